Source: an optimization exercise on an open RTL-to-GDS flow (aim: small area). Production flows keep margins and buffers that such runs may drop.
Only simulation tests tie the RTL to the original design; equivalence was not proved.
Runs are listed by start time; runs that overlapped did not see each other's results, and the first one shown may already differ from the original design.
Not every run is shown, and edits may drop behaviour that the tests do not exercise.
Power and IR drop assume default switching activity.

--- flow/run.sh ---
#!/bin/bash
# Standard ORFS layout (standard.sh, unchanged synthesis, floorplan, tap cells and power
# grid), with two knobs ORFS reads from the environment:
#  - port buffers use the smallest buffer cell instead of a clock delay buffer;
#  - CTS uses clkbuf_8 only, clusters up to 20 sinks, and adds no dummy loads.
set -euo pipefail
export BUFFER_PORTS_ARGS="-buffer_cell sky130_fd_sc_hd__buf_1"
export CTS_ARGS="-sink_clustering_enable -repair_clock_nets -dont_use_dummy_load -buf_list sky130_fd_sc_hd__clkbuf_8 -sink_clustering_size 20 -sink_clustering_max_diameter 60"
bash standard.sh > standard.log 2>&1
--- standard.sh ---
#!/bin/bash
# synth_recipe.tcl (not shown) runs the flow's synth.tcl, then flattens the netlist and writes it again
# the make line also repeats each setting of config.mk as NAME=value (left out here)
make -C /OpenROAD-flow-scripts/flow DESIGN_CONFIG=/design/flow/config.mk WORK_HOME=/design/flow/orfs CLKGATE_MAP_FILE= SYNTH_SCRIPT=/design/flow/synth_recipe.tcl "${@:-finish}"
--- config.mk ---
export PLATFORM = sky130hd
export DESIGN_NAME = lookahead_router_wrapper
export DESIGN_NICKNAME = lookahead_router_wrapper
export VERILOG_FILES = /design/flow/design.v
export SDC_FILE = /design/flow/constraint.sdc
export NUM_CORES = 4
export LEC_CHECK = 0
export CAP_MARGIN = 30
export CORE_MARGIN = 2
export CORE_UTILIZATION = 65
export CTS_BUF_LIST = sky130_fd_sc_hd__clkbuf_8
export CTS_CLUSTER_DIAMETER = 60
export CTS_CLUSTER_SIZE = 20
export SLEW_MARGIN = 20
--- constraint.sdc ---
create_clock -name core_clock -period 5.5 [get_ports {clk}]
set_input_delay 1.1000 -clock core_clock [delete_from_list [all_inputs] [get_ports {clk}]]
set_output_delay 1.1000 -clock core_clock [all_outputs]
set_load 0.01 [all_outputs]
--- design.v ---
package noc;
  parameter int unsigned PortQueueDepth = 4;
  parameter int unsigned xMax = 8;
  parameter int unsigned yMax = 8;
  parameter int unsigned messageTypeWidth = 5;
  parameter bit [4:0] AllPorts               = 5'b11111;
  parameter bit [4:0] TopLeftRouterPorts     = 5'b11010;
  parameter bit [4:0] TopRightRouterPorts    = 5'b10110;
  parameter bit [4:0] BottomLeftRouterPorts  = 5'b11001;
  parameter bit [4:0] BottomRightRouterPorts = 5'b10101;
  typedef enum logic [2:0] {
    kNorthPort = 3'd0,
    kSouthPort = 3'd1,
    kWestPort  = 3'd2,
    kEastPort  = 3'd3,
    kLocalPort = 3'd4
  } noc_port_t;
  typedef struct packed {
    logic        go_local;
    logic        go_east;
    logic        go_west;
    logic        go_south;
    logic        go_north;
  } direction_t;
  parameter direction_t goNorth = 5'b00001;
  parameter direction_t goSouth = 5'b00010;
  parameter direction_t goWest  = 5'b00100;
  parameter direction_t goEast  = 5'b01000;
  parameter direction_t goLocal = 5'b10000;
  parameter int unsigned xWidth = $clog2(xMax);
  parameter int unsigned yWidth = $clog2(xMax);
  typedef struct packed {
    logic [yWidth-1:0] y;
    logic [xWidth-1:0] x;
  } xy_t;
  typedef enum logic {
    kFlowControlAckNack = 1'b0,
    kFlowControlCreditBased = 1'b1
  } noc_flow_control_t;
  parameter int unsigned CreditsWidth = $clog2(PortQueueDepth + 1);
  typedef logic [4:0][CreditsWidth-1:0] credits_t;
  typedef logic [messageTypeWidth-1:0] message_t;
  typedef struct packed {
    logic head;
    logic tail;
  } preamble_t;
  typedef struct packed {
    xy_t source;
    xy_t destination;
    message_t message;
  } packet_info_t;
endpackage
module lookahead_router_wrapper
  #(
    parameter bit FlowControl = noc::kFlowControlAckNack,
    parameter int unsigned Width = 66,
    parameter bit [4:0] Ports = noc::AllPorts
    )
  (
   input  logic clk,
   input  logic rst,
   input  logic[2:0] CONST_localx,
   input  logic[2:0] CONST_localy,
   input  logic [Width-1:0] data_n_in,
   input  logic [Width-1:0] data_s_in,
   input  logic [Width-1:0] data_w_in,
   input  logic [Width-1:0] data_e_in,
   input  logic [Width-1:0] data_p_in,
   input  logic [4:0] data_void_in,
   output logic [4:0] stop_out,
   output logic [Width-1:0] data_n_out,
   output logic [Width-1:0] data_s_out,
   output logic [Width-1:0] data_w_out,
   output logic [Width-1:0] data_e_out,
   output logic [Width-1:0] data_p_out,
   output logic [4:0] data_void_out,
   input  logic [4:0] stop_in
   );
  localparam int W = Width;
  localparam int HEAD = W - 1;
  localparam int TAIL = W - 2;
  logic reset;
  assign reset = ~rst;
  logic [W-1:0] din [5];
  assign din[0] = data_n_in;
  assign din[1] = data_s_in;
  assign din[2] = data_w_in;
  assign din[3] = data_e_in;
  assign din[4] = data_p_in;
  logic [W-1:0] dout [5];
  assign data_n_out = dout[0];
  assign data_s_out = dout[1];
  assign data_w_out = dout[2];
  assign data_e_out = dout[3];
  assign data_p_out = dout[4];
  logic [W-1:0] fh [5];           
  logic [4:0] in_unvalid;
  logic [4:0] rd_or;
  logic [4:0] final_req [5];      
  logic [4:0] empty, full;
  logic [4:0] sel [5];            
  for (genvar j = 0; j < 5; j++) begin : g_in
    logic [W-1:0] mem [4];
    logic [1:0] hp, tp;
    logic e, f;
    logic wr, vr, vw;
    logic [4:0] saved_req;
    logic valid_head;
    assign wr = ~data_void_in[j];
    assign vr = rd_or[j] & ~e;
    assign vw = e ? wr & ~rd_or[j] : wr & ~f;
    always_ff @(posedge clk) begin
      if (reset) begin
        hp <= '0;
        tp <= '0;
        e <= 1'b1;
        f <= 1'b0;
      end else begin
        if (vr) hp <= hp + 2'd1;
        if (vw) tp <= tp + 2'd1;
        if (vw & ~vr) begin
          e <= 1'b0;
          f <= (tp + 2'd1) == hp;
        end else if (vr & ~vw) begin
          f <= 1'b0;
          e <= (hp + 2'd1) == tp;
        end
      end
    end
    for (genvar k = 0; k < 4; k++) begin : g_mem
      always_ff @(posedge clk) begin
        if (~f && tp == k) mem[k] <= din[j];
      end
    end
    logic [3:0] hsel;
    for (genvar k = 0; k < 4; k++) begin : g_hsel
      assign hsel[k] = ~e & (hp == k);
    end
    always_comb begin
      fh[j] = {W{e}} & din[j];
      for (int k = 0; k < 4; k++) fh[j] = fh[j] | ({W{hsel[k]}} & mem[k]);
    end
    assign empty[j] = e;
    assign full[j] = f;
    assign stop_out[j] = f;
    assign in_unvalid[j] = e & data_void_in[j];
    assign valid_head = fh[j][HEAD] & ~in_unvalid[j];
    always_ff @(posedge clk) begin
      if (reset) begin
        saved_req <= '0;
      end else if (fh[j][TAIL]) begin
        saved_req <= '0;
      end else if (valid_head) begin
        saved_req <= fh[j][4:0];
      end
    end
    assign final_req[j] = valid_head ? fh[j][4:0] : saved_req;
    always_comb begin
      rd_or[j] = 1'b0;
      for (int g = 0; g < 5; g++) rd_or[j] = rd_or[j] | (sel[g][j] & ~stop_in[g]);
    end
  end
  logic [2:0] npx [4];
  logic [2:0] npy [4];
  assign npx[0] = CONST_localx;         assign npy[0] = CONST_localy - 3'd1;
  assign npx[1] = CONST_localx;         assign npy[1] = CONST_localy + 3'd1;
  assign npx[2] = CONST_localx - 3'd1;  assign npy[2] = CONST_localy;
  assign npx[3] = CONST_localx + 3'd1;  assign npy[3] = CONST_localy;
  for (genvar g = 0; g < 5; g++) begin : g_out
    logic nbp;
    logic [3:0] req, grant, saved_cfg;
    logic state, fip, unvalid, load, ftail;
    logic [5:0] pri;    
    logic [W-1:0] xbar;
    logic [W-1:0] last;
    logic vout;
    logic [4:0] nh;
    assign nbp = ~stop_in[g];
    for (genvar j = 0; j < 5; j++) begin : g_req
      if (j < g) begin : g_lt
        assign req[j] = final_req[j][g];
      end else if (j > g) begin : g_gt
        assign req[j-1] = final_req[j][g];
      end
    end
    logic [15:0] pm;
    assign pm = {1'b0, ~pri[5], ~pri[4], ~pri[2],      
                 pri[5], 1'b0, ~pri[3], ~pri[1],       
                 pri[4], pri[3], 1'b0, ~pri[0],        
                 pri[2], pri[1], pri[0], 1'b0};        
    always_comb begin
      for (int i = 0; i < 4; i++) begin
        logic blk;
        blk = 1'b0;
        for (int k = 0; k < 4; k++) blk = blk | (req[k] & pm[4*k+i]);
        grant[i] = req[i] & ~blk;
      end
    end
    assign fip = state | (|req & nbp);
    logic [3:0] cfg;
    assign cfg = state ? saved_cfg : nbp ? grant : 4'b0;
    for (genvar j = 0; j < 5; j++) begin : g_sel
      if (j < g) begin : g_lt
        assign sel[g][j] = cfg[j];
      end else if (j > g) begin : g_gt
        assign sel[g][j] = cfg[j-1];
      end else begin : g_eq
        assign sel[g][j] = 1'b0;
      end
    end
    always_comb begin
      xbar = '0;
      unvalid = ~|cfg;
      for (int j = 0; j < 5; j++) begin
        xbar = xbar | ({W{sel[g][j]}} & fh[j]);
        unvalid = unvalid | (sel[g][j] & in_unvalid[j]);
      end
    end
    if (g < 4) begin : g_la
      logic [2:0] dx, dy;
      logic [4:0] west, east, north, south;
      assign dx = xbar[54:52];
      assign dy = xbar[57:55];
      assign west  = npx[g] > dx ? 5'b00100 : 5'b11011;
      assign east  = npx[g] < dx ? 5'b01000 : 5'b10111;
      assign north = npy[g] > dy ? 5'b01101 : 5'b11110;
      assign south = npy[g] < dy ? 5'b01110 : 5'b11101;
      assign nh = ~state ? (west & east & north & south) : xbar[4:0];
    end else begin : g_local
      assign nh = xbar[4:0];
    end
    assign load = nbp & fip & ~unvalid;
    assign ftail = xbar[TAIL] & ~unvalid & nbp;
    always_ff @(posedge clk) begin
      if (nbp) last <= {xbar[W-1:5], nh};
    end
    always_ff @(posedge clk) begin
      if (reset) begin
        vout <= 1'b1;
      end else if (nbp) begin
        vout <= ~(fip & ~unvalid);
      end
    end
    always_ff @(posedge clk) begin
      if (reset) begin
        state <= 1'b0;
      end else if (state) begin
        if (ftail) state <= 1'b0;
      end else if (|req & nbp & ~xbar[TAIL]) begin
        state <= 1'b1;
      end
    end
    always_ff @(posedge clk) begin
      if (~state & nbp) saved_cfg <= grant;
    end
    always_ff @(posedge clk) begin
      if (reset) begin
        pri <= 6'b111111;
      end else if (ftail) begin
        if (grant[0]) begin pri[0] <= 1'b0; pri[1] <= 1'b0; pri[2] <= 1'b0; end
        if (grant[1]) begin pri[0] <= 1'b1; pri[3] <= 1'b0; pri[4] <= 1'b0; end
        if (grant[2]) begin pri[1] <= 1'b1; pri[3] <= 1'b1; pri[5] <= 1'b0; end
        if (grant[3]) begin pri[2] <= 1'b1; pri[4] <= 1'b1; pri[5] <= 1'b1; end
      end
    end
    assign dout[g] = last;
    assign data_void_out[g] = vout;
  end
endmodule
==> qor.csv, run 1 <==
stage,metric,value,unit
status,outcome,finished clean,
place,dp_cells,7059,
setup_path,worstPathCellList,inv_1 -> ha_1 -> a222oi_1 -> a22o_1 -> mux2_2 -> o21ai_0 -> nor2_1 -> a21boi_4 -> buf_4 -> o22ai_1 -> nor2_1 -> ha_1 -> nor2b_1 -> o21ai_0 -> nand2b_1 -> a32o_1,
setup_path,worst_ep_arrival_time,5.55,ns
clock_tree,cts.path.max_buffers,3,
timing,maxSlewHeadroom,0.07409,
route,routed_wl,271.3,mm
synth,synthArstFlopShare,0,
floorplanning,boundaryPins,688,
route,drt.antenna.violating_nets,0,
clock_tree,cts.sinks,1760,
synth,ys.flop_type,edfxtp_1,
route,wire_per_inst,37.35,um
setup_path,r2r-start,g_in[4].hp[0]$_SDFFE_PN0P_,
grt,antenna_found_initial,93,
timing,tns,0,ns
setup_path,slowest_delay,0.58,ns
setup_path,cpMaxStageDelayCell,a22o_1,
timing,rsz0062_at_grt,no,
place,globalplace.congestion,1.019,
grt,grt_max_degree,66,
setup_path,cp-end-kind,flip-flop,
flow_run,cap_violations,0,
min_path,hold_path.class,flip-flop to flip-flop,
place,portBuffers,687,
finish,fin_nets,6138,
clock_tree,tritoncts,built,
synth,seq_area_frac_synth,0.7130,
finish,syn2layout_area_growth,11.17,%
clock_tree,htreeDepth,4,
synth,synth_edf_count,1670,
setup_path,critical_path.max_fanout,29,
timing,finalSetupViolations,0,
min_path,holdCritStartpoint,g_out[3].vout$_SDFFE_PN1N_,
timing,fin_worst_skew,0.09793,ns
synth,synth_cell_type_count,87,
clock_tree,cts_buffers,131,
floorplanning,die_y,338.8,um
synth,syn_nets,5362,
floorplanning,row_count,122,
place,hpwl,187.8,mm
route,vias_per_cell,7.469,
clock_tree,holdBufCountCts,0,
floorplanning,die_width,338.8,um
timing,fin_crit_sh,0.9020,
finish,final_common_cell,edfxtp_1,
grt,grt_pass1_vias,50280,
power,worst_ir_drop_vdd,385.1,uV
finish,fillers,7315,
grt,grt.overflow.total,0,
clock_tree,ctsResizeCount,0,
timing,hold_violations,0,
floorplanning,fp.dieArea,114800,sq um
timing,finalCriticalPeriod,4.961,ns
synth,synthCells,4941,
setup_path,required,6.09,ns
setup_path,critPathLaunchType,flip-flop,
finish,final_layout_size_suffix_gt1_frac,0.1025,
floorplanning,core,111000,sq um
power,p_leak,27.30,nW
route,dr.pass1.iters,8,
synth,yosys_warnings,13,
timing,worst_slew_pin_slew,1.389,ns
finish,fin_cells,7265,
route,drc,0,
timing,max_freq,201.6,MHz
setup_path,crit_family,compound AO/OA/AOI/OAI gates,
setup_path,cp_num_cells,16,
grt,grt_pass1_wl,376.1,mm
synth,yosys_register_bits,1760,
setup_path,r2r_cells,16,
clock_tree,path_clk_slew,0.11,ns
min_path,holdPathStages,2,
clock_tree,postCtsSetupBuffers,0,
clock_tree,cts_root_buf,clkbuf_8,
power,p_per_area,577.2,nW/um^2
synth,synth_area_per_cell,14.75,sq um
synth,synthesis.area,72860,sq um
grt,grtUsageTotal,0.4655,
setup_path,cp_num_buf_inv,2,
floorplanning,start_util,0.6565,
setup_path,crit_type,flip-flop to flip-flop,
route,routed-via-count,54260,
setup_path,crit_start,g_in[4].hp[0]$_SDFFE_PN0P_,
timing,drv_slew,0,
finish,final_cell_mix,"edfxtp_1 (1670), buf_1 (687), nand2_1 (667)",
route,drt_iter0_drc,9913,
timing,holdWs,0.4867,ns
clock_tree,insertion_delay,0.89,ns
-- final timing paths --
path,slack [ns],to
setup / recovery,0.54,g_out[0].last[0]$_DFFE_PN_
hold / removal,0.49,g_out[3].vout$_SDFFE_PN1N_
setup reg to reg,0.54,g_out[0].last[0]$_DFFE_PN_
hold reg to reg,0.49,g_out[3].vout$_SDFFE_PN1N_
-- final cells by class --
cell class                      count  area [sq um]  share of cell area
Clock buffer                      131          1803             0.02226
Multi-Input combinational cell   2728         19770              0.2441
Timing Repair Buffer              997          5059             0.06246
Inverter                           99         379.1            0.004681
Tap cell                         1488          1862             0.02299
Sequential cell                  1760         51970              0.6416
Antenna cell                       62         155.1            0.001916
-- metrics by stage --
stage	setup WS, ns	area (sq um)	util	total power (W)
6_report	0.5390	80990	0.7298	0.04675
4_1_cts	0.6480	80700	0.7272	0.04552
5_1_grt	0.1954	80950	0.7294	0.04768
3_5_place_dp	0.5527	78900	0.7110	0.03964
2_1_floorplan	0.6341	72860	-	0.03071
3_3_place_gp	0.6451	78740	0.7096	0.03934
-- kinds of logic after synthesis --
kind of cell / Yosys count / synth area share
compound gates: 1631 / 0.1846
xor+xnor: 26 / 0.003126
fa+ha+maj: 73 / 0.01254
buf+inv: 453 / 0.02394
flops: 1760 / 0.7130
mux: 55 / 0.008054
simple gates: 943 / 0.05472
-- metal layers --
| metal | vias up | share of wire | track usage | routed length (um) |
|---|---|---|---|---|
| met5 | - | 0.0013 | 0 | 358 |
| met4 | 42 | 0.084 | 0.3118 | 22740 |
| met3 | 1026 | 0.16 | 0.1781 | 44470 |
| met2 | 5002 | 0.42 | 0.6595 | 115300 |
| met1 | 26450 | 0.33 | 0.5998 | 88470 |
| li1 | 21740 | - | - | - |
-- tightest hold or removal path: stages (launching register included) --
cell     delay, ns
dfxtp_1       0.33
o21ai_0       0.07
nand2_1       0.06
-- cells in the mapped netlist, types with 7 or more instances --
master / number / area, sq um
and3_1: 13 / 81.33
nand2_1: 667 / 2504
a22o_1: 35 / 306.5
a31o_2: 7 / 61.31
inv_1: 97 / 364.1
o21a_1: 13 / 97.59
o221ai_1: 293 / 2566
nor2_1: 87 / 326.6
a221o_1: 7 / 70.07
o22ai_1: 65 / 406.6
mux2i_1: 40 / 400.4
o21ai_0: 59 / 295.3
buf_4: 10 / 75.07
ha_1: 73 / 913.4
o31a_1: 7 / 61.31
a21o_1: 10 / 75.07
edfxtp_1: 1670 / 50150
and2_1: 9 / 56.30
nor2b_1: 71 / 444.2
a221oi_1: 303 / 2654
o22a_1: 287 / 2514
a22oi_1: 360 / 2703
o31ai_1: 20 / 150.1
o311ai_0: 20 / 175.2
mux2_2: 11 / 123.9
xnor2_1: 17 / 148.9
nand3_1: 37 / 185.2
a32oi_1: 10 / 87.58
a21oi_1: 42 / 210.2
a31oi_1: 10 / 62.56
buf_1: 29 / 108.9
xor2_1: 9 / 78.83
dfxtp_1: 90 / 1802
nand2b_1: 29 / 181.4
clkbuf_1: 310 / 1164
-- registers in the layout (all words and copies together) (netlist names) --
name	cells
g_in.mem	1320
g_out.last	330
g_out.pri	30
g_in.saved_req	20
g_out.saved_cfg	20
g_in.hp	10
g_in.tp	10
g_in.e	5
g_in.f	5
g_out.state	5
g_out.vout	5
-- power by group --
group	switching, W	internal, W
sequential	0.00198	0.0195
clock	0.00395	0.00214
combinational	0.0134	0.00572
==> run 2, diff against run 1 <==
==> run.sh (new file) <==
#!/bin/bash
# synth_recipe.tcl (not shown) runs the flow's synth.tcl, then flattens the netlist and writes it again
# the make line also repeats each setting of config.mk as NAME=value (left out here)
make -C /OpenROAD-flow-scripts/flow DESIGN_CONFIG=/design/flow/config.mk WORK_HOME=/design/flow/orfs CLKGATE_MAP_FILE= SYNTH_SCRIPT=/design/flow/synth_recipe.tcl finish
--- a/config.mk
+++ b/config.mk
@@ -11,4 +11,4 @@
 export CTS_BUF_LIST = sky130_fd_sc_hd__clkbuf_8
-export CTS_CLUSTER_DIAMETER = 60
-export CTS_CLUSTER_SIZE = 20
+export CTS_CLUSTER_DIAMETER = 50
+export CTS_CLUSTER_SIZE = 14
 export SLEW_MARGIN = 20
removed: flow/run.sh
removed: standard.sh
==> run 2 against run 1 <==
Cell count rose by 1.4%. Utilization up 5.1 points. Clock skew shrank 0.042 ns. Via count up 2.1%. Still clean. Worst hold slack lost 0.0015 ns. Die area unchanged. Clock power rose by 26%. Routed wire length is 3.4% higher. Sequential cell count unchanged. Global-route usage increased by 1.4 points. Total power grew 7.6%.
==> qor.csv, run 2 <==
stage,metric,value,unit,change
grt,grtUsageTotal,0.4794,,was 0.4655
clock_tree,cts_buffers,157,,was 131
clock_tree,holdBufCountCts,0,,unchanged
grt,grt.overflow.total,0,,unchanged
setup_path,crit_type,flip-flop to flip-flop,,unchanged
power,power.internal,0.03020,W,was 0.02739 W
finish,final_common_cell,edfxtp_1,,unchanged
setup_path,cp-end-kind,flip-flop,,unchanged
timing,drv_slew,0,,unchanged
power,pwr-share-clk,0.153,,was 0.130
timing,holdWs,0.4852,ns,was 0.4867 ns
floorplanning,boundaryPins,688,,unchanged
clock_tree,path_clk_slew,0.08,ns,was 0.11 ns
timing,rsz0062_at_grt,no,,unchanged
synth,yosys.area.top_type,edfxtp_1,,unchanged
place,portBuffers,687,,unchanged
finish,largest_reg_flops,1320,,unchanged
timing,fin_worst_skew,0.05578,ns,was 0.09793 ns
flow_run,cap_violations,0,,unchanged
synth,yosys_warnings,13,,unchanged
synth,synthesis.area,72860,sq um,unchanged
power,sequentialPowerShare,0.431,,was 0.460
power,swShare,0.3999,,was 0.4142
synth,synth.area.top_cells,"edfxtp_1 (69%), a22oi_1 (3.7%), a221oi_1 (3.6%), o221ai_1 (3.5%), o22a_1 (3.5%)",,unchanged
place,place_area,83250,sq um,was 78900 sq um
timing,tns,0,ns,unchanged
synth,synthCells,4941,,unchanged
clock_tree,ctsResizeCount,0,,unchanged
floorplanning,row_count,122,,unchanged
finish,final_cell_mix,"edfxtp_1 (1670), clkdlybuf4s50_1 (687), nand2_1 (667)",,"was edfxtp_1 (1670), buf_1 (687), nand2_1 (667)"
timing,max_freq,203.6,MHz,was 201.6 MHz
route,routed_wl,280.6,mm,was 271.3 mm
synth,ys.flop_type,edfxtp_1,,unchanged
clock_tree,cts.sinks,1760,,unchanged
clock_tree,postCtsSetupBuffers,0,,unchanged
floorplanning,start_util,0.6565,,unchanged
synth,synthArstFlopShare,0,,unchanged
power,p_per_area,580.6,nW/um^2,was 577.2 nW/um^2
floorplanning,core,111000,sq um,unchanged
clock_tree,htreeDepth,4,,unchanged
power,p_leak,29.81,nW,was 27.30 nW
power,p_sw,0.02012,W,was 0.01936 W
timing,fin_crit_sh,0.8932,,was 0.9020
setup_path,critPathLaunchType,flip-flop,,unchanged
finish,stdcell_area,86660,sq um,was 80990 sq um
finish,reg_top3,"g_in.mem: 1320 flops, g_out.last: 330 flops, g_out.pri: 30 flops",,unchanged
route,wire_per_inst,38.09,um,was 37.35 um
synth,synth_top_area_frac,0.6883,,unchanged
status,outcome,finished clean,,unchanged
synth,synth_area_per_cell,14.75,sq um,unchanged
route,dr.pass1.iters,8,,unchanged
floorplanning,die_y,338.8,um,unchanged
timing,finalCriticalPeriod,4.912,ns,was 4.961 ns
grt,grt_pass1_vias,51720,,was 50280
setup_path,worst_ep_arrival_time,5.55,ns,about the same
route,drt.antenna.violating_nets,0,,unchanged
synth,synth_cell_type_count,87,,unchanged
place,globalplace.congestion,1.041,,was 1.019
finish,fin_cells,7366,,was 7265
synth,yosys-top-cells-count,"edfxtp_1 (1670), nand2_1 (667), a22oi_1 (360)",,unchanged
finish,final_layout_size_suffix_gt1_frac,0.1156,,was 0.1025
power,worst_ir_drop_vdd,351.8,uV,was 385.1 uV
finish,fin_nets,6158,,was 6138
grt,grt_max_degree,70,,was 66
synth,synth_most_common_cell,edfxtp_1,,unchanged
timing,maxSlewHeadroom,0.07926,,was 0.07409
clock_tree,cts_root_buf,clkbuf_8,,unchanged
setup_path,required,6.14,ns,was 6.09 ns
grt,grt_pass1_wl,387.5,mm,was 376.1 mm
clock_tree,cts.path.max_buffers,3,,unchanged
synth,yosys_register_bits,1760,,unchanged
finish,largest-register,g_in.mem,,unchanged
clock_tree,tritoncts,built,,unchanged
timing,hold_violations,0,,unchanged
grt,antenna_found_initial,91,,was 93
floorplanning,die_width,338.8,um,unchanged
floorplanning,fp.dieArea,114800,sq um,unchanged
setup_path,critical_path.max_fanout,8,,was 29
power,comb_power_share,0.417,,was 0.410
clock_tree,insertion_delay,0.92,ns,was 0.89 ns
place,dp_cells,7044,,was 7059
timing,worst_slew_pin_slew,1.381,ns,was 1.389 ns
route,routed-via-count,55380,,was 54260
synth,seq_area_frac_synth,0.7130,,unchanged
place,hpwl,190.6,mm,was 187.8 mm
route,vias_per_cell,7.518,,was 7.469
synth,synth_edf_count,1670,,unchanged
finish,syn2layout_area_growth,18.95,%,was 11.17%
route,drt_iter0_drc,11010,,was 9913
timing,finalSetupViolations,0,,unchanged
route,drc,0,,unchanged
min_path,hold_path.class,flip-flop to flip-flop,,unchanged
synth,syn_nets,5362,,unchanged
## run 2: cell counts after synthesis
No cell type changed its count.
## run 2: cell families (layout without fill, tap and decap cells)
logic type / count (synthesis) / in the layout / synth area share
compound gates: 1631 / 1631 / 0.1846
xor+xnor: 26 / 26 / 0.003126
fa+ha+maj: 73 / 73 / 0.01254
buf+inv: 453 / 1326 / 0.02394
flops: 1760 / 1760 / 0.7130
mux: 55 / 55 / 0.008054
other cells: 0 / 64 / 0
simple gates: 943 / 943 / 0.05472
## run 2: final cells by class
type | count | area (sq um)
Multi-Input combinational cell | 2728 | 19920
Timing Repair Buffer | 991 | 9452
Sequential cell | 1760 | 51970
Fill cell | 6458 | 24310
Antenna cell | 64 | 160.2
Tap cell | 1488 | 1862
Clock buffer | 166 | 2285
Clock inverter | 70 | 643.1
Inverter | 99 | 377.9
## run 2: per-stage QoR
step / power (W) / util / worst slack (ns)
detailed placement: 0.04135 / 0.7502 / 0.2932
finish: 0.05032 / 0.7809 / 0.5876
floorplan: 0.03071 / - / 0.6341
global route: 0.05110 / 0.7806 / 0.3923
global placement: 0.04090 / 0.7486 / 0.3857
CTS: 0.04886 / 0.7765 / 0.7155
## run 2: path summary, 6_finish.rpt
path              slack (ns)                  startpoint                          to  cells past startpoint
setup / recovery        0.59  g_in[3].hp[0]$_SDFFE_PN0P_  g_out[0].last[0]$_DFFE_PN_                     18
hold / removal          0.49  g_out[2].vout$_SDFFE_PN1N_  g_out[2].vout$_SDFFE_PN1N_                      2
setup reg to reg        0.59  g_in[3].hp[0]$_SDFFE_PN0P_  g_out[0].last[0]$_DFFE_PN_                     18
hold reg to reg         0.49  g_out[2].vout$_SDFFE_PN1N_  g_out[2].vout$_SDFFE_PN1N_                      2
## run 2: worst max-delay path, cell delays in order (launching register included)
cell      delay, ns
dfxtp_1        0.41
inv_1          0.12
ha_1           0.32
a222oi_1       0.61
a22oi_2        0.16
buf_4          0.20
buf_4          0.17
mux2i_1        0.27
o21ai_1        0.14
a221oi_2       0.63
a21boi_4       0.20
o22ai_1        0.18
nor2_1         0.09
ha_1           0.29
nor2b_1        0.13
o21a_1         0.16
o21ai_0        0.23
nor2_1         0.11
a32o_1         0.25
## run 2: per-layer routing
metal  up-vias  routed length [um]  track usage
li1      21890                   -            -
met1     26720               88460       0.6001
met2      5555              119200       0.6847
met3      1167               47400       0.1915
met4        52               24800       0.3344
met5         -                 733      0.01250
## run 2: power groups by stage
| stage | clock, W | combinational (W) | sequential [W] |
|---|---|---|---|
| after floorplan | 0 | 0.00924 | 0.0215 |
| after global placement | 0 | 0.0193 | 0.0216 |
| after detailed placement | 0 | 0.0197 | 0.0217 |
| after CTS | 0.00763 | 0.0198 | 0.0214 |
| after global routing | 0.00811 | 0.0212 | 0.0218 |
| final | 0.00769 | 0.0210 | 0.0217 |
==> run 3, diff against run 2 <==
==> flow/run.sh (new file) <==
#!/bin/bash
# Standard ORFS layout (standard.sh, unchanged synthesis, floorplan, tap cells and power
# grid), with two knobs ORFS reads from the environment:
#  - port buffers use the smallest buffer cell instead of a clock delay buffer;
#  - CTS uses clkbuf_8 only, clusters up to 14 sinks, and adds no dummy loads.
set -euo pipefail
export BUFFER_PORTS_ARGS="-buffer_cell sky130_fd_sc_hd__buf_1"
export CTS_ARGS="-sink_clustering_enable -repair_clock_nets -dont_use_dummy_load -buf_list sky130_fd_sc_hd__clkbuf_8 -sink_clustering_size 14 -sink_clustering_max_diameter 50"
bash standard.sh > standard.log 2>&1
==> standard.sh (new file) <==
#!/bin/bash
# synth_recipe.tcl (not shown) runs the flow's synth.tcl, then flattens the netlist and writes it again
# the make line also repeats each setting of config.mk as NAME=value (left out here)
make -C /OpenROAD-flow-scripts/flow DESIGN_CONFIG=/design/flow/config.mk WORK_HOME=/design/flow/orfs CLKGATE_MAP_FILE= SYNTH_SCRIPT=/design/flow/synth_recipe.tcl "${@:-finish}"
--- a/config.mk
+++ b/config.mk
@@ -7,3 +7,3 @@
 export LEC_CHECK = 0
-export CAP_MARGIN = 30
+export CAP_MARGIN = 40
 export CORE_MARGIN = 2
@@ -13,2 +13,2 @@
 export CTS_CLUSTER_SIZE = 14
-export SLEW_MARGIN = 20
+export SLEW_MARGIN = 40
removed: run.sh
==> run 3 against run 2 <==
Clock skew up 0.038 ns. Sequential cell count unchanged. Routed wire length down 2.8%. Utilization down 4.1 points. Clock power down 11%. Combinational power down 8%. Fmax down 1.3%. Sequential share of layout area up 3.4 points. Synthesized cell count unchanged. Total power down 5.1%. Non-clock buffer count up 26. Critical endpoint unchanged. Largest cell class unchanged. Largest power group unchanged.
==> qor.csv, run 3 <==
stage,metric,value,unit,change
timing,finalSetupViolations,0,,unchanged
min_path,hold_path.class,flip-flop to flip-flop,,unchanged
clock_tree,path_clk_slew,0.07,ns,was 0.08 ns
power,worst_ir_drop_vdd,375.7,uV,was 351.8 uV
finish,fin_nets,6193,,was 6158
floorplanning,fp.dieArea,114800,sq um,unchanged
power,p_per_area,582.0,nW/um^2,was 580.6 nW/um^2
grt,grt_pass1_vias,50900,,was 51720
route,dr.pass1.iters,8,,unchanged
timing,holdWs,0.4931,ns,was 0.4852 ns
floorplanning,boundaryPins,688,,unchanged
floorplanning,die_width,338.8,um,unchanged
synth,yosys.area.top_type,edfxtp_1,,unchanged
grt,grt.overflow.total,0,,unchanged
grt,grtUsageTotal,0.4663,,was 0.4794
floorplanning,row_count,122,,unchanged
synth,synthArstFlopShare,0,,unchanged
place,hpwl,187.6,mm,was 190.6 mm
clock_tree,cts.sinks,1760,,unchanged
synth,synthesis.area,72860,sq um,unchanged
route,routed-via-count,54770,,was 55380
finish,final_cell_mix,"edfxtp_1 (1670), buf_1 (689), nand2_1 (667)",,"was edfxtp_1 (1670), clkdlybuf4s50_1 (687), nand2_1 (667)"
clock_tree,cts.path.max_buffers,3,,unchanged
route,drt_iter0_drc,9916,,was 11010
clock_tree,insertion_delay,0.88,ns,was 0.92 ns
synth,synthCells,4941,,unchanged
route,routed_wl,272.7,mm,was 280.6 mm
place,pre_cts_ws,0.5363,ns,was 0.2932 ns
timing,hold_violations,0,,unchanged
timing,rsz0062_at_grt,no,,unchanged
clock_tree,ctsResizeCount,0,,unchanged
timing,maxSlewHeadroom,0.3092,,was 0.07926
timing,drv_slew,0,,unchanged
clock_tree,cts_buffers,166,,was 157
timing,tns,0,ns,unchanged
synth,ys.flop_type,edfxtp_1,,unchanged
timing,worst_slew_pin_slew,1.036,ns,was 1.381 ns
grt,grt_pass1_wl,377.2,mm,was 387.5 mm
setup_path,critPathLaunchType,flip-flop,,unchanged
floorplanning,start_util,0.6565,,unchanged
grt,grt_max_degree,67,,was 70
route,drc,0,,unchanged
timing,finalCriticalPeriod,4.977,ns,was 4.912 ns
grt,antenna_found_initial,95,,was 91
place,place_area,79490,sq um,was 83250 sq um
floorplanning,die_y,338.8,um,unchanged
setup_path,crit_type,flip-flop to flip-flop,,unchanged
synth,synth_cell_type_count,87,,unchanged
synth,yosys_warnings,13,,unchanged
clock_tree,cts_root_buf,clkbuf_8,,unchanged
setup_path,cp-end-kind,flip-flop,,unchanged
setup_path,required,6.10,ns,was 6.14 ns
route,vias_per_cell,7.477,,was 7.518
synth,synth_top_area_frac,0.6883,,unchanged
finish,final_util,0.7395,,was 0.7809
status,outcome,finished clean,,unchanged
finish,reg_top3,"g_in.mem: 1320 flops, g_out.last: 330 flops, g_out.pri: 30 flops",,unchanged
finish,syn2layout_area_growth,12.64,%,was 18.95%
finish,final_layout_size_suffix_gt1_frac,0.1165,,was 0.1156
synth,yosys_register_bits,1760,,unchanged
finish,largest-register,g_in.mem,,unchanged
synth,synth_most_common_cell,edfxtp_1,,unchanged
finish,stdcell_area,82070,sq um,was 86660 sq um
setup_path,critical_path.max_fanout,29,,was 8
route,wire_per_inst,37.23,um,was 38.09 um
clock_tree,htreeDepth,4,,unchanged
timing,fin_ws,0.5226,ns,was 0.5876 ns
timing,fin_worst_skew,0.09350,ns,was 0.05578 ns
synth,synth.area.top_cells,"edfxtp_1 (69%), a22oi_1 (3.7%), a221oi_1 (3.6%), o221ai_1 (3.5%), o22a_1 (3.5%)",,unchanged
route,drt.antenna.violating_nets,0,,unchanged
synth,synth_edf_count,1670,,unchanged
synth,seq_area_frac_synth,0.7130,,unchanged
floorplanning,core,111000,sq um,unchanged
setup_path,worst_ep_arrival_time,5.57,ns,was 5.55 ns
clock_tree,postCtsSetupBuffers,0,,unchanged
place,portBuffers,687,,unchanged
synth,yosys-top-cells-count,"edfxtp_1 (1670), nand2_1 (667), a22oi_1 (360)",,unchanged
clock_tree,tritoncts,built,,unchanged
finish,final_common_cell,edfxtp_1,,unchanged
synth,synth_area_per_cell,14.75,sq um,unchanged
synth,syn_nets,5362,,unchanged
timing,fin_crit_sh,0.9050,,was 0.8932
power,p_leak,27.71,nW,was 29.81 nW
clock_tree,holdBufCountCts,0,,unchanged
timing,max_freq,200.9,MHz,was 203.6 MHz
flow_run,cap_violations,0,,unchanged
finish,largest_reg_flops,1320,,unchanged
finish,fillers,7123,,was 6458
place,globalplace.congestion,1.019,,was 1.041
==> run 3: changes by cell type in the layout (fill, tap and decap cells not counted), sizes merged <==
cell           delta
clkinvlp          -5
clkbuf            -1
buf             +713
clkinv           -20
bufinv            -9
clkdlybuf4s18     +1
clkdlybuf4s50   -687
inv              -36
diode             +3
==> run 3: cell families (layout without fill, tap and decap cells) <==
kind of cell	after synthesis	in the layout	share of synthesized area
flip-flops	1760	1760	0.7130
multiplexers	55	55	0.008054
other	0	67	0
adder cells (fa/ha/maj)	73	73	0.01254
AO/OA/AOI/OAI	1631	1631	0.1846
XOR/XNOR	26	26	0.003126
buffers and inverters	453	1282	0.02394
AND/OR/NAND/NOR	943	943	0.05472
==> run 3: area by class of cell <==
cell class / instances / area, sq um / area share
Sequential cell: 1760 / 51970 / 0.6333
Multi-Input combinational cell: 2728 / 20140 / 0.2454
Timing Repair Buffer: 1017 / 5256 / 0.06405
Clock buffer: 166 / 2285 / 0.02784
Tap cell: 1488 / 1862 / 0.02269
Inverter: 99 / 382.9 / 0.004665
Antenna cell: 67 / 167.7 / 0.002043
==> run 3: worst paths after layout <==
check / startpoint / end / slack (ns) / cells past startpoint
setup / recovery: g_in[4].hp[1]$_SDFFE_PN0P_ / g_out[0].last[0]$_DFFE_PN_ / 0.52 / 16
hold reg to reg: g_out[3].vout$_SDFFE_PN1N_ / g_out[3].vout$_SDFFE_PN1N_ / 0.49 / 2
setup reg to reg: g_in[4].hp[1]$_SDFFE_PN0P_ / g_out[0].last[0]$_DFFE_PN_ / 0.52 / 16
hold / removal: g_out[3].vout$_SDFFE_PN1N_ / g_out[3].vout$_SDFFE_PN1N_ / 0.49 / 2
==> run 3: worst max-delay path, cell delays in order (launching register included) <==
cell and delay (ns):
dfxtp_1 0.42, inv_1 0.09, ha_1 0.29, a222oi_1 0.42, a22o_1 0.60, mux2_2 0.46, o21ai_0 0.31, nor2_1 0.20
a21boi_4 0.23, buf_4 0.42, o22ai_1 0.15, nor2_1 0.19, ha_1 0.28, nor2b_1 0.13, o21ai_0 0.15, nand2b_1 0.12
a32o_1 0.23
==> run 3: report_power, final <==
group / leakage (nW) / switching (W) / internal (W) / total, W
registers: 16.7 / 0.00201 / 0.0195 / 0.0215
logic: 9.84 / 0.0135 / 0.00588 / 0.0194
clock network: 1.19 / 0.00415 / 0.00268 / 0.00683
total: 27.7 / 0.0197 / 0.0281 / 0.0478
==> run 3: per-layer routing <==
| layer | wire [um] | global-route usage | vias to the layer above |
|---|---|---|---|
| li1 | - | - | 21890 |
| met5 | 380 | 0 | - |
| met4 | 24220 | 0.3432 | 56 |
| met3 | 45400 | 0.1800 | 1068 |
| met1 | 88290 | 0.5985 | 26490 |
| met2 | 114400 | 0.6478 | 5266 |
==> run 3: stage by stage <==
stage | std cells | total power, W
6_report | 7325 | 0.04776
5_1_grt | 7304 | 0.04869
4_1_cts | 7245 | 0.04650
3_5_place_dp | 7079 | 0.03986
3_3_place_gp | 7043 | 0.03934
2_1_floorplan | 4941 | 0.03071
==> run 4, diff against run 3 <==
--- a/design.v
+++ b/design.v
@@ -233,5 +233,9 @@
     assign ftail = xbar[TAIL] & ~unvalid & nbp;
-    always_ff @(posedge clk) begin
-      if (nbp) last <= {xbar[W-1:5], nh};
-    end
+    logic [W-1:0] last_d;
+    always_comb begin
+      last_d = {W{~nbp}} & last;
+      for (int j = 0; j < 5; j++) last_d = last_d | ({W{sel[g][j] & nbp}} & fh[j]);
+      last_d[4:0] = nbp ? nh : last[4:0];
+    end
+    always_ff @(posedge clk) last <= last_d;
     always_ff @(posedge clk) begin
==> run 4 against run 3 <==
Still clean. Critical path depth is the same. Die area shrank 0.30%. Register-to-register slack lost 0.20 ns. Routed wire length grew 9.1%. Non-clock buffer count grew 25. Cell count grew 11%. Sequential power is essentially flat. Clock skew grew 0.028 ns. Count of clock-buffer cells in the layout shrank 1. Largest cell class unchanged.
==> qor.csv, run 4 <==
stage,metric,value,unit,change
status,outcome,finished clean,,unchanged
route,routed_wl,297.6,mm,was 272.7 mm
finish,reg_top3,"g_in.mem: 1320 flops, g_out.last: 330 flops, g_out.pri: 30 flops",,unchanged
setup_path,worst_ep_arrival_time,5.73,ns,was 5.57 ns
synth,synth_cell_type_count,91,,was 87
synth,yosys.area.top_type,edfxtp_1,,unchanged
clock_tree,cts_root_buf,clkbuf_8,,unchanged
route,wire_per_inst,36.55,um,was 37.23 um
synth,synth_top_area_frac,0.5643,,was 0.6883
finish,largest-register,g_in.mem,,unchanged
route,drc,0,,unchanged
clock_tree,postCtsSetupBuffers,0,,unchanged
timing,fin_worst_skew,0.1219,ns,was 0.09350 ns
timing,maxSlewHeadroom,0.3428,,was 0.3092
finish,largest_reg_flops,1320,,unchanged
synth,ys.flop_type,edfxtp_1,,unchanged
clock_tree,ctsResizeCount,0,,unchanged
clock_tree,htreeDepth,4,,unchanged
timing,fin_ws,0.3230,ns,was 0.5226 ns
finish,final_layout_size_suffix_gt1_frac,0.1130,,was 0.1165
synth,synth-simple-area-share,0.09576,,was 0.05472
place,portBuffers,687,,unchanged
finish,syn2layout_area_growth,12.76,%,was 12.64%
floorplanning,boundaryPins,688,,unchanged
floorplanning,fp.dieArea,114400,sq um,was 114800 sq um
finish,final_common_cell,edfxtp_1,,unchanged
setup_path,cp-end-kind,flip-flop,,unchanged
route,routed-via-count,60260,,was 54770
synth,synth_edf_count,1365,,was 1670
timing,finalCriticalPeriod,5.177,ns,was 4.977 ns
synth,synth_most_common_cell,edfxtp_1,,unchanged
floorplanning,start_util,0.6554,,was 0.6565
clock_tree,cts_buffers,165,,was 166
synth,muxShareOfSynthArea,0.008200,,was 0.008054
setup_path,critPathLaunchType,flip-flop,,unchanged
clock_tree,cts.path.max_buffers,3,,unchanged
grt,antenna_found_initial,86,,was 95
synth,synthesis.area,72630,sq um,was 72860 sq um
synth,synthCells,5776,,was 4941
power,p_leak,28.69,nW,was 27.71 nW
timing,max_freq,193.2,MHz,was 200.9 MHz
timing,drv_slew,0,,unchanged
synth,syn_nets,6197,,was 5362
power,worst_ir_drop_vdd,379.6,uV,was 375.7 uV
timing,finalSetupViolations,0,,unchanged
floorplanning,core,110800,sq um,was 111000 sq um
clock_tree,insertion_delay,0.92,ns,was 0.88 ns
grt,grt_pass1_vias,54680,,was 50900
floorplanning,die_width,338.3,um,was 338.8 um
setup_path,required,6.05,ns,was 6.10 ns
clock_tree,path_clk_slew,0.08,ns,was 0.07 ns
finish,final_cell_mix,"edfxtp_1 (1365), nand2_1 (856), buf_1 (683)",,"was edfxtp_1 (1670), buf_1 (689), nand2_1 (667)"
place,globalplace.congestion,1.045,,was 1.019
route,dr.pass1.iters,9,,was 8
timing,worst_slew_pin_slew,0.9858,ns,was 1.036 ns
synth,seq_area_frac_synth,0.6732,,was 0.7130
timing,hold_violations,0,,unchanged
power,p_per_area,586.2,nW/um^2,was 582.0 nW/um^2
min_path,hold_path.class,flip-flop to flip-flop,,unchanged
synth,yosys_warnings,13,,unchanged
timing,rsz0062_at_grt,no,,unchanged
place,hpwl,205.7,mm,was 187.6 mm
grt,grt.overflow.total,0,,unchanged
finish,fin_nets,7005,,was 6193
synth,synth_fa_ha_area_frac,0.01257,,was 0.01254
synth,synth_xor_area_frac,0.003376,,was 0.003126
synth,yosys-top-cells-count,"edfxtp_1 (1365), nand2_1 (861), dfxtp_1 (395)",,"was edfxtp_1 (1670), nand2_1 (667), a22oi_1 (360)"
clock_tree,cts.sinks,1760,,unchanged
synth,synth_top_family_by_area,compound AO/OA/AOI/OAI gates,,unchanged
clock_tree,holdBufCountCts,0,,unchanged
synth,synth_area_per_cell,12.58,sq um,was 14.75 sq um
floorplanning,die_y,338.3,um,was 338.8 um
synth,synth.area.top_cells,"edfxtp_1 (56%), dfxtp_1 (11%), nand2_1 (4.4%), a22oi_1 (3.7%), a221oi_1 (3.6%)",,"was edfxtp_1 (69%), a22oi_1 (3.7%), a221oi_1 (3.6%), o221ai_1 (3.5%), o22a_1 (3.5%)"
grt,grt_pass1_wl,409.4,mm,was 377.2 mm
route,drt_iter0_drc,11700,,was 9916
flow_run,cap_violations,0,,unchanged
route,vias_per_cell,7.403,,was 7.477
grt,grtUsageTotal,0.5051,,was 0.4663
route,drt.antenna.violating_nets,0,,unchanged
clock_tree,tritoncts,built,,unchanged
timing,fin_crit_sh,0.9413,,was 0.9050
grt,grt_max_degree,67,,unchanged
timing,tns,0,ns,unchanged
synth,yosys_register_bits,1760,,unchanged
setup_path,critical_path.max_fanout,9,,was 29
place,pre_cts_ws,0.3909,ns,was 0.5363 ns
setup_path,crit_type,flip-flop to flip-flop,,unchanged
floorplanning,row_count,122,,unchanged
synth,synthArstFlopShare,0,,unchanged
synth,synth_compound_area_frac,0.1808,,was 0.1846
==> run 4: per-layer routing <==
layer	up-vias	GRT usage	share of wire
met5	-	0	0.00080
met3	1339	0.2088	0.17
met1	28940	0.6334	0.32
li1	24040	-	-
met4	34	0.3759	0.099
met2	5914	0.7026	0.41
==> run 4: worst max-delay path, cell delays in order (launching register included) <==
cell	delay [ns]
dfxtp_1	0.47
inv_1	0.10
ha_1	0.30
a222oi_1	0.44
a22o_1	0.46
mux2_2	0.46
o21bai_1	0.30
nor2_1	0.15
a21boi_0	0.56
buf_4	0.29
o22ai_1	0.10
nor3_1	0.37
ha_1	0.35
a21oi_1	0.19
nor2_1	0.11
nand3_1	0.11
o21ai_0	0.09
==> run 4: cell type report <==
class / instances / area (sq um)
diodes: 71 / 177.7
repair buffers: 1042 / 5468
inverters: 75 / 281.5
clock buffers: 165 / 2271
multi-input cells: 3540 / 22920
well taps: 1488 / 1862
fillers: 7321 / 28920
flip-flops and latches: 1760 / 48920
==> run 4: worst paths after layout <==
kind / from / end / slack [ns] / cells after the start
worst max-delay path: g_in[4].hp[0]$_SDFFE_PN0P_ / g_out[0].last[4]$_DFFE_PN_ / 0.32 / 16
worst max register to register: g_in[4].hp[0]$_SDFFE_PN0P_ / g_out[0].last[4]$_DFFE_PN_ / 0.32 / 16
worst min register to register: g_out[0].last[64]$_DFF_P_ / g_out[0].last[64]$_DFF_P_ / 0.48 / 2
worst min-delay path: g_out[0].last[64]$_DFF_P_ / g_out[0].last[64]$_DFF_P_ / 0.48 / 2
==> run 4: through the flow <==
step | instance area (sq um) | hold slack [ns] | std cells | total power [W] | util
3_5_place_dp | 79230 | 0.4678 | 7883 | 0.03987 | 0.7149
6_report | 81900 | 0.4790 | 8141 | 0.04801 | 0.7390
5_1_grt | 81840 | 0.4728 | 8117 | 0.04874 | 0.7385
2_1_floorplan | 72630 | 0.4437 | 5776 | 0.03009 | -
4_1_cts | 81500 | 0.4316 | 8048 | 0.04645 | 0.7354
3_3_place_gp | 78320 | 0.4616 | 7829 | 0.03902 | 0.7067
==> run 4: cells by family after synthesis <==
group	after synthesis
AO/OA/AOI/OAI	1797
flip-flops	1760
AND/OR/NAND/NOR	1587
buffers and inverters	476
adder cells (fa/ha/maj)	73
multiplexers	55
XOR/XNOR	28
==> run 4: report_power, final <==
group / internal, W / switching [W]
sequential: 0.0189 / 0.00229
combinational: 0.00582 / 0.0142
clock: 0.00267 / 0.00421
total: 0.0273 / 0.0207
==> run 5, diff against run 4 <==
--- a/config.mk
+++ b/config.mk
@@ -9,3 +9,3 @@
 export CORE_MARGIN = 2
-export CORE_UTILIZATION = 65
+export CORE_UTILIZATION = 75
 export CTS_BUF_LIST = sky130_fd_sc_hd__clkbuf_8
==> run 5 against run 4 <==
The flow now stops in 5_1_grt. Area after synthesis did not move. Synthesized cell count unchanged.
==> qor.csv, run 5 <==
stage,metric,value,unit,change
status,error_line,[ERROR GRT-0232] Routing congestion too high. Check the congestion heatmap in the GUI.,,
floorplanning,start_util,0.7544,,was 0.6554
synth,ys.flop_type,edfxtp_1,,unchanged
synth,yosys_register_bits,1760,,unchanged
floorplanning,die_width,315.2,um,was 338.3 um
place,portBuffers,687,,unchanged
synth,synth_top_area_frac,0.5643,,unchanged
clock_tree,ctsResizeCount,0,,unchanged
synth,synth_cell_type_count,91,,unchanged
synth,synthCells,5776,,unchanged
floorplanning,die_y,315.2,um,was 338.3 um
grt,grt.overflow.total,38,,
status,outcome,stopped before the end,,was finished clean
grt,grt_max_degree,67,,
synth,synthArstFlopShare,0,,unchanged
synth,synth_edf_count,1365,,unchanged
synth,yosys.area.top_type,edfxtp_1,,unchanged
synth,synth_area_per_cell,12.58,sq um,unchanged
place,hpwl,219.8,mm,was 205.7 mm
place,globalplace.congestion,1.045,,about the same
floorplanning,boundaryPins,688,,unchanged
synth,synth.area.top_cells,"edfxtp_1 (56%), dfxtp_1 (11%), nand2_1 (4.4%), a22oi_1 (3.7%), a221oi_1 (3.6%)",,unchanged
clock_tree,holdBufCountCts,0,,unchanged
synth,syn_nets,6197,,unchanged
synth,yosys_warnings,13,,unchanged
clock_tree,cts.sinks,1760,,unchanged
clock_tree,cts_root_buf,clkbuf_8,,unchanged
synth,seq_area_frac_synth,0.6732,,unchanged
place,pre_cts_ws,0.5606,ns,was 0.3909 ns
synth,synth_most_common_cell,edfxtp_1,,unchanged
clock_tree,cts_buffers,160,,was 165
status,failed_stage,5_1_grt,,
grt,grtUsageTotal,0.7669,,
floorplanning,row_count,114,,was 122
synth,yosys-top-cells-count,"edfxtp_1 (1365), nand2_1 (861), dfxtp_1 (395)",,unchanged
clock_tree,postCtsSetupBuffers,0,,unchanged
clock_tree,cts.path.max_buffers,3,,unchanged
synth,synthesis.area,72630,sq um,unchanged
clock_tree,htreeDepth,4,,unchanged
## run 5: cell counts after synthesis
Identical to the previous run, type by type.
## run 5: metrics by stage
step	cells	hold slack, ns	utilization	total power [W]	area [sq um]
floorplan	5776	0.4437	-	0.03009	72630
CTS	7813	0.4506	0.8419	0.04686	81050
detailed placement	7653	0.4629	0.8190	0.03995	78850
global placement	7616	0.4549	0.8104	0.03863	78020
## run 5: kinds of logic after synthesis
logic type / count (synthesis) / synth area share
AND/OR/NAND/NOR: 1587 / 0.09576
multiplexers: 55 / 0.008200
XOR/XNOR: 28 / 0.003376
flip-flops: 1760 / 0.6732
AO/OA/AOI/OAI: 1797 / 0.1808
adder cells (fa/ha/maj): 73 / 0.01257
buffers and inverters: 476 / 0.02606
## run 5: worst max path at each step
stage                                       to  slack (ns)
floorplan           g_out[2].last[0]$_DFFE_PN_        1.18
global placement        g_in[2].e$_SDFFE_PN1P_        0.68
detailed placement  g_out[0].last[0]$_DFFE_PN_        0.56
CTS                 g_out[0].last[0]$_DFFE_PN_        0.59
## run 5: routing by layer
metal  track usage  overflow
met1        0.7748         0
met2        0.9089        20
met3        0.6414         2
met4        0.7327        16
met5        0.3839         0
## run 5: power by group through the flow
stage / Clock (W) / Sequential [W] / Combinational [W]
after floorplan: 0 / 0.0209 / 0.00915
after global placement: 0 / 0.0210 / 0.0177
after detailed placement: 0 / 0.0213 / 0.0186
after CTS: 0.00672 / 0.0212 / 0.0189
==> run 6, diff against run 5 <==
--- a/design.v
+++ b/design.v
@@ -79,2 +79,6 @@
   localparam int W = Width;
+  function automatic logic gt3(input logic [2:0] a, input logic [2:0] b);
+    gt3 = (a[2] & ~b[2]) |
+          ((a[2] | ~b[2]) & ((a[1] & ~b[1]) | ((a[1] | ~b[1]) & a[0] & ~b[0])));
+  endfunction
   localparam int HEAD = W - 1;
@@ -220,10 +224,11 @@
       logic [2:0] dx, dy;
-      logic [4:0] west, east, north, south;
+      logic gtx, ltx, gty, lty, eqx;
       assign dx = xbar[54:52];
       assign dy = xbar[57:55];
-      assign west  = npx[g] > dx ? 5'b00100 : 5'b11011;
-      assign east  = npx[g] < dx ? 5'b01000 : 5'b10111;
-      assign north = npy[g] > dy ? 5'b01101 : 5'b11110;
-      assign south = npy[g] < dy ? 5'b01110 : 5'b11101;
-      assign nh = ~state ? (west & east & north & south) : xbar[4:0];
+      assign gtx = gt3(npx[g], dx);
+      assign ltx = gt3(dx, npx[g]);
+      assign gty = gt3(npy[g], dy);
+      assign lty = gt3(dy, npy[g]);
+      assign eqx = ~gtx & ~ltx;
+      assign nh = ~state ? {eqx & ~gty & ~lty, ltx, gtx, eqx & lty, eqx & gty} : xbar[4:0];
     end else begin : g_local
==> flow/run.sh (replaced) <==
#!/bin/bash
# Standard ORFS layout (standard.sh, unchanged synthesis, floorplan, tap cells and power
# grid), with two knobs ORFS reads from the environment:
#  - port buffers use the smallest buffer cell instead of a clock delay buffer;
#  - CTS uses clkbuf_8 only, clusters up to 16 sinks, and adds no dummy loads.
set -euo pipefail
export BUFFER_PORTS_ARGS="-buffer_cell sky130_fd_sc_hd__buf_1"
export CTS_ARGS="-sink_clustering_enable -repair_clock_nets -dont_use_dummy_load -buf_list sky130_fd_sc_hd__clkbuf_8 -sink_clustering_size 16 -sink_clustering_max_diameter 50"
bash standard.sh > standard.log 2>&1
--- a/config.mk
+++ b/config.mk
@@ -9,6 +9,6 @@
 export CORE_MARGIN = 2
-export CORE_UTILIZATION = 75
+export CORE_UTILIZATION = 65
 export CTS_BUF_LIST = sky130_fd_sc_hd__clkbuf_8
 export CTS_CLUSTER_DIAMETER = 50
-export CTS_CLUSTER_SIZE = 14
+export CTS_CLUSTER_SIZE = 16
 export SLEW_MARGIN = 40
==> run 6 against run 5 <==
The run now finishes clean. Area after synthesis shrank 0.28%. Synthesized cell count shrank 5.0%.
==> qor.csv, run 6 <==
stage,metric,value,unit,change
synth,synth_edf_count,1365,,unchanged
finish,reg_top3,"g_in.mem: 1320 flops, g_out.last: 330 flops, g_out.pri: 30 flops",,
clock_tree,tritoncts,built,,
synth,synth_cell_type_count,95,,was 91
clock_tree,insertion_delay,0.92,ns,
clock_tree,cts.sinks,1760,,unchanged
finish,final_util,0.7314,,
setup_path,crit_type,flip-flop to flip-flop,,
clock_tree,postCtsSetupBuffers,0,,unchanged
power,p_leak,27.41,nW,
timing,tns,0,ns,
grt,antenna_found_initial,64,,
route,wire_per_inst,38.27,um,
route,drt.antenna.violating_nets,0,,
floorplanning,die_width,337.8,um,was 315.2 um
min_path,hold_path.class,flip-flop to flip-flop,,
clock_tree,cts_root_buf,clkbuf_8,,unchanged
place,globalplace.congestion,1.168,,was 1.045
floorplanning,row_count,122,,was 114
finish,largest_reg_flops,1320,,
synth,synth_area_per_cell,13.20,sq um,was 12.58 sq um
floorplanning,die_y,337.8,um,was 315.2 um
flow_run,cap_violations,0,,
setup_path,required,6.25,ns,
clock_tree,holdBufCountCts,0,,unchanged
setup_path,cp-end-kind,flip-flop,,
grt,grtUsageTotal,0.5121,,
power,p_per_area,595.0,nW/um^2,
synth,yosys-top-cells-count,"edfxtp_1 (1365), nand2_1 (662), o221ai_1 (449)",,"was edfxtp_1 (1365), nand2_1 (861), dfxtp_1 (395)"
clock_tree,cts.path.max_buffers,3,,unchanged
synth,synthesis.area,72430,sq um,was 72630 sq um
place,portBuffers,687,,unchanged
floorplanning,boundaryPins,688,,unchanged
finish,final_cell_mix,"edfxtp_1 (1365), buf_1 (686), nand2_1 (661)",,
place,hpwl,205.8,mm,was 219.8 mm
setup_path,crit_start,g_in[1].hp[0]$_SDFFE_PN0P_,,
setup_path,critical_path.max_fanout,9,,
floorplanning,fp.dieArea,114100,sq um,
timing,fin_crit_sh,0.8956,,
synth,ys.flop_type,edfxtp_1,,unchanged
timing,maxSlewHeadroom,0.2870,,
timing,drv_slew,0,,
route,dr.pass1.iters,10,,
status,outcome,finished clean,,was stopped before the end
timing,worst_slew_pin_slew,1.069,ns,
setup_path,worst_ep_arrival_time,5.68,ns,
timing,rsz0062_at_grt,no,,
synth,yosys_warnings,13,,unchanged
floorplanning,start_util,0.6545,,was 0.7544
finish,largest-register,g_in.mem,,
clock_tree,path_clk_slew,0.07,ns,
timing,finalSetupViolations,0,,
timing,finalCriticalPeriod,4.926,ns,
synth,synth_most_common_cell,edfxtp_1,,unchanged
route,vias_per_cell,7.599,,
power,worst_ir_drop_vdd,354.2,uV,
clock_tree,htreeDepth,4,,unchanged
timing,fin_worst_skew,0.1053,ns,
finish,fillers,7393,,
synth,yosys.area.top_type,edfxtp_1,,unchanged
grt,grt_pass1_wl,407.2,mm,
synth,synthArstFlopShare,0,,unchanged
finish,final_common_cell,edfxtp_1,,
floorplanning,core,110700,sq um,
route,drt_iter0_drc,10720,,
route,routed_wl,297.4,mm,
grt,grt.overflow.total,0,,
finish,fin_nets,6638,,
finish,syn2layout_area_growth,11.75,%,
timing,max_freq,203.0,MHz,
grt,grt_max_degree,96,,
synth,yosys_register_bits,1760,,unchanged
setup_path,r2r-start,g_in[1].hp[0]$_SDFFE_PN0P_,,
clock_tree,ctsResizeCount,0,,unchanged
synth,syn_nets,5885,,was 6197
synth,synth_top_area_frac,0.5659,,was 0.5643
grt,grt_pass1_vias,54000,,
route,drc,0,,
timing,hold_violations,0,,
synth,seq_area_frac_synth,0.6751,,was 0.6732
min_path,holdCritStartpoint,g_out[0].last[55]$_DFF_P_,,
synth,synthCells,5488,,was 5776
synth,synth.area.top_cells,"edfxtp_1 (57%), dfxtp_1 (11%), o221ai_1 (5.4%), a22oi_1 (3.8%), nand2_1 (3.4%)",,"was edfxtp_1 (56%), dfxtp_1 (11%), nand2_1 (4.4%), a22oi_1 (3.7%), a221oi_1 (3.6%)"
finish,stdcell_area,80950,sq um,
place,place_area,78450,sq um,was 78850 sq um
clock_tree,cts_buffers,156,,was 160
setup_path,critPathLaunchType,flip-flop,,
route,routed-via-count,59060,,
finish,final_layout_size_suffix_gt1_frac,0.1141,,
-- run 6: cell types whose count changed after synthesis, moves of 40 or more --
cell      delta
o221ai_1   +427
o22ai_1    -191
nor2_1     -158
a21oi_1     -64
or3_1      -154
o211ai_1    -40
nand2_1    -199
o21ai_0     +68
-- run 6: cell families (layout without fill, tap and decap cells) --
family          count (synthesis)  after routing  synth area share
flops                        1760           1760            0.6751
other cells                     0             44                 0
compound gates               1963           1963            0.2065
fa+ha+maj                      62             62           0.01026
xor+xnor                       44             44          0.005320
buf+inv                       522           1273           0.02819
mux                            64             64          0.009345
simple gates                 1073           1073           0.06531
-- run 6: layout make-up --
type                            instances  area [sq um]  area share
Timing Repair Buffer                 1026          5210     0.06436
Multi-Input combinational cell       3206         22350      0.2761
Clock buffer                          156          2147     0.02652
Tap cell                             1488          1862     0.02300
Antenna cell                           44         110.1    0.001360
Sequential cell                      1760         48920      0.6043
Inverter                               91         352.8    0.004359
-- run 6: routing by layer --
layer	track usage	wire length [um]	vias to the layer above
li1	-	-	23570
met1	0.6198	95010	28410
met2	0.7192	123600	5654
met3	0.2019	46000	1388
met4	0.4349	32600	40
met5	0.0004255	277	-
-- run 6: power by group --
part           internal (W)  switching (W)  leakage [nW]
clock               0.00253        0.00412          1.12
sequential           0.0190        0.00258          16.1
combinational       0.00548         0.0144          10.2
-- run 6: worst paths after layout --
| kind | endpoint | slack (ns) | cells after the start |
|---|---|---|---|
| worst min register to register | g_out[0].last[55]$_DFF_P_ | 0.47 | 1 |
| worst max register to register | g_in[3].e$_SDFFE_PN1P_ | 0.57 | 12 |
| worst max-delay path | g_in[3].e$_SDFFE_PN1P_ | 0.57 | 12 |
| worst min-delay path | g_out[0].last[55]$_DFF_P_ | 0.47 | 1 |
-- run 6: critical path: stages (launching register included) --
cell and delay [ns]:
dfxtp_1 0.41, inv_1 0.11, ha_1 0.23, a222oi_1 0.41, a22o_1 0.70, mux2i_1 0.58
a22oi_1 0.22, a32oi_2 0.56, or2_2 0.23, nand4_1 0.28, a211oi_1 0.41, ha_1 0.33
o311ai_0 0.31
-- run 6: per-stage QoR --
stage	hold WS, ns	setup WS [ns]	total power (W)	cells
3_3_place_gp	0.4468	0.6440	0.03947	7506
3_5_place_dp	0.4542	0.5265	0.04015	7546
5_1_grt	0.4747	0.3811	0.04882	7752
6_report	0.4678	0.5744	0.04816	7771
2_1_floorplan	0.4429	1.072	0.03022	5488
4_1_cts	0.4595	0.7217	0.04653	7702
==> run 7, diff against run 6 <==
--- a/design.v
+++ b/design.v
@@ -102,3 +102,5 @@
   logic [4:0] rd_or;
-  logic [4:0] final_req [5];      
+  logic [4:0] valid_head;         
+  logic [4:0] alive;              
+  logic [4:0] locked_to [5];      
   logic [4:0] empty, full;
@@ -110,4 +112,2 @@
     logic wr, vr, vw;
-    logic [4:0] saved_req;
-    logic valid_head;
     assign wr = ~data_void_in[j];
@@ -150,13 +150,12 @@
     assign in_unvalid[j] = e & data_void_in[j];
-    assign valid_head = fh[j][HEAD] & ~in_unvalid[j];
-    always_ff @(posedge clk) begin
-      if (reset) begin
-        saved_req <= '0;
+    assign valid_head[j] = fh[j][HEAD] & ~in_unvalid[j];
+    always_ff @(posedge clk) begin
+      if (reset) begin
+        alive[j] <= 1'b0;
       end else if (fh[j][TAIL]) begin
-        saved_req <= '0;
-      end else if (valid_head) begin
-        saved_req <= fh[j][4:0];
-      end
-    end
-    assign final_req[j] = valid_head ? fh[j][4:0] : saved_req;
+        alive[j] <= 1'b0;
+      end else if (valid_head[j]) begin
+        alive[j] <= 1'b1;
+      end
+    end
     always_comb begin
@@ -184,5 +183,5 @@
       if (j < g) begin : g_lt
-        assign req[j] = final_req[j][g];
+        assign req[j] = valid_head[j] ? fh[j][g] : alive[j] & locked_to[j][g];
       end else if (j > g) begin : g_gt
-        assign req[j-1] = final_req[j][g];
+        assign req[j-1] = valid_head[j] ? fh[j][g] : alive[j] & locked_to[j][g];
       end
@@ -212,2 +211,9 @@
         assign sel[g][j] = 1'b0;
+      end
+      if (j < g) begin : g_lk_lt
+        assign locked_to[j][g] = state & saved_cfg[j];
+      end else if (j > g) begin : g_lk_gt
+        assign locked_to[j][g] = state & saved_cfg[j-1];
+      end else begin : g_lk_eq
+        assign locked_to[j][g] = 1'b0;
       end
==> run 7 against run 6 <==
Sequential share of layout area up 0.050 points. Via count down 1.4%. Critical endpoint is now g_out[4].pri[4]$_SDFFE_PN1P_. Synthesized cell count up 2.8%. Cell count up 2.1%. Count of clock-buffer cells in the layout down 3. Global-route usage down 1.8 points. Routed wire length down 4.1%. Non-clock buffer count down 9.
==> qor.csv, run 7 <==
stage,metric,value,unit,change
synth,synth.area.top_cells,"edfxtp_1 (57%), dfxtp_1 (11%), nand2_1 (4.0%), a22oi_1 (3.9%), o221ai_1 (3.6%)",,"was edfxtp_1 (57%), dfxtp_1 (11%), o221ai_1 (5.4%), a22oi_1 (3.8%), nand2_1 (3.4%)"
floorplanning,fp.dieArea,113500,sq um,was 114100 sq um
finish,reg_top3,"g_in.mem: 1320 flops, g_out.last: 330 flops, g_out.pri: 30 flops",,unchanged
floorplanning,die_width,336.9,um,was 337.8 um
synth,synth_cell_type_count,97,,was 95
setup_path,cp-end-kind,flip-flop,,unchanged
route,dr.pass1.iters,8,,was 10
finish,fin_nets,6801,,was 6638
finish,largest-register,g_in.mem,,unchanged
setup_path,crit_family,compound AO/OA/AOI/OAI gates,,unchanged
synth,synth_area_per_cell,12.77,sq um,was 13.20 sq um
route,vias_per_cell,7.339,,was 7.599
finish,stdcell_area,80380,sq um,was 80950 sq um
setup_path,critical_path.max_fanout,14,,was 9
timing,rsz0062_at_grt,no,,unchanged
timing,hold_violations,0,,unchanged
synth,yosys.area.top_type,edfxtp_1,,unchanged
power,worst_ir_drop_vdd,339.9,uV,was 354.2 uV
setup_path,critPathLaunchType,flip-flop,,unchanged
place,place_area,78010,sq um,was 78450 sq um
setup_path,cpMaxStageDelayCell,a222oi_1,,was a22o_1
finish,largest_reg_flops,1320,,unchanged
route,drt.antenna.violating_nets,0,,unchanged
flow_run,cap_violations,0,,unchanged
route,drt_iter0_drc,10460,,was 10720
clock_tree,cts.path.max_buffers,3,,unchanged
synth,seq_area_frac_synth,0.6747,,was 0.6751
finish,final_cell_mix,"edfxtp_1 (1365), nand2_1 (755), buf_1 (685)",,"was edfxtp_1 (1365), buf_1 (686), nand2_1 (661)"
floorplanning,die_y,336.9,um,was 337.8 um
grt,grt.overflow.total,0,,unchanged
grt,grt_pass1_wl,394.2,mm,was 407.2 mm
finish,syn2layout_area_growth,11.60,%,was 11.75%
clock_tree,ctsResizeCount,0,,unchanged
grt,antenna_found_initial,57,,was 64
floorplanning,row_count,122,,unchanged
grt,grtUsageTotal,0.4943,,was 0.5121
place,globalplace.congestion,1.123,,was 1.168
route,routed-via-count,58220,,was 59060
timing,fin_worst_skew,0.1240,ns,was 0.1053 ns
synth,synthesis.area,72020,sq um,was 72430 sq um
setup_path,cp_num_buf_inv,1,,unchanged
status,outcome,finished clean,,unchanged
clock_tree,cts_buffers,153,,was 156
setup_path,worst_ep_arrival_time,5.82,ns,was 5.68 ns
setup_path,required,6.28,ns,was 6.25 ns
finish,final_common_cell,edfxtp_1,,unchanged
clock_tree,tritoncts,built,,unchanged
finish,final_layout_size_suffix_gt1_frac,0.1057,,was 0.1141
timing,max_freq,198.2,MHz,was 203.0 MHz
min_path,hold_path.class,flip-flop to flip-flop,,unchanged
place,portBuffers,687,,unchanged
timing,tns,0,ns,unchanged
timing,finalSetupViolations,0,,unchanged
timing,finalCriticalPeriod,5.046,ns,was 4.926 ns
setup_path,cpMostUsedCell,or3_1,,was ha_1
timing,worst_slew_pin_slew,1.044,ns,was 1.069 ns
synth,yosys_register_bits,1745,,was 1760
place,hpwl,197.1,mm,was 205.8 mm
route,wire_per_inst,35.95,um,was 38.27 um
setup_path,worstPathCellList,inv_1 -> ha_1 -> a222oi_1 -> a22o_1 -> mux2i_1 -> o21ai_0 -> o41a_2 -> and4_1 -> or3_1 -> or3_1 -> or2_1 -> a21bo_1,,was inv_1 -> ha_1 -> a222oi_1 -> a22o_1 -> mux2i_1 -> a22oi_1 -> a32oi_2 -> or2_2 -> nand4_1 -> a211oi_1 -> ha_1 -> o311ai_0
place,pre_cts_ws,0.5405,ns,was 0.5265 ns
clock_tree,htreeDepth,4,,unchanged
clock_tree,postCtsSetupBuffers,0,,unchanged
synth,yosys-top-cells-count,"edfxtp_1 (1365), nand2_1 (758), dfxtp_1 (380)",,"was edfxtp_1 (1365), nand2_1 (662), o221ai_1 (449)"
grt,grt_pass1_vias,53720,,was 54000
setup_path,reg2reg_slack,0.45,ns,was 0.57 ns
floorplanning,start_util,0.6535,,was 0.6545
grt,grt_max_degree,75,,was 96
setup_path,slowest_delay,0.61,ns,was 0.70 ns
timing,drv_slew,0,,unchanged
route,drc,0,,unchanged
clock_tree,path_clk_slew,0.09,ns,was 0.07 ns
synth,syn_nets,6038,,was 5885
synth,synthArstFlopShare,0,,unchanged
synth,synthCells,5641,,was 5488
route,routed_wl,285.2,mm,was 297.4 mm
clock_tree,cts.sinks,1745,,was 1760
floorplanning,core,110200,sq um,was 110700 sq um
clock_tree,insertion_delay,0.91,ns,was 0.92 ns
synth,synth_most_common_cell,edfxtp_1,,unchanged
clock_tree,cts_root_buf,clkbuf_8,,unchanged
synth,synth_top_area_frac,0.5691,,was 0.5659
power,power,0.04672,W,was 0.04816 W
synth,synth_edf_count,1365,,unchanged
setup_path,crit_type,flip-flop to flip-flop,,unchanged
timing,maxSlewHeadroom,0.3037,,was 0.2870
clock_tree,holdBufCountCts,0,,unchanged
power,p_leak,27.65,nW,was 27.41 nW
timing,fin_ws,0.4539,ns,was 0.5744 ns
synth,ys.flop_type,edfxtp_1,,unchanged
power,p_per_area,581.3,nW/um^2,was 595.0 nW/um^2
floorplanning,boundaryPins,688,,unchanged
synth,yosys_warnings,13,,unchanged
timing,fin_crit_sh,0.9175,,was 0.8956
run 7: cell families (layout without fill, tap and decap cells):
| kind of cell | after synthesis | count (layout) | share of synthesized area |
|---|---|---|---|
| adder cells (fa/ha/maj) | 62 | 62 | 0.01032 |
| other | 0 | 43 | 0 |
| AND/OR/NAND/NOR | 1430 | 1430 | 0.08568 |
| AO/OA/AOI/OAI | 1810 | 1810 | 0.1897 |
| multiplexers | 41 | 41 | 0.006132 |
| buffers and inverters | 507 | 1268 | 0.02787 |
| XOR/XNOR | 46 | 46 | 0.005594 |
| flip-flops | 1745 | 1745 | 0.6747 |
run 7: layout make-up:
type	instances	area [sq um]
clock buffer	153	2106
fill	7549	29830
antenna	43	107.6
sequential	1745	48610
multi-input combinational	3389	22150
timing repair buffer	1017	5170
inverter	98	372.9
tap	1488	1862
run 7: per-layer routing:
metal / wire (um) / track usage / vias to the layer above
met5: 175 / 0 / -
met4: 29950 / 0.4133 / 24
met3: 44750 / 0.1940 / 1329
met2: 120000 / 0.7039 / 5336
met1: 90370 / 0.5924 / 27830
li1: - / - / 23700
run 7: path summary, 6_finish.rpt:
check	endpoint	depth (start not counted)	start
setup / recovery	g_out[4].pri[4]$_SDFFE_PN1P_	12	g_in[0].hp[0]$_SDFFE_PN0P_
setup reg to reg	g_out[4].pri[4]$_SDFFE_PN1P_	12	g_in[0].hp[0]$_SDFFE_PN0P_
hold reg to reg	g_out[1].last[55]$_DFF_P_	2	g_out[1].last[55]$_DFF_P_
hold / removal	g_out[1].last[55]$_DFF_P_	2	g_out[1].last[55]$_DFF_P_
run 7: where the power goes:
part / leakage, nW / total, W / internal (W) / switching, W
clock: 1.10 / 0.00654 / 0.00248 / 0.00407
sequential: 16.0 / 0.0211 / 0.0188 / 0.00230
combinational: 10.6 / 0.0191 / 0.00543 / 0.0137
total: 27.7 / 0.0467 / 0.0267 / 0.0201
run 7: metrics by stage:
| step | utilization | std cells | hold slack (ns) |
|---|---|---|---|
| 6_report | 0.7293 | 7933 | 0.4483 |
| 5_1_grt | 0.7289 | 7913 | 0.4765 |
| 4_1_cts | 0.7269 | 7880 | 0.4437 |
| 3_5_place_dp | 0.7078 | 7727 | 0.4385 |
| 3_3_place_gp | 0.7020 | 7679 | 0.4365 |
| 2_1_floorplan | - | 5641 | 0.4260 |
run 7: worst register-to-register path, stage by stage, from the launching register on:
cell,delay [ns]
dfxtp_1,0.45
inv_1,0.10
ha_1,0.36
a222oi_1,0.61
a22o_1,0.59
mux2i_1,0.53
o21ai_0,0.23
o41a_2,0.58
and4_1,0.26
or3_1,0.35
or3_1,0.44
or2_1,0.29
a21bo_1,0.20
==> run 8, diff against run 7 <==
==> flow/run.sh (replaced) <==
#!/bin/bash
# Standard ORFS layout (standard.sh, unchanged synthesis, floorplan, tap cells and power
# grid), with two knobs ORFS reads from the environment:
#  - port buffers use the smallest buffer cell instead of a clock delay buffer;
#  - CTS uses clkbuf_8 only, clusters up to 18 sinks, and adds no dummy loads.
set -euo pipefail
export BUFFER_PORTS_ARGS="-buffer_cell sky130_fd_sc_hd__buf_1"
export CTS_ARGS="-sink_clustering_enable -repair_clock_nets -dont_use_dummy_load -buf_list sky130_fd_sc_hd__clkbuf_8 -sink_clustering_size 18 -sink_clustering_max_diameter 50"
bash standard.sh > standard.log 2>&1
--- a/config.mk
+++ b/config.mk
@@ -12,3 +12,3 @@
 export CTS_CLUSTER_DIAMETER = 50
-export CTS_CLUSTER_SIZE = 16
+export CTS_CLUSTER_SIZE = 18
 export SLEW_MARGIN = 40
==> run 8 against run 7 <==
Die area did not move. Sequential power barely moved. Total power fell by 0.42%. Highest routed layer unchanged. Count of clock-buffer cells in the layout fell by 7. Critical path depth rose by 1. Setup slack got worse by 0.011 ns. Synthesized cell count did not move. Combinational power barely moved. Cell count fell by 0.19%.
==> qor.csv, run 8 <==
stage,metric,value,unit,change
status,outcome,finished clean,,unchanged
synth,seq_area_frac_synth,0.6747,,unchanged
route,routed-via-count,57960,,was 58220
setup_path,crit_type,flip-flop to flip-flop,,unchanged
setup_path,cp-end-kind,flip-flop,,unchanged
power,power,0.04653,W,was 0.04672 W
grt,antenna_found_initial,56,,was 57
clock_tree,tritoncts,built,,unchanged
synth,synth_area_per_cell,12.77,sq um,unchanged
synth,syn_nets,6038,,unchanged
clock_tree,postCtsSetupBuffers,0,,unchanged
setup_path,critical_path.max_fanout,11,,was 14
setup_path,worstPathCellList,inv_1 -> ha_1 -> a222oi_1 -> a22oi_1 -> buf_2 -> or3_1 -> o221a_4 -> a32oi_2 -> or2_2 -> nand4_1 -> a211oi_2 -> ha_1 -> o311ai_0,,was inv_1 -> ha_1 -> a222oi_1 -> a22o_1 -> mux2i_1 -> o21ai_0 -> o41a_2 -> and4_1 -> or3_1 -> or3_1 -> or2_1 -> a21bo_1
timing,rsz0062_at_grt,no,,unchanged
route,drt.antenna.violating_nets,0,,unchanged
timing,maxSlewHeadroom,0.3096,,was 0.3037
timing,holdWs,0.4484,ns,was 0.4483 ns
clock_tree,cts_buffers,146,,was 153
synth,synthesis.area,72020,sq um,unchanged
setup_path,r2r-end,g_in[4].e$_SDFFE_PN1P_,,was g_out[4].pri[4]$_SDFFE_PN1P_
finish,final_cell_mix,"edfxtp_1 (1365), nand2_1 (755), buf_1 (685)",,unchanged
synth,yosys_warnings,13,,unchanged
power,comb_power_share,0.410,,was 0.409
timing,drv_slew,0,,unchanged
clock_tree,cts_root_buf,clkbuf_8,,unchanged
finish,final_layout_size_suffix_gt1_frac,0.1043,,was 0.1057
floorplanning,die_y,336.9,um,unchanged
route,vias_per_cell,7.319,,was 7.339
clock_tree,cts.path.max_buffers,3,,unchanged
timing,tns,0,ns,unchanged
clock_tree,htreeDepth,4,,unchanged
grt,grt.overflow.total,0,,unchanged
synth,ys.flop_type,edfxtp_1,,unchanged
power,p_leak,27.58,nW,was 27.65 nW
route,routed_wl,285.0,mm,was 285.2 mm
timing,hold_violations,0,,unchanged
place,portBuffers,687,,unchanged
clock_tree,path_clk_slew,0.07,ns,was 0.09 ns
finish,largest-register,g_in.mem,,unchanged
min_path,hold_path.class,flip-flop to flip-flop,,unchanged
floorplanning,boundaryPins,688,,unchanged
grt,grt_pass1_vias,53600,,was 53720
route,drt_iter0_drc,10500,,was 10460
synth,synthCells,5641,,unchanged
setup_path,cpMaxStageDelayCell,a222oi_1,,unchanged
route,wire_per_inst,35.99,um,was 35.95 um
place,globalplace.congestion,1.123,,unchanged
setup_path,r2r-start,g_in[0].hp[0]$_SDFFE_PN0P_,,unchanged
clock_tree,insertion_delay,0.92,ns,was 0.91 ns
grt,grtUsageTotal,0.4941,,was 0.4943
timing,fin_worst_skew,0.1192,ns,was 0.1240 ns
setup_path,critPathLaunchType,flip-flop,,unchanged
power,pwr-share-clk,0.138,,was 0.140
finish,fin_nets,6791,,was 6801
synth,yosys.area.top_type,edfxtp_1,,unchanged
floorplanning,die_width,336.9,um,unchanged
min_path,holdPathStages,2,,unchanged
setup_path,reg2reg_slack,0.44,ns,was 0.45 ns
setup_path,worst_ep_arrival_time,5.78,ns,was 5.82 ns
setup_path,cpMostUsedCell,ha_1,,was or3_1
finish,syn2layout_area_growth,11.37,%,was 11.60%
grt,grt_pass1_wl,393.9,mm,was 394.2 mm
setup_path,crit_family,compound AO/OA/AOI/OAI gates,,unchanged
timing,fin_crit_sh,0.9195,,was 0.9175
clock_tree,cts.sinks,1745,,unchanged
setup_path,slowest_delay,0.62,ns,was 0.61 ns
route,drc,0,,unchanged
finish,reg_top3,"g_in.mem: 1320 flops, g_out.last: 330 flops, g_out.pri: 30 flops",,unchanged
timing,finalCriticalPeriod,5.057,ns,was 5.046 ns
power,swShare,0.4297,,was 0.4292
synth,synthArstFlopShare,0,,unchanged
grt,grt_max_degree,75,,unchanged
setup_path,r2r_cells,13,,was 12
place,pre_cts_ws,0.5405,ns,unchanged
finish,fillers,7580,,was 7549
power,power.internal,0.02654,W,was 0.02667 W
route,dr.pass1.iters,10,,was 8
timing,finalSetupViolations,0,,unchanged
timing,fin_ws,0.4427,ns,was 0.4539 ns
floorplanning,start_util,0.6535,,unchanged
synth,yosys_register_bits,1745,,unchanged
power,p_sw,0.01999,W,was 0.02005 W
synth,synth_most_common_cell,edfxtp_1,,unchanged
timing,max_freq,197.7,MHz,was 198.2 MHz
power,p_per_area,580.1,nW/um^2,was 581.3 nW/um^2
synth,synth_edf_count,1365,,unchanged
floorplanning,core,110200,sq um,unchanged
synth,synth_top_area_frac,0.5691,,unchanged
floorplanning,row_count,122,,unchanged
setup_path,cp_num_cells,13,,was 12
min_path,hold_path_end,g_out[1].last[55]$_DFF_P_,,unchanged
timing,worst_slew_pin_slew,1.036,ns,was 1.044 ns
setup_path,required,6.23,ns,was 6.28 ns
min_path,holdCritStartpoint,g_out[1].last[55]$_DFF_P_,,unchanged
power,sequentialPowerShare,0.452,,was 0.451
synth,synth.area.top_cells,"edfxtp_1 (57%), dfxtp_1 (11%), nand2_1 (4.0%), a22oi_1 (3.9%), o221ai_1 (3.6%)",,unchanged
finish,final_common_cell,edfxtp_1,,unchanged
flow_run,cap_violations,0,,unchanged
finish,largest_reg_flops,1320,,unchanged
floorplanning,fp.dieArea,113500,sq um,unchanged
clock_tree,ctsResizeCount,0,,unchanged
synth,yosys-top-cells-count,"edfxtp_1 (1365), nand2_1 (758), dfxtp_1 (380)",,unchanged
power,worst_ir_drop_vdd,358.5,uV,was 339.9 uV
place,hpwl,197.1,mm,unchanged
setup_path,cp_num_buf_inv,2,,was 1
synth,synth_cell_type_count,97,,unchanged
clock_tree,holdBufCountCts,0,,unchanged
-- run 8: cell counts after synthesis --
Identical to the previous run, type by type.
-- run 8: logic make-up (layout without fill, tap and decap cells) --
group	after synthesis	in the layout	synth area share
xor+xnor	46	46	0.005594
mux	41	41	0.006132
compound gates	1810	1810	0.1897
other cells	0	38	0
simple gates	1430	1430	0.08568
fa+ha+maj	62	62	0.01032
buf+inv	507	1258	0.02787
flops	1745	1745	0.6747
-- run 8: routing by layer --
metal,share of wire,track usage
met2,0.42,0.7042
met3,0.15,0.1939
met1,0.32,0.5909
met5,0.0011,0
met4,0.11,0.4143
-- run 8: worst max path at each step --
stage	start	endpoint	slack, ns
6_report	g_in[0].hp[0]$_SDFFE_PN0P_	g_in[4].e$_SDFFE_PN1P_	0.44
5_1_grt	g_in[0].hp[0]$_SDFFE_PN0P_	g_out[4].pri[4]$_SDFFE_PN1P_	0.25
3_5_place_dp	g_in[0].hp[0]$_SDFFE_PN0P_	g_out[4].pri[4]$_SDFFE_PN1P_	0.54
3_3_place_gp	g_in[0].hp[0]$_SDFFE_PN0P_	g_out[4].pri[4]$_SDFFE_PN1P_	0.77
4_1_cts	g_in[0].hp[0]$_SDFFE_PN0P_	g_out[4].pri[4]$_SDFFE_PN1P_	0.51
2_1_floorplan	data_void_in[3]	g_in[4].e$_SDFFE_PN1P_	1.45
-- run 8: layout make-up --
| class | instances | area, sq um | share of cell area |
|---|---|---|---|
| timing repair buffer | 1014 | 5114 | 0.06375 |
| multi-input combinational | 3389 | 22150 | 0.2761 |
| clock buffer | 146 | 2009 | 0.02505 |
| tap | 1488 | 1862 | 0.02321 |
| sequential | 1745 | 48610 | 0.6061 |
| inverter | 98 | 372.9 | 0.004648 |
| antenna | 38 | 95.09 | 0.001185 |
-- run 8: stage by stage --
step,utilization,instances,instance area (sq um)
after floorplan,-,5641,72020
after global placement,0.7020,7679,77370
after detailed placement,0.7078,7727,78010
after CTS,0.7260,7873,80020
after global routing,0.7276,7907,80180
final,0.7278,7918,80210
-- run 8: power by group through the flow --
stage | Clock, W | Sequential (W) | Combinational [W]
2_1_floorplan | 0 | 0.0209 | 0.00896
3_3_place_gp | 0 | 0.0210 | 0.0174
3_5_place_dp | 0 | 0.0212 | 0.0179
4_1_cts | 0.00634 | 0.0209 | 0.0179
5_1_grt | 0.00677 | 0.0212 | 0.0194
6_report | 0.00642 | 0.0210 | 0.0191
-- run 8: tightest hold or removal path, delay by kind of cell, from the launching register on --
| kind | cells | cell delay (ns) |
|---|---|---|
| AOI/OAI and AO/OA | 1 | 0.05 |
| buffers and inverters | 1 | 0.04 |
| DFF | 1 | 0.31 |

==> re-timing with driven ports <==
No port has a modelled driver above. Below, the same layouts with a new extraction and two added sets of constraints. Step 1 sets driving cells, clkbuf_16 on the clock port and buf_2 on the other inputs (assumed; they add their load-dependent delay and slew). Step 2 adds t to the input delays and takes it off the output delays; t is the mean of the earliest and latest rising clock arrival at the registers after step 1. Input paths then give back, and output paths get back, about the clock's delay inside the block. Slacks: ideal ports / drivers / drivers and shift; pairs: ideal ports / drivers.
run	t, ns	slack for setup (ns)	hold WS [ns]	worst data-port slew with drivers (ns)	cell pins on the clock port's net
run 1	0.924	0.539 / 0.539 / 0.350	0.487 / 0.461 / 0.487	0.26	1
run 2	0.984	0.588 / 0.588 / 0.082	0.485 / 0.485 / 0.485	0.26	1
run 3	0.917	0.523 / 0.523 / 0.360	0.493 / 0.465 / 0.493	0.24	1
run 4	0.938	0.323 / 0.323 / 0.138	0.479 / 0.430 / 0.479	0.24	1
run 6	0.952	0.574 / 0.574 / 0.378	0.468 / 0.429 / 0.468	0.27	1
run 7	0.933	0.454 / 0.454 / 0.414	0.448 / 0.434 / 0.448	0.26	1
run 8	0.948	0.443 / 0.443 / 0.414	0.448 / 0.419 / 0.448	0.25	1
After both steps every run listed still meets setup and hold. For run 2, which loses most, drivers alone change the setup slack by 0.000 ns; drivers and shift together by -0.506 ns.
